Context: an optimization exercise on an open-source flow, tuned for small area. The choices shown serve that exercise and are no tape-out recipe.
In this exercise RTL edits were held to simulation tests only and were not proved equivalent to the original.
Runs are listed by start time; runs that overlapped did not see each other's results, and the first one shown may already differ from the original design.
Not every run is shown, and edits may drop behaviour that the tests do not exercise.
Power is estimated from default activity; no workload was simulated. No driver is modelled on the clock port, so clocking that relies on it looks cheaper here than on a real chip.

**design/flow/run.sh**
```bash
#!/bin/bash
# synth_recipe.tcl (not shown) runs the flow's synth.tcl, then flattens the netlist and writes it again
# the make line also repeats each setting of config.mk as NAME=value (left out here)
make -C /OpenROAD-flow-scripts/flow DESIGN_CONFIG=/design/flow/config.mk WORK_HOME=/design/flow/orfs CLKGATE_MAP_FILE= SYNTH_SCRIPT=/design/flow/synth_recipe.tcl finish
```
**design/flow/design.v**
```verilog
module Core (
  input  logic        clock,
  input  logic        reset,
  output logic [31:0] imem_addr,
  input  logic [31:0] imem_rdata,
  output logic        dmem_req,
  output logic [31:0] dmem_addr,
  input  logic [31:0] dmem_rdata,
  output logic        wb_valid,
  output logic [4:0]  wb_addr,
  output logic [31:0] wb_data
);
  localparam logic [1:0] C_LOAD = 2'b00;
  localparam logic [1:0] C_OPIMM = 2'b01;
  localparam logic [1:0] C_JAL = 2'b10;
  localparam logic [1:0] C_OP = 2'b11;
  logic [29:0] pc;
  logic        d_v;
  logic [1:0]  d_cls;
  logic [31:7] d_f;
  logic        e_v;
  logic [1:0]  e_cls;
  logic [4:0]  e_rd;
  logic [31:12] e_f;
  logic [31:0] e_a;       
  logic        m_v;
  logic        m_ld;
  logic [4:0]  m_rd;
  logic [31:0] m_res;
  logic        w_v;
  logic [4:0]  w_rd;
  logic [31:0] w_data;
  logic [31:0] rf [1:31];
  logic [4:0] d_rs1, d_rs2, d_rd;
  logic d_op, d_opimm, d_load, d_jal;
  assign d_rs1 = d_f[19:15];
  assign d_rs2 = d_f[24:20];
  assign d_rd  = d_f[11:7];
  assign d_op    = d_v & (d_cls == C_OP);
  assign d_opimm = d_v & (d_cls == C_OPIMM);
  assign d_load  = d_v & (d_cls == C_LOAD);
  assign d_jal   = d_v & (d_cls == C_JAL);
  logic e_load;
  assign e_load = e_v & (e_cls == C_LOAD);
  logic wbh1, wbh2, lu1, lu2;
  assign wbh1 = (d_rs1 == w_rd) & (d_rs1 != e_rd) & (d_rs1 != m_rd) & w_v & (w_rd != 5'd0);
  assign wbh2 = (d_rs2 == w_rd) & (d_rs2 != e_rd) & (d_rs2 != m_rd) & w_v & (w_rd != 5'd0);
  assign lu1  = e_load & (d_rs1 == e_rd);
  assign lu2  = e_load & (d_rs2 == e_rd);
  logic stall, flush;
  assign stall = (d_op & (wbh1 | wbh2 | lu1 | lu2)) | ((d_opimm | d_load) & (wbh1 | lu1));
  assign flush = e_v & (e_cls == C_JAL);
  logic [31:0] rs1_val;
  assign rs1_val = (d_rs1 == 5'd0) ? 32'd0 : rf[d_rs1];
  logic [4:0] e_rs1, e_rs2;
  logic e_op, e_opimm, e_jal;
  assign e_rs1 = e_f[19:15];
  assign e_rs2 = e_f[24:20];
  assign e_op    = e_v & (e_cls == C_OP);
  assign e_opimm = e_v & (e_cls == C_OPIMM);
  assign e_jal   = e_v & (e_cls == C_JAL);
  logic fa_m, fa_w, fb_m, fb_w;
  assign fa_m = (e_op | e_opimm) & (e_rs1 == m_rd) & (m_rd != 5'd0) & m_v;
  assign fa_w = (e_op | e_opimm) & (e_rs1 == w_rd) & (w_rd != 5'd0) & w_v & ~fa_m;
  assign fb_m = (e_rs2 == m_rd) & (m_rd != 5'd0) & m_v;
  assign fb_w = (e_rs2 == w_rd) & (w_rd != 5'd0) & w_v & ~fb_m;
  logic [31:0] rs2_val;
  assign rs2_val = (e_rs2 == 5'd0) ? 32'd0 : rf[e_rs2];
  logic [29:0] jal_off;   
  assign jal_off = {{12{e_f[31]}}, e_f[19:12], e_f[20], e_f[30:22]} - 30'd1;
  logic [31:0] op_a, op_b;
  always_comb begin
    if (fa_m)      op_a = m_res;
    else if (fa_w) op_a = w_data;
    else           op_a = e_a;
    if (e_cls == C_OP) begin
      if (fb_m)      op_b = m_res;
      else if (fb_w) op_b = w_data;
      else           op_b = rs2_val;
    end else if (e_cls == C_JAL) begin
      op_b = {jal_off, 2'b00};
    end else begin
      op_b = {{20{e_f[31]}}, e_f[31:20]};
    end
  end
  logic sub, slt, lt;
  logic [31:0] sum, alu;
  assign sub = (e_cls == C_OP) & (e_f[30] | e_f[13]);
  assign slt = (e_cls == C_OP) & e_f[13];
  assign sum = op_a + (sub ? ~op_b : op_b) + {31'd0, sub};
  assign lt  = (op_a[31] ^ op_b[31]) ? op_a[31] : sum[31];
  assign alu = slt ? {31'd0, lt} : sum;
  always_ff @(posedge clock) begin
    if (reset)
      pc <= 30'd0;
    else if (flush)
      pc <= sum[31:2];
    else if (!stall)
      pc <= pc + 30'd1;
  end
  always_ff @(posedge clock) begin
    d_v <= ~(reset | flush);
    if (!stall) begin
      d_cls <= imem_rdata[5:4];
      d_f   <= imem_rdata[31:7];
    end
  end
  logic e_go;
  assign e_go = d_v & ~stall & ~flush & ~reset;
  always_ff @(posedge clock) begin
    e_v   <= e_go;
    e_rd  <= e_go ? d_rd : 5'd0;
    e_cls <= d_cls;
    e_f   <= d_f[31:12];
    e_a   <= d_jal ? {pc, 2'b00} : rs1_val;
  end
  always_ff @(posedge clock) begin
    m_v   <= e_v;
    m_ld  <= (e_cls == C_LOAD);
    m_rd  <= e_rd;
    m_res <= e_jal ? e_a : alu;
  end
  always_ff @(posedge clock) begin
    w_v    <= m_v;
    w_rd   <= m_rd;
    w_data <= m_ld ? dmem_rdata : m_res;
  end
  logic [31:0] rf_wdata;
  assign rf_wdata = reset ? 32'd0 : w_data;
  genvar i;
  generate
    for (i = 1; i < 32; i++) begin : g_rf
      always_ff @(posedge clock) begin
        if (reset | (w_v & (w_rd == i)))
          rf[i] <= rf_wdata;
      end
    end
  endgenerate
  assign imem_addr = {pc, 2'b00};
  assign dmem_req  = m_v & m_ld;
  assign dmem_addr = m_res;
  assign wb_valid  = w_v;
  assign wb_addr   = w_rd;
  assign wb_data   = w_data;
endmodule
```
**design/flow/constraint.sdc**
```tcl
create_clock -name core_clock -period 8.0 [get_ports {clock}]
set_input_delay 1.6000 -clock core_clock [delete_from_list [all_inputs] [get_ports {clock}]]
set_output_delay 1.6000 -clock core_clock [all_outputs]
set_load 0.01 [all_outputs]
```
**design/flow/config.mk**
```make
export PLATFORM = sky130hd
export DESIGN_NAME = Core
export DESIGN_NICKNAME = Core
export VERILOG_FILES = /design/flow/design.v
export SDC_FILE = /design/flow/constraint.sdc
export NUM_CORES = 4
export LEC_CHECK = 0
export CAP_MARGIN = 20
export CORE_MARGIN = 2
export CORE_UTILIZATION = 40
export SLEW_MARGIN = 20
```
==> impl_metrics.tcl, run 1 <==
set metrics [dict create \
    cts_buffers 118 \
    min_from "d_f[28]" \
    grt_max_degree 63 \
    finalSetupTns_ns 0 \
    rsz0062_at_grt "false" \
    ys_seq_elements 1187 \
    track_usage 0.3576 \
    finalWirelength_mm 249.8 \
    cts.repair.resized 0 \
    gr-total-overflow 0 \
    seq_area_frac_synth 0.6459 \
    pin_count 169 \
    skew_ns 0.07148 \
    min_period_ns 7.259 \
    yosysWarnings 34 \
    rows 133 \
    drc 0 \
    post_cts_buffers 0 \
    fmax_ghz 0.1378 \
    num_vias 44370 \
    cp-start-kind "register" \
    cts.sinks 1187 \
    r2r_start "e_f[21]" \
    status "timing/DRC/antenna clean" \
    syn_to_final_growth_pct 17.19 \
    cts_buffer_depth 3 \
    mostFrequentLayoutCells "edfxtp_1 (1019), a22oi_1 (538), buf_4 (206)" \
    syn_area_um2 52590 \
    h-tree-depth 3 \
    worstSetupEndpointType "register" \
    power_mw 17.82 \
    utilization 0.4706 \
    syn_inst 4010 \
    ys.flop_type "edfxtp_1" \
    drive_gt1_frac 0.1370 \
    drv_slew 0 \
    clk_latency_ns 0.80 \
    cp.arrival_ns 7.96 \
    grt_antenna_before_repair 13 \
    cts_root_buffer "clkbuf_16" \
    crit_required_ns 8.70 \
    syn_area_per_cell_um2 13.11 \
    hold_viol 0 \
    mostFrequentLayoutCell "edfxtp_1" \
    fp.dieArea_um2 134400 \
    grt_pass1_vias 41360 \
    fin_nets 4292 \
    powerDensity_nw_per_um2 289.2 \
    start_util 0.4015 \
    timing.final.setup_violations 0 \
    cellLeakagePower_nw 21.30 \
    cap_viol_max_count 0 \
    async_flop_share 0 \
    wire_per_inst_um 41.28 \
    maxSlewHeadroom 0.1272 \
    synthDistinctLibCells 83 \
    tritoncts "built" \
    startpoint "e_f[21]" \
    fin_crit_sh 0.9074 \
    crit_fanout 36 \
    drt_pass1_iterations 13 \
    vias_per_cell 7.334 \
    gp_congestion 0.9677 \
    hold_buffers 0 \
    drt_iter0_markers 11000 \
    max_slew.worst_pin.slew_ns 1.297 \
    die_h_um 366.6 \
    hp-class "reg -> reg" \
    synth-edff-count 1019 \
    core-area_um2 131000 \
    ir_worst_vdd_mv 0.2196 \
    clk_pin_slew_worst_paths_ns 0.06 \
    hpwl_mm 141.5 \
    die_width_um 366.6 \
    critPathKind "reg -> reg" \
    port_buffers 161 \
    grt_pass1_wl_mm 336.4 \
    ant_nets 0 \
]
worst paths after layout:
| kind | to | slack [ns] | depth (start not counted) |
|---|---|---|---|
| max | m_res[27] | 0.74 | 23 |
| min | e_f[28] | 0.34 | 0 |
| max reg2reg | m_res[27] | 0.74 | 23 |
| min reg2reg | e_f[28] | 0.34 | 0 |
cell type report:
cell class	instances	area, um^2
antenna	10	25.02
clock buffer	148	3118
clock inverter	70	970.9
fill	11530	69340
inverter	29	108.9
multi-input combinational	2479	18010
sequential	1187	33970
tap	1755	2196
timing repair buffer	372	3229
cell families (layout without fill, tap and decap cells):
group           after synthesis  in the layout  synth area share
other cells                   1             12        0.00007131
xor+xnor                    136            136           0.02265
simple gates                853            853           0.08549
mux                          91             91           0.01854
compound gates             1357           1357            0.1913
flops                      1187           1187            0.6459
buf+inv                     345            619           0.02641
fa+ha+maj                    40             40          0.009637
metrics by stage:
step           std cells  setup slack (ns)  hold slack (ns)  instance area, um^2
2_1_floorplan       4011             2.502           0.3233                52590
3_3_place_gp        5819             1.068           0.3264                57370
3_5_place_dp        5821             1.010           0.3269                57410
4_1_cts             6039             1.018           0.3408                61500
5_1_grt             6041            0.5599           0.3605                61600
6_report            6050            0.7406           0.3397                61630
routing by layer:
| metal | global-route usage | share of wire |
|---|---|---|
| met1 | 0.4321 | 0.33 |
| met2 | 0.5125 | 0.41 |
| met3 | 0.1667 | 0.17 |
| met4 | 0.2273 | 0.081 |
| met5 | 0.006766 | 0.0023 |
cells in the mapped netlist, drive strengths merged (29+ instances only):
master / number / area share
a211oi: 31 / 0.0045
a21oi: 152 / 0.015
a221oi: 156 / 0.026
a222oi: 62 / 0.012
a22o: 158 / 0.026
a22oi: 538 / 0.077
buf: 86 / 0.0079
clkbuf: 230 / 0.016
dfxtp: 168 / 0.064
edfxtp: 1019 / 0.58
ha: 38 / 0.0090
inv: 29 / 0.0021
mux2: 31 / 0.0066
mux2i: 58 / 0.011
nand2: 145 / 0.010
nand3: 91 / 0.0087
nand4: 169 / 0.020
nor2: 204 / 0.015
nor2b: 39 / 0.0046
nor3: 54 / 0.0052
nor4: 35 / 0.0042
o21ai: 151 / 0.015
xnor2: 80 / 0.013
xor2: 56 / 0.0093
state kept, by name, summed over array words and instances, names as in the netlist, 2 cells and up:
register,cells
e_f,20
e_rd,5
m_rd,5
e_cls,2
d_f,25
d_cls,2
e_a,32
w_data,32
pc,30
w_rd,5
m_res,32
rf,992
where the power goes:
part           internal, mW  switching, mW  leakage (nW)  total, mW
Sequential             8.09          0.879          11.8       8.97
Clock                  3.39           2.56          1.97       5.95
Combinational          1.03           1.87          7.52       2.90
critical path, stage by stage, from the launching register on:
cell      delay, ns
dfxtp_2        0.87
buf_4          0.32
inv_1          0.15
nor3_2         0.76
buf_4          0.37
a22oi_1        0.09
nand4_1        0.10
or3_1          0.33
o211ai_1       0.19
a31oi_1        0.31
o21a_1         0.15
nor3_1         0.04
a221oi_1       0.40
ha_1           0.37
a21o_1         0.20
or3_1          0.30
o22a_1         0.24
or4_1          0.53
a31o_2         0.29
nor2_1         0.16
o21ai_1        0.18
a41o_1         0.33
or2_1          0.28
o31ai_1        0.23
==> run 2: changes to the inputs <==
--- a/design/flow/design.v
+++ b/design/flow/design.v
@@ -1,3 +1,78 @@
+module rf_aoi222 (input logic a1, a2, b1, b2, c1, c2, output logic y);
+  assign y = ~((a1 & a2) | (b1 & b2) | (c1 & c2));
+endmodule
+module rf_nand2 (input logic a, b, output logic y);
+  assign y = ~(a & b);
+endmodule
+module rf_nand3 (input logic a, b, c, output logic y);
+  assign y = ~(a & b & c);
+endmodule
+module rf_nand4 (input logic a, b, c, d, output logic y);
+  assign y = ~(a & b & c & d);
+endmodule
+module rf_or2 (input logic a, b, output logic y);
+  assign y = a | b;
+endmodule
+module rf_or3 (input logic a, b, c, output logic y);
+  assign y = a | b | c;
+endmodule
+module rf_or4 (input logic a, b, c, d, output logic y);
+  assign y = a | b | c | d;
+endmodule
+module rf_mux_bit #(parameter int N = 34) (
+  input  logic [N-1:0] s,
+  input  logic [N-1:0] d,
+  output logic         y
+);
+  localparam int A3 = N / 3;                 
+  localparam int G1 = A3 + N % 3;            
+  localparam int G2 = (G1 + 3) / 4;          
+  logic [G1-1:0] l1;                         
+  logic [G2-1:0] l2;                         
+  genvar g;
+  generate
+    for (g = 0; g < G1; g++) begin : g_l1
+      if (g < A3) begin : g3
+        rf_aoi222 u (.a1(s[3*g]), .a2(d[3*g]), .b1(s[3*g+1]), .b2(d[3*g+1]),
+                     .c1(s[3*g+2]), .c2(d[3*g+2]), .y(l1[g]));
+      end else begin : g1
+        rf_nand2 u (.a(s[3*A3+g-A3]), .b(d[3*A3+g-A3]), .y(l1[g]));
+      end
+    end
+    for (g = 0; g < G2; g++) begin : g_l2
+      if (4 * g + 3 < G1) begin : g4
+        rf_nand4 u (.a(l1[4*g]), .b(l1[4*g+1]), .c(l1[4*g+2]), .d(l1[4*g+3]), .y(l2[g]));
+      end else if (4 * g + 2 < G1) begin : g3
+        rf_nand3 u (.a(l1[4*g]), .b(l1[4*g+1]), .c(l1[4*g+2]), .y(l2[g]));
+      end else begin : g2
+        rf_nand2 u (.a(l1[4*g]), .b(l1[4*g+1]), .y(l2[g]));
+      end
+    end
+    if (G2 == 4) begin : g_o4
+      rf_or4 u (.a(l2[0]), .b(l2[1]), .c(l2[2]), .d(l2[3]), .y(y));
+    end else if (G2 == 3) begin : g_o3
+      rf_or3 u (.a(l2[0]), .b(l2[1]), .c(l2[2]), .y(y));
+    end else begin : g_o2
+      rf_or2 u (.a(l2[0]), .b(l2[1]), .y(y));
+    end
+  endgenerate
+endmodule
+module rf_mux #(parameter int N = 34) (
+  input  logic [N-1:0]    s,
+  input  logic [N*32-1:0] d,                 
+  output logic [31:0]     y
+);
+  genvar b, i;
+  generate
+    for (b = 0; b < 32; b++) begin : g_bit
+      logic [N-1:0] col;
+      for (i = 0; i < N; i++) begin : g_col
+        assign col[i] = d[32*i + b];
+      end
+      rf_mux_bit #(.N(N)) u (.s(s), .d(col), .y(y[b]));
+    end
+  endgenerate
+endmodule
 module Core (
   input  logic        clock,
   input  logic        reset,
@@ -50,41 +125,55 @@
   logic stall, flush;
   assign stall = (d_op & (wbh1 | wbh2 | lu1 | lu2)) | ((d_opimm | d_load) & (wbh1 | lu1));
   assign flush = e_v & (e_cls == C_JAL);
-  logic [31:0] rs1_val;
-  assign rs1_val = (d_rs1 == 5'd0) ? 32'd0 : rf[d_rs1];
-  logic [4:0] e_rs1, e_rs2;
-  logic e_op, e_opimm, e_jal;
-  assign e_rs1 = e_f[19:15];
+  logic fa_m, fa_w, fb_m, fb_w;
+  assign fa_m = (d_op | d_opimm) & (d_rs1 == e_rd) & (e_rd != 5'd0) & e_v;
+  assign fa_w = (d_op | d_opimm) & (d_rs1 == m_rd) & (m_rd != 5'd0) & m_v & ~fa_m;
+  assign fb_m = d_op & (d_rs2 == e_rd) & (e_rd != 5'd0) & e_v;
+  assign fb_w = d_op & (d_rs2 == m_rd) & (m_rd != 5'd0) & m_v & ~fb_m;
+  logic [31:0]      alu, w_next;
+  logic [33:0]      ra_s;
+  logic [34*32-1:0] ra_d;
+  logic [31:0]      rs1_val;
+  always_comb begin
+    for (int k = 1; k < 32; k++) begin
+      ra_s[k-1] = (d_rs1 == k) & ~d_jal & ~fa_m & ~fa_w;
+      ra_d[32*(k-1) +: 32] = rf[k];
+    end
+    ra_s[31] = d_jal;
+    ra_d[32*31 +: 32] = {pc, 2'b00};
+    ra_s[32] = fa_m;
+    ra_d[32*32 +: 32] = alu;
+    ra_s[33] = fa_w;
+    ra_d[32*33 +: 32] = w_next;
+  end
+  rf_mux #(.N(34)) u_rd_a (.s(ra_s), .d(ra_d), .y(rs1_val));
+  logic [4:0] e_rs2;
+  logic e_jal;
   assign e_rs2 = e_f[24:20];
-  assign e_op    = e_v & (e_cls == C_OP);
-  assign e_opimm = e_v & (e_cls == C_OPIMM);
-  assign e_jal   = e_v & (e_cls == C_JAL);
-  logic fa_m, fa_w, fb_m, fb_w;
-  assign fa_m = (e_op | e_opimm) & (e_rs1 == m_rd) & (m_rd != 5'd0) & m_v;
-  assign fa_w = (e_op | e_opimm) & (e_rs1 == w_rd) & (w_rd != 5'd0) & w_v & ~fa_m;
-  assign fb_m = (e_rs2 == m_rd) & (m_rd != 5'd0) & m_v;
-  assign fb_w = (e_rs2 == w_rd) & (w_rd != 5'd0) & w_v & ~fb_m;
-  logic [31:0] rs2_val;
-  assign rs2_val = (e_rs2 == 5'd0) ? 32'd0 : rf[e_rs2];
+  assign e_jal = e_v & (e_cls == C_JAL);
+  logic e_fbm, e_fbw;     
   logic [29:0] jal_off;   
   assign jal_off = {{12{e_f[31]}}, e_f[19:12], e_f[20], e_f[30:22]} - 30'd1;
-  logic [31:0] op_a, op_b;
+  logic [31:0] op_a, op_b, imm;
+  assign op_a = e_a;
+  assign imm = (e_cls == C_JAL) ? {jal_off, 2'b00} : {{20{e_f[31]}}, e_f[31:20]};
+  logic [33:0]      rb_s;
+  logic [34*32-1:0] rb_d;
   always_comb begin
-    if (fa_m)      op_a = m_res;
-    else if (fa_w) op_a = w_data;
-    else           op_a = e_a;
-    if (e_cls == C_OP) begin
-      if (fb_m)      op_b = m_res;
-      else if (fb_w) op_b = w_data;
-      else           op_b = rs2_val;
-    end else if (e_cls == C_JAL) begin
-      op_b = {jal_off, 2'b00};
-    end else begin
-      op_b = {{20{e_f[31]}}, e_f[31:20]};
-    end
-  end
+    for (int k = 1; k < 32; k++) begin
+      rb_s[k-1] = (e_rs2 == k) & (e_cls == C_OP) & ~e_fbm & ~e_fbw;
+      rb_d[32*(k-1) +: 32] = rf[k];
+    end
+    rb_s[31] = e_fbm;
+    rb_d[32*31 +: 32] = m_res;
+    rb_s[32] = e_fbw;
+    rb_d[32*32 +: 32] = w_data;
+    rb_s[33] = (e_cls != C_OP);
+    rb_d[32*33 +: 32] = imm;
+  end
+  rf_mux #(.N(34)) u_rd_b (.s(rb_s), .d(rb_d), .y(op_b));
   logic sub, slt, lt;
-  logic [31:0] sum, alu;
+  logic [31:0] sum;
   assign sub = (e_cls == C_OP) & (e_f[30] | e_f[13]);
   assign slt = (e_cls == C_OP) & e_f[13];
   assign sum = op_a + (sub ? ~op_b : op_b) + {31'd0, sub};
@@ -112,7 +201,9 @@
     e_rd  <= e_go ? d_rd : 5'd0;
     e_cls <= d_cls;
     e_f   <= d_f[31:12];
-    e_a   <= d_jal ? {pc, 2'b00} : rs1_val;
+    e_a   <= rs1_val;
+    e_fbm <= fb_m;
+    e_fbw <= fb_w;
   end
   always_ff @(posedge clock) begin
     m_v   <= e_v;
@@ -120,10 +211,11 @@
     m_rd  <= e_rd;
     m_res <= e_jal ? e_a : alu;
   end
+  assign w_next = m_ld ? dmem_rdata : m_res;
   always_ff @(posedge clock) begin
     w_v    <= m_v;
     w_rd   <= m_rd;
-    w_data <= m_ld ? dmem_rdata : m_res;
+    w_data <= w_next;
   end
   logic [31:0] rf_wdata;
   assign rf_wdata = reset ? 32'd0 : w_data;
==> design/flow/flow/run.sh (new file) <==
#!/bin/bash
# Layout flow: the standard ORFS flow, with two changes of how the layout
# is built (the design, clock period and constraints are unchanged):
#  - ports are buffered with the smallest buffer cell instead of the default;
#  - clock tree synthesis clusters more sinks per leaf buffer and inserts no
#    dummy loads.
# Each tool's full output stays in orfs/logs/ (ORFS's own per-step logs) and
# the make output in flow_make.log, both in this work folder.
set -euo pipefail
export BUFFER_PORTS_ARGS="-buffer_cell sky130_fd_sc_hd__buf_1"
export CTS_ARGS="-sink_clustering_enable -repair_clock_nets -dont_use_dummy_load -sink_clustering_size 30 -sink_clustering_max_diameter 60 -buf_list sky130_fd_sc_hd__clkbuf_16"
bash standard.sh > flow_make.log 2>&1
==> design/flow/standard.sh (new file) <==
#!/bin/bash
# synth_recipe.tcl (not shown) runs the flow's synth.tcl, then flattens the netlist and writes it again
# the make line also repeats each setting of config.mk as NAME=value (left out here)
make -C /OpenROAD-flow-scripts/flow DESIGN_CONFIG=/design/flow/config.mk WORK_HOME=/design/flow/orfs CLKGATE_MAP_FILE= SYNTH_SCRIPT=/design/flow/synth_recipe.tcl "${@:-finish}"
--- a/design/flow/config.mk
+++ b/design/flow/config.mk
@@ -7,5 +7,7 @@
 export LEC_CHECK = 0
 export CAP_MARGIN = 20
 export CORE_MARGIN = 2
-export CORE_UTILIZATION = 40
+export CORE_UTILIZATION = 50
+export PLACE_DENSITY = 0.6
 export SLEW_MARGIN = 20
+export SYNTH_HIERARCHICAL = 1
removed: design/flow/run.sh
==> run 2 against run 1 <==
  * Still clean on timing, DRC and antenna
  * Final area decreased by 11%
  * Core utilization up 9.2 points
  * Combinational power down 18%
  * Flip-flop and latch count is 2 higher
  * Via count shrank 14%
  * Global-route usage up 0.60 points
  * Register-to-register slack better by 0.16 ns
  * Clock-buffer cell count shrank 55
  * Critical endpoint is now e_a[22]
  * Largest cell class unchanged
==> impl_metrics.tcl, run 2 <==
set metrics [dict create \
    yosysTopAreaCellShare 0.6213 \
    finalWirelength_mm 191.0 \
    grt_max_degree 57 \
    drv_slew 0 \
    status "timing/DRC/antenna clean" \
    crit_fanout 33 \
    hold_viol 0 \
    skew_ns 0.07642 \
    port_buffers 161 \
    num_vias 38190 \
    place_inst 4699 \
    track_usage 0.3636 \
    power_mw 15.23 \
    fin_crit_sh 0.8877 \
    syn_inst 3187 \
    synth-edff-count 1019 \
    die_h_um 317.9 \
    hpwl_mm 116.9 \
    utilization 0.5627 \
    ir_worst_vdd_mv 0.1524 \
    gr-total-overflow 0 \
    fmax_ghz 0.1408 \
    tritoncts "built" \
    top_register "rf" \
    hold_buffers 0 \
    core-area_um2 97990 \
    start_util 0.5026 \
    h-tree-depth 3 \
    cts.repair.resized 0 \
    crit_required_ns 8.57 \
    rsz0062_at_grt "false" \
    cts.sinks 1189 \
    grt_pass1_wl_mm 263.2 \
    syn_to_final_growth_pct 11.94 \
    max_slew.worst_pin.slew_ns 1.166 \
    drt_iter0_markers 9484 \
    cts_buffer_depth 3 \
    synth_common_cells "edfxtp_1 (1019), a222oi_1 (704), nand4_1 (208)" \
    drive_gt1_frac 0.1235 \
    syn_area_per_cell_um2 15.45 \
    netSwitchingPower_mw 4.363 \
    vias_per_cell 7.957 \
    seq_area_frac_synth 0.6904 \
    hp-class "reg -> reg" \
    syn_area_um2 49250 \
    fp.dieArea_um2 101000 \
    rows 115 \
    drc 0 \
    drt_pass1_iterations 14 \
    worstSetupEndpointType "register" \
    mostFrequentLayoutCell "edfxtp_1" \
    fin_nets 3611 \
    powerDensity_nw_per_um2 276.2 \
    wire_per_inst_um 39.80 \
    ant_nets 0 \
    comb_power_share 0.155 \
    maxSlewHeadroom 0.2225 \
    clk_pin_slew_worst_paths_ns 0.09 \
    ys.flop_type "edfxtp_1" \
    post-synth-top-count-cell "edfxtp_1" \
    timing.final.setup_violations 0 \
    synth_top_area_cell "edfxtp_1" \
    die_width_um 317.9 \
    post_cts_buffers 0 \
    pin_count 169 \
    grt_antenna_before_repair 24 \
    clk_latency_ns 0.72 \
    synthDistinctLibCells 74 \
    final_cell_count_no_fill 4799 \
    ys_seq_elements 1189 \
    clock_power_share 0.268 \
    critPathKind "reg -> reg" \
    synth_area_leaders "edfxtp_1 (62%), a222oi_1 (14%), dfxtp_1 (6.9%)" \
    cp.arrival_ns 7.67 \
    cp-start-kind "register" \
    min_period_ns 7.102 \
    finalSetupTns_ns 0 \
    switching_share 0.2865 \
    cts_buffers 93 \
    yosysWarnings 8 \
    pwr-share-seq 0.577 \
    largest_register_ffs 992 \
    internal_power_mw 10.86 \
    grt_pass1_vias 36310 \
    cts_root_buffer "clkbuf_16" \
    mostFrequentLayoutCells "edfxtp_1 (1019), a222oi_1 (704), nand4_1 (208)" \
    cap_viol_max_count 0 \
    gp_congestion 0.9654 \
    async_flop_share 0 \
    cellLeakagePower_nw 18.42 \
]
## run 2: worst paths after layout
kind | start | endpoint | slack, ns | cells after the start
worst max-delay path | e_fbm | e_a[22] | 0.90 | 22
worst min-delay path | d_f[30] | e_f[30] | 0.34 | 0
worst max register to register | e_fbm | e_a[22] | 0.90 | 22
worst min register to register | d_f[30] | e_f[30] | 0.34 | 0
## run 2: per-module statistics from Yosys (local to each module, per instance), a selection
module     copies in the design  cell area [um^2]  flip-flops and latches
Core                          1             40360                    1189
rf_aoi222                   704             10.01                       0
rf_or3                       64             6.256                       0
rf_nand2                     64             3.754                       0
rf_nand4                    192             6.256                       0
## run 2: cells by family (layout without fill, tap and decap cells)
logic type,after synthesis,in the layout,synth area share
flip-flops,1189,1189,0.6904
AO/OA/AOI/OAI,926,926,0.1754
AND/OR/NAND/NOR,755,755,0.08078
XOR/XNOR,127,127,0.02258
buffers and inverters,108,424,0.01120
multiplexers,43,43,0.009806
adder cells (fa/ha/maj),38,38,0.009755
other,1,10,0.00007614
## run 2: critical path, stage by stage, from the launching register on
cell	delay, ns
dfxtp_1	0.35
buf_4	0.54
nor4b_1	0.13
buf_4	0.20
nand2_1	0.19
nor2_2	0.04
buf_4	0.34
a222oi_1	0.46
nand4_1	0.28
or3_1	0.60
nand2_1	0.21
o21ai_0	0.13
fa_1	0.47
a211oi_1	0.41
o21ai_0	0.25
a22oi_1	0.53
and2_1	0.25
a21o_1	0.17
xor2_1	0.34
nor2_1	0.09
a222oi_1	0.32
nand4_1	0.29
or3_1	0.37
## run 2: layout make-up
class / instances / area [um^2]
inverters: 13 / 48.80
flip-flops and latches: 1189 / 34000
diodes: 6 / 15.01
multi-input cells: 1893 / 15240
repair buffers: 318 / 1889
fillers: 7764 / 42850
well taps: 1287 / 1610
clock buffers: 93 / 2327
## run 2: power groups by stage
| stage | Combinational [mW] | Sequential [mW] | Clock [mW] |
|---|---|---|---|
| floorplan | 1.27 | 8.68 | 0 |
| global placement | 2.21 | 8.78 | 0 |
| detailed placement | 2.26 | 8.86 | 0 |
| CTS | 2.27 | 8.73 | 4.09 |
| global route | 2.48 | 8.86 | 4.31 |
| finish | 2.37 | 8.78 | 4.08 |
## run 2: routing by layer
layer	global-route usage	vias up	part of all wire
li1	-	15050	-
met1	0.4922	19010	0.36
met2	0.5432	3545	0.43
met3	0.1199	558	0.16
met4	0.1449	16	0.040
met5	0	-	0.00054
## run 2: per-stage QoR
stage / worst slack, ns / hold WS [ns] / cell area, um^2
after floorplan: 1.867 / 0.3233 / 49260
after global placement: 1.189 / 0.3369 / 52650
after detailed placement: 1.228 / 0.3269 / 52690
after CTS: 1.190 / 0.3505 / 55020
after global routing: 0.7211 / 0.3641 / 55120
final: 0.8981 / 0.3445 / 55140
==> run 3: changes to the inputs <==
==> design/flow/run.sh (new file) <==
#!/bin/bash
# synth_recipe.tcl (not shown) runs the flow's synth.tcl, then flattens the netlist and writes it again
# the make line also repeats each setting of config.mk as NAME=value (left out here)
make -C /OpenROAD-flow-scripts/flow DESIGN_CONFIG=/design/flow/config.mk WORK_HOME=/design/flow/orfs CLKGATE_MAP_FILE= SYNTH_SCRIPT=/design/flow/synth_recipe.tcl finish
--- a/design/flow/config.mk
+++ b/design/flow/config.mk
@@ -8,6 +8,8 @@
 export CAP_MARGIN = 20
 export CORE_MARGIN = 2
 export CORE_UTILIZATION = 50
+export CTS_CLUSTER_DIAMETER = 60
+export CTS_CLUSTER_SIZE = 30
 export PLACE_DENSITY = 0.6
 export SLEW_MARGIN = 20
 export SYNTH_HIERARCHICAL = 1
removed: design/flow/flow/run.sh
removed: design/flow/standard.sh
==> run 3 against run 2 <==
  * Synthesized cell count unchanged
  * Sequential power about the same
  * Flip-flop and latch count unchanged
  * Final area up 3.2%
  * Combinational power up 11%
  * Critical path type unchanged
  * Critical endpoint is now e_a[31]
  * Largest power group unchanged
==> impl_metrics.tcl, run 3 <==
set metrics [dict create \
    mostFrequentLayoutCells "edfxtp_1 (1019), a222oi_1 (704), nand4_1 (208)" \
    synth-edff-count 1019 \
    track_usage 0.3561 \
    start_util 0.5026 \
    pin_count 169 \
    die_h_um 317.9 \
    cts_buffer_depth 3 \
    clk_latency_ns 0.72 \
    ant_nets 0 \
    cts.sinks 1189 \
    fillers 7438 \
    top_register "rf" \
    finalSetupTns_ns 0 \
    syn_area_um2 49250 \
    mostFrequentLayoutCell "edfxtp_1" \
    cts.repair.resized 0 \
    port_buffers 161 \
    fp.dieArea_um2 101000 \
    crit_fanout 20 \
    hpwl_mm 113.3 \
    synthDistinctLibCells 74 \
    cellLeakagePower_nw 19.19 \
    r2r_cells 21 \
    grt_busiest_layer "met2" \
    synth_common_cells "edfxtp_1 (1019), a222oi_1 (704), nand4_1 (208)" \
    wire_per_inst_um 38.42 \
    finalWirelength_mm 186.5 \
    rows 115 \
    fmax_ghz 0.1350 \
    r2r-end "e_a[31]" \
    critPathKind "reg -> reg" \
    largest_register_ffs 992 \
    grt_pass1_wl_mm 260.3 \
    crit_required_ns 8.60 \
    skew_ns 0.03313 \
    hold_viol 0 \
    num_vias 38140 \
    hold_depth 0 \
    drt_pass1_iterations 14 \
    grt_util_met3 0.1169 \
    h-tree-depth 3 \
    ys.flop_type "edfxtp_1" \
    drive_gt1_frac 0.1364 \
    worstSetupEndpointType "register" \
    syn_to_final_growth_pct 15.47 \
    drv_slew 0 \
    gr-total-overflow 0 \
    grt_max_degree 65 \
    cts_root_buffer "clkbuf_16" \
    timing.final.setup_violations 0 \
    die_width_um 317.9 \
    async_flop_share 0 \
    tritoncts "built" \
    syn_area_per_cell_um2 15.45 \
    cap_viol_max_count 0 \
    yosysWarnings 8 \
    hp-class "reg -> reg" \
    post-synth-top-count-cell "edfxtp_1" \
    rsz0062_at_grt "false" \
    hold_buffers 0 \
    fin_crit_sh 0.9260 \
    gp_congestion 1.050 \
    min_period_ns 7.408 \
    r2r_slack_ns 0.59 \
    final-seq-area_um2 34000 \
    ys_seq_elements 1189 \
    drc 0 \
    ir_worst_vdd_mv 0.1696 \
    maxSlewHeadroom 0.2060 \
    multiInputGateArea_um2 15250 \
    yosysTopAreaCellShare 0.6213 \
    grt_antenna_before_repair 16 \
    drt_iter0_markers 10280 \
    use_met1 0.4828 \
    hold_end "e_f[13]" \
    grt_use_met2 0.5324 \
    status "timing/DRC/antenna clean" \
    clk_pin_slew_worst_paths_ns 0.08 \
    powerDensity_nw_per_um2 287.4 \
    fin_nets 3593 \
    cp-start-kind "register" \
    max_slew.worst_pin.slew_ns 1.190 \
    holdWs_ns 0.3437 \
    core-area_um2 97990 \
    cp.arrival_ns 8.00 \
    startpoint "e_fbm" \
    vias_per_cell 7.855 \
    seq_area_frac_synth 0.6904 \
    synth_top_area_cell "edfxtp_1" \
    r2r_start "e_fbm" \
    min_from "d_f[13]" \
    post_cts_buffers 0 \
    cts_buffers 85 \
    grt_pass1_vias 36750 \
    syn_inst 3187 \
    utilization 0.5804 \
    synth_area_leaders "edfxtp_1 (62%), a222oi_1 (14%), dfxtp_1 (6.9%)" \
]
==> run 3: cell counts after synthesis <==
Identical to the previous run, type by type.
==> run 3: logic make-up (layout without fill, tap and decap cells) <==
kind of cell / count (synthesis) / after routing / synth area share
mux: 43 / 43 / 0.009806
simple gates: 755 / 755 / 0.08078
compound gates: 926 / 926 / 0.1754
other cells: 1 / 9 / 0.00007614
flops: 1189 / 1189 / 0.6904
fa+ha+maj: 38 / 38 / 0.009755
buf+inv: 108 / 481 / 0.01120
xor+xnor: 127 / 127 / 0.02258
==> run 3: modules after synthesis (local to each module, per instance), a selection <==
| module | flip-flops and latches | cell area (um^2) | cells |
|---|---|---|---|
| rf_nand4 | 0 | 6.256 | 1 |
| Core | 1189 | 40360 | 2163 |
| rf_aoi222 | 0 | 10.01 | 1 |
| rf_or3 | 0 | 6.256 | 1 |
| rf_nand2 | 0 | 3.754 | 1 |
==> run 3: layer usage <==
metal | vias to the layer above | routed length [um]
li1 | 15110 | -
met1 | 18820 | 66360
met2 | 3634 | 81090
met3 | 565 | 31350
met4 | 10 | 7673
met5 | - | 58
==> run 3: area by class of cell <==
class / instances / share of cell area
sequential: 1189 / 0.5979
multi-input combinational: 1893 / 0.2681
timing repair buffer: 308 / 0.04791
clock buffer: 85 / 0.03740
tap: 1287 / 0.02831
clock inverter: 75 / 0.01929
inverter: 13 / 0.0008580
antenna: 5 / 0.0002200
==> run 3: through the flow <==
stage	area [um^2]	std cells	worst slack, ns	total power, mW
2_1_floorplan	49260	3190	1.867	9.956
3_3_place_gp	53530	4690	1.037	11.22
3_5_place_dp	53560	4690	0.9890	11.37
4_1_cts	56780	4850	0.9812	16.22
5_1_grt	56860	4850	0.3224	16.81
6_report	56870	4855	0.5922	16.35
==> run 3: worst max-delay path by stage <==
stage,to,slack (ns),cells after the start
2_1_floorplan,e_a[20],1.87,19
3_3_place_gp,e_a[29],1.04,21
3_5_place_dp,e_a[22],0.99,21
4_1_cts,e_a[22],0.98,21
5_1_grt,e_a[22],0.32,21
6_report,e_a[31],0.59,21
==> run 3: critical path, cell delays in order (launching register included) <==
cell and delay, ns:
dfxtp_1 0.94, nor4_1 0.10, buf_4 0.20, nand2_1 0.31, nor2_2 0.27, buf_4 0.35
a222oi_1 0.40, nand4_1 0.41, or3_1 0.50, xnor2_1 0.14, ha_1 0.43, a21oi_1 0.28
nor2_1 0.06, a2111oi_0 0.67, o21ai_0 0.27, a21oi_2 0.34, o31ai_4 0.13, xnor2_1 0.43
nor2_1 0.08, a222oi_1 0.34, nand4_1 0.26, or3_1 0.37
==> run 3: report_power, final <==
part,internal (mW),switching [mW]
clock network,2.36,2.58
registers,8.08,0.705
logic,0.936,1.68
total,11.4,4.97
==> run 4: changes to the inputs <==
==> design/flow/flow/run.sh (new file) <==
#!/bin/bash
# Layout flow: the standard ORFS flow, with two changes of how the layout
# is built (the design, clock period and constraints are unchanged):
#  - ports are buffered with the smallest buffer cell instead of the default;
#  - clock tree synthesis clusters more sinks per leaf buffer and inserts no
#    dummy loads.
# Each tool's full output stays in orfs/logs/ (ORFS's own per-step logs) and
# the make output in flow_make.log, both in this work folder.
set -euo pipefail
export BUFFER_PORTS_ARGS="-buffer_cell sky130_fd_sc_hd__buf_1"
export CTS_ARGS="-sink_clustering_enable -repair_clock_nets -dont_use_dummy_load -sink_clustering_size 25 -sink_clustering_max_diameter 100 -buf_list sky130_fd_sc_hd__clkbuf_16"
bash standard.sh > flow_make.log 2>&1
==> design/flow/standard.sh (new file) <==
#!/bin/bash
# synth_recipe.tcl (not shown) runs the flow's synth.tcl, then flattens the netlist and writes it again
# the make line also repeats each setting of config.mk as NAME=value (left out here)
make -C /OpenROAD-flow-scripts/flow DESIGN_CONFIG=/design/flow/config.mk WORK_HOME=/design/flow/orfs CLKGATE_MAP_FILE= SYNTH_SCRIPT=/design/flow/synth_recipe.tcl "${@:-finish}"
--- a/design/flow/config.mk
+++ b/design/flow/config.mk
@@ -8,8 +8,6 @@
 export CAP_MARGIN = 20
 export CORE_MARGIN = 2
 export CORE_UTILIZATION = 50
-export CTS_CLUSTER_DIAMETER = 60
-export CTS_CLUSTER_SIZE = 30
 export PLACE_DENSITY = 0.6
 export SLEW_MARGIN = 20
 export SYNTH_HIERARCHICAL = 1
removed: design/flow/run.sh
==> run 4 against run 3 <==
  * First-iteration DRC count shrank 11%
  * Cell count shrank 2.1%
  * Flip-flop and latch count is the same
  * Area after synthesis is the same
  * Power shrank 13%
  * Die area is the same
  * Still clean on timing, DRC and antenna
  * Global-route usage grew 0.63 points
  * Maximum frequency grew 4.4%
  * Final area shrank 4.9%
  * Hold slack gained 0.010 ns
  * Non-clock buffer count grew 9
  * Clock power shrank 38%
==> impl_metrics.tcl, run 4 <==
set metrics [dict create \
    status "timing/DRC/antenna clean" \
    start_util 0.5026 \
    fin_nets 3570 \
    top_register "rf" \
    cts.sinks 1189 \
    synth_simple_gate_area_share 0.08078 \
    synth-edff-count 1019 \
    ys.flop_type "edfxtp_1" \
    grt_max_degree 57 \
    gr-total-overflow 0 \
    synth_top_family_by_area "compound AO/OA/AOI/OAI gates" \
    crit_top_cell "buf_4" \
    final-seq-area_um2 34000 \
    crit_fanout 33 \
    die_h_um 317.9 \
    syn_area_per_cell_um2 15.45 \
    fmax_ghz 0.1409 \
    hold_end "e_f[31]" \
    cts_buffers 53 \
    mostFrequentLayoutCell "edfxtp_1" \
    synth_common_cells "edfxtp_1 (1019), a222oi_1 (704), nand4_1 (208)" \
    max_stage_delay_ns 0.59 \
    ant_nets 0 \
    multiInputGateArea_um2 15250 \
    rows 115 \
    min_period_ns 7.095 \
    holdWs_ns 0.3540 \
    cts_buffer_depth 3 \
    worstSetupEndpointType "register" \
    critPathKind "reg -> reg" \
    synthXorXnorAreaFrac 0.02258 \
    track_usage 0.3624 \
    yosysTopAreaCellShare 0.6213 \
    largest_register_ffs 992 \
    post_cts_buffers 0 \
    synth_compound_area_frac 0.1754 \
    grt_antenna_before_repair 25 \
    cp-start-kind "register" \
    vias_per_cell 7.937 \
    cellLeakagePower_nw 17.91 \
    drive_gt1_frac 0.1131 \
    hold_viol 0 \
    r2r_cells 22 \
    clk_latency_ns 0.73 \
    hp-class "reg -> reg" \
    tritoncts "built" \
    synth_top_area_cell "edfxtp_1" \
    drt_pass1_iterations 14 \
    cts_root_buffer "clkbuf_16" \
    synthAdderAreaFrac 0.009755 \
    wire_per_inst_um 39.94 \
    grt_pass1_wl_mm 262.5 \
    ir_worst_vdd_mv 0.1741 \
    hpwl_mm 116.9 \
    cts.repair.resized 0 \
    cp.arrival_ns 7.67 \
    core-area_um2 97990 \
    mostFrequentLayoutCells "edfxtp_1 (1019), a222oi_1 (704), nand4_1 (208)" \
    crit_chain "buf_4 -> nor4b_1 -> buf_4 -> nand2_1 -> nor2_2 -> buf_4 -> a222oi_1 -> nand4_1 -> or3_1 -> nand2_1 -> o21ai_0 -> fa_1 -> a211oi_1 -> o21ai_0 -> a22oi_1 -> and2_1 -> a21o_1 -> xor2_1 -> nor2_1 -> a222oi_1 -> nand4_1 -> or3_1" \
    drv_slew 0 \
    hold_buffers 0 \
    finalWirelength_mm 189.9 \
    post-synth-top-count-cell "edfxtp_1" \
    r2r-end "e_a[22]" \
    syn_to_final_growth_pct 9.867 \
    timing.final.setup_violations 0 \
    utilization 0.5522 \
    fin_crit_sh 0.8869 \
    crit_required_ns 8.57 \
    yosysWarnings 8 \
    ys_seq_elements 1189 \
    drt_iter0_markers 9136 \
    rsz0062_at_grt "false" \
    r2r_slack_ns 0.90 \
    cap_viol_max_count 0 \
    seq_area_frac_synth 0.6904 \
    syn_inst 3187 \
    pin_count 169 \
    finalSetupTns_ns 0 \
    fillers 7870 \
    die_width_um 317.9 \
    clk_pin_slew_worst_paths_ns 0.10 \
    h-tree-depth 2 \
    async_flop_share 0 \
    synth_mux_area_frac 0.009806 \
    synthDistinctLibCells 74 \
    drc 0 \
    min_from "d_f[31]" \
    fp.dieArea_um2 101000 \
    synth_area_leaders "edfxtp_1 (62%), a222oi_1 (14%), dfxtp_1 (6.9%)" \
    maxSlewHeadroom 0.2354 \
    cp_slowest_cell "or3_1" \
    gp_congestion 0.9654 \
    num_vias 37740 \
    max_slew.worst_pin.slew_ns 1.147 \
    grt_pass1_vias 35900 \
    port_buffers 161 \
    powerDensity_nw_per_um2 262.2 \
    r2r_start "e_fbm" \
    skew_ns 0.06581 \
    hold_depth 0 \
    syn_area_um2 49250 \
]
-- run 4: cell families after synthesis --
logic type,count (synthesis)
mux,43
flops,1189
xor+xnor,127
other cells,1
buf+inv,108
fa+ha+maj,38
compound gates,926
simple gates,755
-- run 4: how the worst max path moves through the flow --
stage              from  endpoint  slack, ns  cells after the start
2_1_floorplan  e_cls[0]   e_a[20]       1.87                     19
3_3_place_gp      e_fbm   e_a[22]       1.19                     22
3_5_place_dp      e_fbm   e_a[22]       1.23                     22
4_1_cts           e_fbm   e_a[22]       1.16                     22
5_1_grt         e_f[29]   e_a[24]       0.67                     22
6_report          e_fbm   e_a[22]       0.90                     22
-- run 4: metrics by stage --
step	setup WS [ns]	cells	power, mW	area [um^2]
after CTS	1.156	4752	14.06	54020
after global routing	0.6687	4752	14.59	54110
after floorplan	1.867	3190	9.956	49260
final	0.9048	4755	14.19	54110
after detailed placement	1.228	4699	11.12	52690
after global placement	1.189	4697	10.99	52650
-- run 4: power by group --
group | switching (mW) | internal [mW]
logic | 1.63 | 0.735
clock network | 1.87 | 1.18
registers | 0.687 | 8.08
total | 4.19 | 10.0
-- run 4: routing by layer --
| layer | track usage | up-vias | part of all wire |
|---|---|---|---|
| li1 | - | 14950 | - |
| met1 | 0.4953 | 18830 | 0.37 |
| met2 | 0.5422 | 3417 | 0.44 |
| met3 | 0.1132 | 521 | 0.16 |
| met4 | 0.1416 | 20 | 0.041 |
| met5 | 0 | - | 0.00070 |
-- run 4: per-module statistics from Yosys (local to each module, per instance), a selection --
module | cells | copies in the design | cell area (um^2)
rf_nand2 | 1 | 64 | 3.754
rf_aoi222 | 1 | 704 | 10.01
rf_or3 | 1 | 64 | 6.256
rf_nand4 | 1 | 192 | 6.256
Core | 2163 | 1 | 40360
-- run 4: area by class of cell --
| cell class | count | area share |
|---|---|---|
| diodes | 3 | 0.0001387 |
| flip-flops and latches | 1189 | 0.6284 |
| multi-input cells | 1893 | 0.2818 |
| repair buffers | 317 | 0.03454 |
| inverters | 13 | 0.0009018 |
| clock buffers | 53 | 0.02451 |
| well taps | 1287 | 0.02976 |
-- run 4: worst max-delay path: cells and delay by family (launching register included) --
kind                       cells  cell delay [ns]
AOI/OAI and AO/OA              7             2.22
adders and majority gates      1             0.46
xor gates and xnor gates       1             0.36
and+or+nand+nor               10             2.44
buffers and inverters          3             1.09
DFF                            1             0.36
==> run 5: changes to the inputs <==
==> design/flow/config.mk (replaced) <==
export PLATFORM = sky130hd
export DESIGN_NAME = Core
export DESIGN_NICKNAME = Core
export VERILOG_FILES = /design/flow/design.v
export SDC_FILE = /design/flow/constraint.sdc
export NUM_CORES = 4
export LEC_CHECK = 0
export CAP_MARGIN = 10
export CORE_MARGIN = 2
export CORE_UTILIZATION = 50
export PLACE_DENSITY = 0.6
export SLEW_MARGIN = 10
export SYNTH_HIERARCHICAL = 1
==> run 5 against run 4 <==
  * Critical endpoint unchanged
  * Still clean on timing, DRC and antenna
  * Largest cell class unchanged
  * Cell count barely moved
  * Largest power group unchanged
  * Critical path type unchanged
  * Combinational power barely moved
  * Non-clock buffer count rose by 1
==> impl_metrics.tcl, run 5 <==
set metrics [dict create \
    ys_seq_elements 1189 \
    min_period_ns 7.136 \
    max_stage_delay_ns 0.60 \
    skew_ns 0.05899 \
    timing.final.setup_violations 0 \
    rows 115 \
    synth_simple_gate_area_share 0.08078 \
    synth_top_area_cell "edfxtp_1" \
    hp-class "reg -> reg" \
    yosysWarnings 8 \
    syn_area_per_cell_um2 15.45 \
    die_h_um 317.9 \
    tritoncts "built" \
    h-tree-depth 2 \
    num_vias 37810 \
    fp.dieArea_um2 101000 \
    post-synth-top-count-cell "edfxtp_1" \
    cp.arrival_ns 7.71 \
    finalSetupTns_ns 0 \
    synthDistinctLibCells 74 \
    largest_register_ffs 992 \
    status "timing/DRC/antenna clean" \
    grt_max_degree 57 \
    synth_common_cells "edfxtp_1 (1019), a222oi_1 (704), nand4_1 (208)" \
    r2r-end "e_a[22]" \
    cellLeakagePower_nw 17.91 \
    syn_inst 3187 \
    min_from "d_f[29]" \
    die_width_um 317.9 \
    cts.repair.resized 0 \
    max_slew.worst_pin.slew_ns 1.289 \
    ir_worst_vdd_mv 0.1639 \
    rsz0062_at_grt "false" \
    synth_top_family_by_area "compound AO/OA/AOI/OAI gates" \
    drive_gt1_frac 0.1134 \
    wire_per_inst_um 40.05 \
    cts_buffers 53 \
    start_util 0.5026 \
    gp_congestion 0.9654 \
    synth_compound_area_frac 0.1754 \
    wl_met2_mm 83.59 \
    fin_crit_sh 0.8920 \
    cts_buffer_depth 3 \
    syn_area_um2 49250 \
    r2r_slack_ns 0.86 \
    powerDensity_nw_per_um2 262.3 \
    cp-start-kind "register" \
    hold_depth 0 \
    seq_area_frac_synth 0.6904 \
    synth_mux_area_frac 0.009806 \
    critPathKind "reg -> reg" \
    r2r_start "e_fbm" \
    crit_required_ns 8.58 \
    ant_nets 0 \
    drc 0 \
    worstSetupEndpointType "register" \
    preCtsSetupSlack_ns 1.221 \
    hold_viol 0 \
    port_buffers 161 \
    cap_viol_max_count 0 \
    synthAdderAreaFrac 0.009755 \
    track_usage 0.3618 \
    hold_buffers 0 \
    fin_nets 3571 \
    finalWirelength_mm 190.5 \
    synthXorXnorAreaFrac 0.02258 \
    routed.top_layer "met5" \
    fmax_ghz 0.1401 \
    core-area_um2 97990 \
    grt_antenna_before_repair 21 \
    yosysTopAreaCellShare 0.6213 \
    drt_iter0_markers 9435 \
    mostFrequentLayoutCells "edfxtp_1 (1019), a222oi_1 (704), nand4_1 (208)" \
    mostFrequentLayoutCell "edfxtp_1" \
    hold_end "e_f[29]" \
    grt_pass1_wl_mm 262.0 \
    synth_area_leaders "edfxtp_1 (62%), a222oi_1 (14%), dfxtp_1 (6.9%)" \
    holdWs_ns 0.3529 \
    crit_top_cell "buf_4" \
    cp_slowest_cell "or3_1" \
    hpwl_mm 117.0 \
    drt_pass1_iterations 14 \
    gr-total-overflow 0 \
    cts_root_buffer "clkbuf_16" \
    syn_to_final_growth_pct 9.831 \
    maxSlewHeadroom 0.1365 \
    async_flop_share 0 \
    clk_pin_slew_worst_paths_ns 0.10 \
    synth-edff-count 1019 \
    drv_slew 0 \
    r2r_cells 22 \
    crit_fanout 33 \
    vias_per_cell 7.951 \
    fin_ws_ns 0.8637 \
    ys.flop_type "edfxtp_1" \
    pin_count 169 \
    startpoint "e_fbm" \
    met1_length_mm 69.49 \
    post_cts_buffers 0 \
    clk_latency_ns 0.72 \
    top_register "rf" \
    grt_pass1_vias 35860 \
    wl_met3_mm 30.24 \
    cts.sinks 1189 \
    crit_chain "buf_4 -> nor4b_1 -> buf_4 -> nand2_1 -> nor2_2 -> buf_4 -> a222oi_1 -> nand4_1 -> or3_1 -> nand2_1 -> o21ai_0 -> fa_1 -> a211oi_1 -> o21ai_0 -> a22oi_1 -> and2_1 -> a21o_1 -> xor2_1 -> nor2_1 -> a222oi_1 -> nand4_1 -> or3_1" \
]
==> run 5: kinds of logic after synthesis <==
kind of cell | Yosys count
flops | 1189
compound gates | 926
simple gates | 755
xor+xnor | 127
buf+inv | 108
mux | 43
fa+ha+maj | 38
other cells | 1
==> run 5: how the worst max path moves through the flow <==
| stage | depth (start not counted) | endpoint | slack, ns |
|---|---|---|---|
| floorplan | 19 | e_a[20] | 1.87 |
| global placement | 22 | e_a[22] | 1.19 |
| detailed placement | 22 | e_a[22] | 1.22 |
| CTS | 22 | e_a[22] | 1.15 |
| global route | 22 | e_a[22] | 0.70 |
| finish | 22 | e_a[22] | 0.86 |
==> run 5: final cells by class <==
class                           instances  area (um^2)
Clock buffer                           53         1326
Inverter                               13        48.80
Sequential cell                      1189        34000
Tap cell                             1287         1610
Multi-Input combinational cell       1893        15210
Antenna cell                            3        7.507
Timing Repair Buffer                  318         1884
Fill cell                            7799        43890
==> run 5: layer usage <==
layer,vias up,global-route usage
li1,14940,-
met1,18940,0.4935
met2,3445,0.5444
met3,477,0.1120
met4,10,0.1386
met5,-,0
==> run 5: power breakdown <==
group          total, mW  switching [mW]  leakage, nW  internal (mW)
registers           8.77           0.688         11.8           8.08
logic               2.37            1.63         5.42          0.732
clock network       3.06            1.87        0.653           1.18
==> run 5: through the flow <==
step	total power, mW	utilization	cells	area, um^2
after detailed placement	11.12	0.5373	4697	52650
final	14.19	0.5521	4756	54100
after floorplan	9.956	-	3190	49260
after CTS	14.05	0.5508	4750	53970
after global placement	10.99	0.5373	4697	52650
after global routing	14.58	0.5520	4753	54090
==> run 5: per-module statistics from Yosys, one instance, submodules excluded, a selection <==
module,copies in the design,flops+latches,area [um^2],cells
Core,1,1189,40360,2163
rf_aoi222,704,0,10.01,1
rf_nand4,192,0,6.256,1
rf_or3,64,0,6.256,1
rf_nand2,64,0,3.754,1
==> run 5: worst max-delay path: cells and delay by family, from the launching register on <==
kind / cells / cell delay (ns)
simple gates: 10 / 2.45
compound gates: 7 / 2.27
flops: 1 / 0.35
xor+xnor: 1 / 0.34
buf+inv: 3 / 1.11
fa+ha+maj: 1 / 0.46
==> run 6: changes to the inputs <==
--- a/design/flow/design.v
+++ b/design/flow/design.v
@@ -136,7 +136,7 @@
   logic [31:0]      rs1_val;
   always_comb begin
     for (int k = 1; k < 32; k++) begin
-      ra_s[k-1] = (d_rs1 == k) & ~d_jal & ~fa_m & ~fa_w;
+      ra_s[k-1] = (d_rs1 == 5'(k)) & ~d_jal & ~fa_m & ~fa_w;
       ra_d[32*(k-1) +: 32] = rf[k];
     end
     ra_s[31] = d_jal;
@@ -161,7 +161,7 @@
   logic [34*32-1:0] rb_d;
   always_comb begin
     for (int k = 1; k < 32; k++) begin
-      rb_s[k-1] = (e_rs2 == k) & (e_cls == C_OP) & ~e_fbm & ~e_fbw;
+      rb_s[k-1] = (e_rs2 == 5'(k)) & (e_cls == C_OP) & ~e_fbm & ~e_fbw;
       rb_d[32*(k-1) +: 32] = rf[k];
     end
     rb_s[31] = e_fbm;
@@ -176,7 +176,30 @@
   logic [31:0] sum;
   assign sub = (e_cls == C_OP) & (e_f[30] | e_f[13]);
   assign slt = (e_cls == C_OP) & e_f[13];
-  assign sum = op_a + (sub ? ~op_b : op_b) + {31'd0, sub};
+  logic [31:0] bx, g0, p0;
+  assign bx = sub ? ~op_b : op_b;
+  assign g0 = op_a & bx;
+  assign p0 = op_a ^ bx;
+  logic [31:0] G;       
+  always_comb begin
+    logic [31:0] g, p;
+    g = g0; p = p0;
+    g[0] = g0[0] | (p0[0] & sub);
+    for (int l = 0; l < 5; l++)
+      for (int i = 0; i < 32; i++)
+        if ((i + 1) % (2 << l) == 0) begin
+          g[i] = g[i] | (p[i] & g[i-(1<<l)]);
+          p[i] = p[i] & p[i-(1<<l)];
+        end
+    for (int l = 3; l >= 0; l--)
+      for (int i = 0; i < 32; i++)
+        if (i >= (3 << l) - 1 && (i + 1 - (3 << l)) % (2 << l) == 0) begin
+          g[i] = g[i] | (p[i] & g[i-(1<<l)]);
+          p[i] = p[i] & p[i-(1<<l)];
+        end
+    G = g;
+  end
+  assign sum = p0 ^ {G[30:0], sub};
   assign lt  = (op_a[31] ^ op_b[31]) ? op_a[31] : sum[31];
   assign alu = slt ? {31'd0, lt} : sum;
   always_ff @(posedge clock) begin
==> design/flow/config.mk (replaced) <==
export PLATFORM = sky130hd
export DESIGN_NAME = Core
export DESIGN_NICKNAME = Core
export VERILOG_FILES = /design/flow/design.v
export SDC_FILE = /design/flow/constraint.sdc
export NUM_CORES = 4
export LEC_CHECK = 0
export CAP_MARGIN = 20
export CORE_MARGIN = 2
export CORE_UTILIZATION = 50
export PLACE_DENSITY = 0.6
export SLEW_MARGIN = 20
export SYNTH_HIERARCHICAL = 1
==> run 6 against run 5 <==
  * Core utilization up 0.12 points
  * Flip-flop and latch count unchanged
  * Clock power about the same
  * Area after synthesis down 1.2%
  * Register-to-register slack worse by 0.55 ns
  * Power down 1.5%
  * Die area down 1.2%
  * Critical endpoint is now e_a[31]
==> impl_metrics.tcl, run 6 <==
set metrics [dict create \
    cts.sinks 1189 \
    clk_pin_slew_worst_paths_ns 0.11 \
    rows 114 \
    place_inst 4524 \
    syn_area_per_cell_um2 16.08 \
    cts_buffer_depth 3 \
    cellLeakagePower_nw 17.89 \
    min_period_ns 7.687 \
    comb_power_share 0.152 \
    mostFrequentLayoutCell "edfxtp_1" \
    crit_fanout 21 \
    cap_viol_max_count 0 \
    seq_area_frac_synth 0.6989 \
    gp_congestion 0.9669 \
    hp-class "reg -> reg" \
    cts_buffers 53 \
    grt_max_degree 61 \
    synth_top_area_cell "edfxtp_1" \
    syn_area_um2 48650 \
    finalWirelength_mm 180.0 \
    ir_worst_vdd_mv 0.1805 \
    cp-start-kind "register" \
    pin_count 169 \
    num_vias 36300 \
    switching_share 0.2863 \
    syn_inst 3025 \
    die_width_um 315.9 \
    status "timing/DRC/antenna clean" \
    synth_common_cells "edfxtp_1 (1019), a222oi_1 (704), nand4_1 (205)" \
    synth-edff-count 1019 \
    final_cell_count_no_fill 4581 \
    mostFrequentLayoutCells "edfxtp_1 (1019), a222oi_1 (704), nand4_1 (205)" \
    grt_antenna_before_repair 16 \
    grt_pass1_wl_mm 248.4 \
    tritoncts "built" \
    maxSlewHeadroom 0.1941 \
    skew_ns 0.03478 \
    yosysWarnings 8 \
    powerDensity_nw_per_um2 261.7 \
    hpwl_mm 112.6 \
    drv_slew 0 \
    fin_nets 3420 \
    hold_buffers 0 \
    ys_seq_elements 1189 \
    hold_viol 0 \
    die_h_um 315.9 \
    clock_power_share 0.219 \
    clk_latency_ns 0.69 \
    fmax_ghz 0.1301 \
    core-area_um2 96570 \
    post-synth-top-count-cell "edfxtp_1" \
    max_slew.worst_pin.slew_ns 1.208 \
    internal_power_mw 9.978 \
    power_mw 13.98 \
    async_flop_share 0 \
    drt_pass1_iterations 14 \
    timing.final.setup_violations 0 \
    ant_nets 0 \
    ys.flop_type "edfxtp_1" \
    port_buffers 161 \
    largest_register_ffs 992 \
    top_register "rf" \
    fin_crit_sh 0.9609 \
    design_area_um2 53430 \
    hold_depth 0 \
    vias_per_cell 7.923 \
    worstSetupEndpointType "register" \
    drc 0 \
    netSwitchingPower_mw 4.002 \
    grt_pass1_vias 35010 \
    h-tree-depth 2 \
    pwr-share-seq 0.629 \
    rsz0062_at_grt "false" \
    cts_root_buffer "clkbuf_16" \
    yosysTopAreaCellShare 0.6290 \
    drive_gt1_frac 0.1245 \
    track_usage 0.3491 \
    cp.arrival_ns 8.25 \
    placed_area_um2 51890 \
    drt_iter0_markers 9781 \
    r2r_cells 25 \
    crit_required_ns 8.56 \
    syn_to_final_growth_pct 9.825 \
    gr-total-overflow 0 \
    utilization 0.5533 \
    wire_per_inst_um 39.30 \
    start_util 0.5038 \
    fp.dieArea_um2 99810 \
    synthDistinctLibCells 54 \
    synth_area_leaders "edfxtp_1 (63%), a222oi_1 (14%), dfxtp_1 (7.0%)" \
    critPathKind "reg -> reg" \
]
==> run 6: cell count changes after synthesis, sizes merged, moves of 8 or more <==
cell,previous run,this run
nand2,146,122
xor2,38,54
clkbuf,46,37
fa,1,16
a21oi,39,18
mux2,42,63
nor2,146,110
xnor2,89,68
nor3,32,16
o31ai,13,1
o21bai,20,12
o21ai,36,23
a211oi,29,21
==> run 6: final timing paths <==
path / from / to / slack [ns]
worst max-delay path: e_cls[0] / e_a[31] / 0.31
worst min-delay path: d_f[14] / e_f[14] / 0.35
worst max register to register: e_cls[0] / e_a[31] / 0.31
worst min register to register: d_f[14] / e_f[14] / 0.35
==> run 6: cell families (layout without fill, tap and decap cells) <==
family	count (synthesis)	after routing	share of synthesized area
buffers and inverters	92	366	0.01036
AND/OR/NAND/NOR	681	681	0.07651
flip-flops	1189	1189	0.6989
other	1	7	0.00007708
adder cells (fa/ha/maj)	50	50	0.01533
multiplexers	65	65	0.01499
XOR/XNOR	122	122	0.02196
AO/OA/AOI/OAI	825	825	0.1618
==> run 6: per-module statistics from Yosys (local to each module, per instance), a selection <==
module     area, um^2  times used
rf_or3          6.256          64
rf_nand4        6.256         192
rf_nand2        3.754          64
Core            39760           1
rf_aoi222       10.01         704
==> run 6: per-layer routing <==
metal | wire [um] | track usage | vias to the layer above
met3 | 28000 | 0.1021 | 527
li1 | - | - | 14300
met1 | 64870 | 0.4741 | 18110
met2 | 79240 | 0.5257 | 3357
met5 | 9 | 0 | -
met4 | 7901 | 0.1494 | 2
==> run 6: power groups by stage <==
stage / Combinational (mW) / Clock, mW / Sequential, mW
floorplan: 1.11 / 0 / 8.70
global route: 2.24 / 3.26 / 8.87
detailed placement: 2.03 / 0 / 8.89
global placement: 1.98 / 0 / 8.81
finish: 2.13 / 3.06 / 8.79
CTS: 2.03 / 3.06 / 8.75
==> run 6: layout make-up <==
class | instances | area [um^2]
multi-input combinational | 1747 | 14770
fill | 7646 | 43140
antenna | 3 | 7.507
inverter | 9 | 33.78
timing repair buffer | 304 | 1694
clock buffer | 53 | 1326
tap | 1276 | 1597
sequential | 1189 | 34010
==> run 6: critical path: stages (launching register included) <==
cell,delay (ns)
dfxtp_1,0.47
nand2_1,0.17
nor4b_1,0.48
nand2_1,0.28
nor2_4,0.44
buf_4,0.48
a222oi_1,0.20
nand4_1,0.17
or3_1,0.19
o21ai_0,0.18
fa_1,0.49
a211oi_1,0.27
nor2_1,0.09
o31a_1,0.35
a211o_1,0.41
a31o_2,0.37
a31oi_1,0.15
nand3_1,0.17
o31ai_1,0.54
fa_1,0.30
xor2_1,0.26
xnor2_1,0.14
and2_1,0.18
a222oi_1,0.28
nand4_1,0.15
or3_1,0.32
==> run 6: metrics by stage <==
| stage | TNS [ns] | hold slack, ns | worst slack (ns) |
|---|---|---|---|
| after floorplan | 0 | 0.3233 | 0.6077 |
| after global placement | 0 | 0.3351 | 0.01366 |
| after detailed placement | -0.1401 | 0.3269 | -0.07879 |
| after CTS | 0 | 0.3534 | 0.2214 |
| after global routing | 0 | 0.3625 | 0.006148 |
| final | 0 | 0.3539 | 0.3129 |
==> run 6: what timing repair did <==
action                                  CTS  global route
endpoints found under the setup margin    2             2
setup buffers                             0             0
gates resized for setup                   1            13
==> run 7: changes to the inputs <==
--- a/design/flow/config.mk
+++ b/design/flow/config.mk
@@ -7,7 +7,7 @@
 export LEC_CHECK = 0
 export CAP_MARGIN = 20
 export CORE_MARGIN = 2
-export CORE_UTILIZATION = 50
-export PLACE_DENSITY = 0.6
+export CORE_UTILIZATION = 58
+export PLACE_DENSITY = 0.68
 export SLEW_MARGIN = 20
 export SYNTH_HIERARCHICAL = 1
==> run 7 against run 6 <==
  * Still clean on timing, DRC and antenna
  * Register-to-register slack better by 0.25 ns
  * Clock-buffer cell count is the same
  * Area after synthesis is the same
  * Core utilization increased by 8.4 points
  * Flip-flop and latch count is the same
  * Power about the same
  * Non-clock buffer count down 4
  * Clock power is essentially flat
  * Die area decreased by 14%
==> impl_metrics.tcl, run 7 <==
set metrics [dict create \
    cts_buffer_depth 3 \
    synth_simple_gate_area_share 0.07651 \
    post-synth-top-count-cell "edfxtp_1" \
    powerDensity_nw_per_um2 263.2 \
    post_cts_buffers 0 \
    drt_pass1_iterations 14 \
    mostFrequentLayoutCells "edfxtp_1 (1019), a222oi_1 (704), nand4_1 (205)" \
    placed_area_um2 51650 \
    crit_fanout 11 \
    r2r-end "e_a[31]" \
    path_depth 28 \
    ys.flop_type "edfxtp_1" \
    mostFrequentLayoutCell "edfxtp_1" \
    hpwl_mm 106.4 \
    cts_buffers 53 \
    gp_congestion 0.9575 \
    endpoint "e_a[31]" \
    clk_pin_slew_worst_paths_ns 0.10 \
    hold_viol 0 \
    drv_slew 0 \
    largest_register_ffs 992 \
    ys_seq_elements 1189 \
    skew_ns 0.04681 \
    die_h_um 293.6 \
    maxSlewHeadroom 0.1961 \
    r2r_slack_ns 0.56 \
    max_slew.worst_pin.slew_ns 1.206 \
    gr-total-overflow 0 \
    synth_compound_area_frac 0.1618 \
    cp-start-kind "register" \
    h-tree-depth 2 \
    synth-edff-count 1019 \
    synth_mux_area_frac 0.01499 \
    port_buffers 161 \
    yosysWarnings 8 \
    critPathTopFamily "compound AO/OA/AOI/OAI gates" \
    startpoint "e_cls[0]" \
    synth_area_leaders "edfxtp_1 (63%), a222oi_1 (14%), dfxtp_1 (7.0%)" \
    min_period_ns 7.442 \
    finalSetupTns_ns 0 \
    hp-class "reg -> reg" \
    status "timing/DRC/antenna clean" \
    synthDistinctLibCells 54 \
    ant_nets 0 \
    syn_area_um2 48650 \
    seq_area_frac_synth 0.6989 \
    core-area_um2 83290 \
    top_register "rf" \
    finalWirelength_mm 173.6 \
    track_usage 0.3898 \
    fillers 5975 \
    utilization 0.6373 \
    r2r_cells 28 \
    drt_iter0_markers 9431 \
    critPathKind "reg -> reg" \
    grt_pass1_wl_mm 241.6 \
    r2r_start "e_cls[0]" \
    cts_root_buffer "clkbuf_16" \
    crit_required_ns 8.55 \
    synth_top_area_cell "edfxtp_1" \
    vias_per_cell 8.325 \
    num_vias 36520 \
    fmax_ghz 0.1344 \
    place_inst 4325 \
    crit_buf_inv 3 \
    fp.dieArea_um2 86210 \
    rsz0062_at_grt "false" \
    fin_nets 3416 \
    max_stage_delay_ns 0.48 \
    design_area_um2 53080 \
    synth_common_cells "edfxtp_1 (1019), a222oi_1 (704), nand4_1 (205)" \
    cp_slowest_cell "or3_1" \
    cts.sinks 1189 \
    pin_count 169 \
    start_util 0.5841 \
    cts.repair.resized 0 \
    clk_latency_ns 0.68 \
    tritoncts "built" \
    yosysTopAreaCellShare 0.6290 \
    cellLeakagePower_nw 17.89 \
    synthXorXnorAreaFrac 0.02196 \
    worstSetupEndpointType "register" \
    synth_top_family_by_area "compound AO/OA/AOI/OAI gates" \
    die_width_um 293.6 \
    wire_per_inst_um 39.58 \
    async_flop_share 0 \
    grt_max_degree 76 \
    hold_buffers 0 \
    syn_to_final_growth_pct 9.115 \
    cap_viol_max_count 0 \
    rows 106 \
    synthAdderAreaFrac 0.01533 \
    ir_worst_vdd_mv 0.1689 \
    drive_gt1_frac 0.1222 \
    fin_crit_sh 0.9302 \
    grt_antenna_before_repair 19 \
    holdWs_ns 0.3533 \
    cp.arrival_ns 7.99 \
    syn_inst 3025 \
    timing.final.setup_violations 0 \
    grt_pass1_vias 35120 \
    drc 0 \
    final_cell_count_no_fill 4387 \
    syn_area_per_cell_um2 16.08 \
]
-- run 7: cell counts after synthesis --
No cell type changed its count.
-- run 7: per-module statistics from Yosys (local to each module, per instance), excerpt --
module,flip-flops and latches,times used
Core,1189,1
rf_aoi222,0,704
rf_nand4,0,192
rf_or3,0,64
rf_nand2,0,64
-- run 7: worst reg2reg max path: cells and delay by family, from the launching register on --
family	cells	cell delay (ns)
AOI/OAI and AO/OA	9	2.69
DFF	1	0.37
adders and majority gates	2	0.76
and+or+nand+nor	12	2.54
xor gates and xnor gates	2	0.43
buffers and inverters	3	0.54
-- run 7: metrics by stage --
stage	worst slack, ns	power, mW
after CTS	0.6633	13.82
after floorplan	0.6077	9.811
final	0.5582	13.97
after global placement	0.6864	10.75
after global routing	0.3345	14.33
after detailed placement	0.6929	10.92
-- run 7: cell families (layout without fill, tap and decap cells) --
group           after synthesis  after routing
compound gates              825            825
xor+xnor                    122            122
fa+ha+maj                    50             50
buf+inv                      92            362
flops                      1189           1189
mux                          65             65
other cells                   1             13
simple gates                681            681
-- run 7: area by class of cell --
type,instances,area [um^2],area share
sequential,1189,34000,0.6406
multi-input combinational,1747,14690,0.2768
timing repair buffer,300,1652,0.03111
tap,1080,1351,0.02546
clock buffer,53,1326,0.02498
inverter,9,33.78,0.0006364
antenna,9,22.52,0.0004243
-- run 7: report_power, final --
| part | internal [mW] | switching [mW] | total (mW) |
|---|---|---|---|
| Clock | 1.19 | 1.85 | 3.03 |
| Combinational | 0.706 | 1.43 | 2.13 |
| Sequential | 8.09 | 0.713 | 8.80 |
| Total | 9.98 | 3.99 | 14.0 |
-- run 7: worst min path at each step --
| stage | from | endpoint | slack (ns) | cells past startpoint |
|---|---|---|---|---|
| 2_1_floorplan | d_f[12] | e_f[12] | 0.32 | 0 |
| 5_1_grt | d_f[13] | e_f[13] | 0.37 | 0 |
| 3_5_place_dp | d_f[26] | e_f[26] | 0.33 | 0 |
| 4_1_cts | d_f[30] | e_f[30] | 0.36 | 0 |
| 6_report | d_f[30] | e_f[30] | 0.35 | 0 |
| 3_3_place_gp | d_f[26] | e_f[26] | 0.33 | 0 |
-- run 7: layer usage --
layer	GRT usage	part of all wire	vias to the layer above
met5	0	0.00020	-
met4	0.1624	0.047	6
met3	0.1263	0.18	619
met2	0.5824	0.43	3653
met1	0.5299	0.35	17940
li1	-	-	14310
==> run 8: changes to the inputs <==
--- a/design/flow/flow/run.sh
+++ b/design/flow/flow/run.sh
@@ -8,5 +8,5 @@
 # the make output in flow_make.log, both in this work folder.
 set -euo pipefail
 export BUFFER_PORTS_ARGS="-buffer_cell sky130_fd_sc_hd__buf_1"
-export CTS_ARGS="-sink_clustering_enable -repair_clock_nets -dont_use_dummy_load -sink_clustering_size 25 -sink_clustering_max_diameter 100 -buf_list sky130_fd_sc_hd__clkbuf_16"
+export CTS_ARGS="-sink_clustering_enable -repair_clock_nets -dont_use_dummy_load -sink_clustering_size 28 -sink_clustering_max_diameter 100 -buf_list sky130_fd_sc_hd__clkbuf_16"
 bash standard.sh > flow_make.log 2>&1
--- a/design/flow/config.mk
+++ b/design/flow/config.mk
@@ -7,7 +7,7 @@
 export LEC_CHECK = 0
 export CAP_MARGIN = 20
 export CORE_MARGIN = 2
-export CORE_UTILIZATION = 58
-export PLACE_DENSITY = 0.68
+export CORE_UTILIZATION = 62
+export PLACE_DENSITY = 0.72
 export SLEW_MARGIN = 20
 export SYNTH_HIERARCHICAL = 1
==> run 8 against run 7 <==
  * Final area shrank 0.44%
  * Clock skew grew 0.025 ns
  * Critical path depth is 1 lower
  * Register-to-register slack lost 0.14 ns
  * Global-route usage grew 1.3 points
  * Still clean on timing, DRC and antenna
  * Clock power shrank 5%
  * Routed wire length fell by 2.7%
==> impl_metrics.tcl, run 8 <==
set metrics [dict create \
    tritoncts "built" \
    ys_seq_elements 1189 \
    grt_pass1_vias 34840 \
    clk_pin_slew_worst_paths_ns 0.11 \
    seq_area_frac_synth 0.6989 \
    cp-start-kind "register" \
    drc 0 \
    cts_buffers 48 \
    die_h_um 284.1 \
    top_register "rf" \
    fin_crit_sh 0.9477 \
    grt_pass1_wl_mm 237.1 \
    pin_count 169 \
    hp-class "reg -> reg" \
    timing.final.setup_violations 0 \
    maxSlewHeadroom 0.2490 \
    yosysTopAreaCellShare 0.6290 \
    syn_area_per_cell_um2 16.08 \
    cellLeakagePower_nw 17.78 \
    cts_buffer_depth 3 \
    worstSetupEndpointType "register" \
    cp.arrival_ns 8.13 \
    status "timing/DRC/antenna clean" \
    num_vias 36570 \
    post-synth-top-count-cell "edfxtp_1" \
    syn_to_final_growth_pct 8.636 \
    h-tree-depth 2 \
    fin_nets 3399 \
    place_inst 4273 \
    fmax_ghz 0.1319 \
    hold_viol 0 \
    grt_max_degree 76 \
    clk_latency_ns 0.68 \
    final_cell_count_no_fill 4326 \
    cts_root_buffer "clkbuf_16" \
    start_util 0.6270 \
    syn_area_um2 48650 \
    drt_iter0_markers 10300 \
    powerDensity_nw_per_um2 261.1 \
    finalWirelength_mm 168.9 \
    synth_area_leaders "edfxtp_1 (63%), a222oi_1 (14%), dfxtp_1 (7.0%)" \
    fp.dieArea_um2 80720 \
    min_period_ns 7.582 \
    gr-total-overflow 0 \
    cp_slowest_cell "or3_1" \
    ir_worst_vdd_mv 0.1970 \
    holdWs_ns 0.3509 \
    max_slew.worst_pin.slew_ns 1.126 \
    gp_congestion 1.017 \
    cap_viol_max_count 0 \
    fin_ws_ns 0.4183 \
    critPathKind "reg -> reg" \
    wire_per_inst_um 39.03 \
    synth_top_area_cell "edfxtp_1" \
    mostFrequentLayoutCell "edfxtp_1" \
    skew_ns 0.07225 \
    ys.flop_type "edfxtp_1" \
    utilization 0.6811 \
    async_flop_share 0 \
    vias_per_cell 8.454 \
    drive_gt1_frac 0.1149 \
    mostFrequentLayoutCells "edfxtp_1 (1019), a222oi_1 (704), nand4_1 (205)" \
    crit_required_ns 8.55 \
    crit_top_cell "nand2_1" \
    synthDistinctLibCells 54 \
    yosysWarnings 8 \
    syn_inst 3025 \
    drv_slew 0 \
    rsz0062_at_grt "false" \
    grt_antenna_before_repair 21 \
    power_mw 13.80 \
    synth-edff-count 1019 \
    ant_nets 0 \
    synth_common_cells "edfxtp_1 (1019), a222oi_1 (704), nand4_1 (205)" \
    die_width_um 284.1 \
    cts.sinks 1189 \
    largest_register_ffs 992 \
    finalSetupTns_ns 0 \
    core-area_um2 77590 \
    crit_fanout 12 \
    design_area_um2 52850 \
    port_buffers 161 \
    rows 102 \
    hpwl_mm 103.6 \
    drt_pass1_iterations 15 \
    track_usage 0.4025 \
    preCtsSetupSlack_ns 0.4300 \
    max_stage_delay_ns 0.52 \
    placed_area_um2 51500 \
]
run 8: kinds of logic after synthesis:
group                    after synthesis  synth area share
XOR/XNOR                             122           0.02196
flip-flops                          1189            0.6989
adder cells (fa/ha/maj)               50           0.01533
AND/OR/NAND/NOR                      681           0.07651
other                                  1        0.00007708
AO/OA/AOI/OAI                        825            0.1618
multiplexers                          65           0.01499
buffers and inverters                 92           0.01036
run 8: worst max-delay path: cells and delay by family (launching register included):
family / cells / cell delay (ns)
AND/OR/NAND/NOR: 12 / 2.89
AO/OA/AOI/OAI: 9 / 2.65
adder cells (fa/ha/maj): 2 / 0.77
buffers and inverters: 2 / 0.40
XOR/XNOR: 2 / 0.39
flip-flops: 1 / 0.38
run 8: worst paths after layout:
path	cells after the start	endpoint	slack, ns	startpoint
worst max-delay path	27	e_a[31]	0.42	e_cls[1]
worst min-delay path	0	e_f[29]	0.35	d_f[29]
worst max register to register	27	e_a[31]	0.42	e_cls[1]
worst min register to register	0	e_f[29]	0.35	d_f[29]
run 8: repair_timing:
item | CTS | global route
gates resized for setup | 0 | 1
endpoints found under the hold margin | 0 | 0
buffers inserted | 0 | 0
hold buffers | 0 | 0
endpoints found under the setup margin | 0 | 2
run 8: area by class of cell:
cell class | count | area (um^2)
flip-flops and latches | 1189 | 34000
diodes | 5 | 12.51
well taps | 1040 | 1301
fillers | 5322 | 24740
multi-input cells | 1747 | 14730
repair buffers | 288 | 1573
inverters | 9 | 33.78
clock buffers | 48 | 1201
run 8: routing by layer:
layer | share of wire | track usage | routed length [um] | vias up
li1 | - | - | - | 14260
met1 | 0.34 | 0.5521 | 56650 | 17830
met2 | 0.43 | 0.5866 | 72410 | 3827
met3 | 0.19 | 0.1465 | 31450 | 646
met4 | 0.049 | 0.1649 | 8257 | 14
met5 | 0.00050 | 0 | 85 | -
run 8: modules after synthesis (local to each module, per instance), excerpt:
module	area [um^2]	flops+latches	times used	cells inside
Core	39760	1189	1	2001
rf_aoi222	10.01	0	704	1
rf_nand4	6.256	0	192	1
rf_or3	6.256	0	64	1
rf_nand2	3.754	0	64	1
run 8: where the power goes:
part | total, mW | switching, mW | internal [mW]
combinational | 2.10 | 1.39 | 0.705
sequential | 8.81 | 0.720 | 8.09
clock | 2.89 | 1.81 | 1.08
total | 13.8 | 3.93 | 9.88
==> run 9: changes to the inputs <==
--- a/design/flow/config.mk
+++ b/design/flow/config.mk
@@ -7,7 +7,7 @@
 export LEC_CHECK = 0
 export CAP_MARGIN = 20
 export CORE_MARGIN = 2
-export CORE_UTILIZATION = 62
-export PLACE_DENSITY = 0.72
+export CORE_UTILIZATION = 66
+export PLACE_DENSITY = 0.76
 export SLEW_MARGIN = 20
 export SYNTH_HIERARCHICAL = 1
==> run 9 against run 8 <==
  * Combinational power about the same
  * Clock skew decreased by 0.0044 ns
  * Area after synthesis unchanged
  * Global-route usage increased by 2.6 points
  * Clock-buffer cell count unchanged
  * Largest power group unchanged
==> impl_metrics.tcl, run 9 <==
set metrics [dict create \
    status "timing/DRC/antenna clean" \
    clk_pin_slew_worst_paths_ns 0.10 \
    synth_mux_area_frac 0.01499 \
    clk_latency_ns 0.68 \
    mostFrequentLayoutCells "edfxtp_1 (1019), a222oi_1 (704), nand4_1 (205)" \
    seq_area_frac_synth 0.6989 \
    cp.arrival_ns 7.82 \
    grt_pass1_vias 35440 \
    die_width_um 275.5 \
    num_vias 36930 \
    max_stage_delay_ns 0.70 \
    cts_root_buffer "clkbuf_16" \
    switching_share 0.2832 \
    netSwitchingPower_mw 3.902 \
    cap_viol_max_count 0 \
    rsz0062_at_grt "false" \
    critPathKind "reg -> reg" \
    hold_viol 0 \
    maxSlewHeadroom 0.1998 \
    post_cts_buffers 0 \
    tritoncts "built" \
    crit_required_ns 8.52 \
    hpwl_mm 104.4 \
    fin_nets 3429 \
    crit_buf_inv 1 \
    synth_top_family_by_area "compound AO/OA/AOI/OAI gates" \
    pin_count 169 \
    synth_top_area_cell "edfxtp_1" \
    ir_worst_vdd_mv 0.2246 \
    yosysTopAreaCellShare 0.6290 \
    synth_common_cells "edfxtp_1 (1019), a222oi_1 (704), nand4_1 (205)" \
    cp_slowest_cell "dfxtp_1" \
    holdWs_ns 0.3493 \
    gr-total-overflow 0 \
    drc 0 \
    synth_area_leaders "edfxtp_1 (63%), a222oi_1 (14%), dfxtp_1 (7.0%)" \
    async_flop_share 0 \
    cp-start-kind "register" \
    finalSetupTns_ns 0 \
    grt_pass1_wl_mm 234.1 \
    skew_ns 0.06790 \
    vias_per_cell 8.642 \
    min_period_ns 7.298 \
    internal_power_mw 9.878 \
    drv_slew 0 \
    fillers 4596 \
    crit_fanout 11 \
    synthDistinctLibCells 54 \
    syn_area_um2 48650 \
    max_slew.worst_pin.slew_ns 1.200 \
    worstSetupEndpointType "register" \
    clock_power_share 0.207 \
    yosysWarnings 8 \
    wire_per_inst_um 39.01 \
    cts.repair.resized 0 \
    hold_buffers 0 \
    cts_buffer_depth 3 \
    cellLeakagePower_nw 17.94 \
    ant_nets 0 \
    ys.flop_type "edfxtp_1" \
    ys_seq_elements 1189 \
    finalWirelength_mm 166.7 \
    synth_simple_gate_area_share 0.07651 \
    grt_antenna_before_repair 15 \
    grt_max_degree 76 \
    rows 99 \
    powerDensity_nw_per_um2 260.2 \
    synthXorXnorAreaFrac 0.02196 \
    drt_iter0_markers 10880 \
    drive_gt1_frac 0.1226 \
    drt_pass1_iterations 19 \
    synth_compound_area_frac 0.1618 \
    syn_inst 3025 \
    hp-class "reg -> reg" \
    syn_to_final_growth_pct 8.860 \
    synthAdderAreaFrac 0.01533 \
    cts_buffers 48 \
    fin_crit_sh 0.9122 \
    power_mw 13.78 \
    post-synth-top-count-cell "edfxtp_1" \
    die_h_um 275.5 \
    port_buffers 161 \
    mostFrequentLayoutCell "edfxtp_1" \
    largest_register_ffs 992 \
    pwr-share-seq 0.640 \
    critPathTopFamily "compound AO/OA/AOI/OAI gates" \
    start_util 0.6668 \
    top_register "rf" \
    h-tree-depth 2 \
    fp.dieArea_um2 75900 \
    fmax_ghz 0.1370 \
    gp_congestion 0.9950 \
    synth-edff-count 1019 \
    cts.sinks 1189 \
    syn_area_per_cell_um2 16.08 \
    comb_power_share 0.153 \
    core-area_um2 72960 \
    track_usage 0.4286 \
    timing.final.setup_violations 0 \
]
## run 9: final cells by class
type / instances / area [um^2] / area share
diodes: 3 / 7.507 / 0.0001418
inverters: 9 / 33.78 / 0.0006379
flip-flops and latches: 1189 / 34000 / 0.6421
multi-input cells: 1747 / 14730 / 0.2781
repair buffers: 318 / 1787 / 0.03374
well taps: 959 / 1200 / 0.02266
clock buffers: 48 / 1201 / 0.02268
## run 9: worst paths after layout
kind | slack [ns] | start | depth (start not counted) | to
hold / removal | 0.35 | d_f[26] | 0 | e_f[26]
setup reg to reg | 0.70 | e_fbw | 25 | e_a[31]
setup / recovery | 0.70 | e_fbw | 25 | e_a[31]
hold reg to reg | 0.35 | d_f[26] | 0 | e_f[26]
## run 9: modules after synthesis, one instance, submodules excluded, a selection
module | flops+latches | cell area, um^2 | cells
Core | 1189 | 39760 | 2001
rf_aoi222 | 0 | 10.01 | 1
rf_nand4 | 0 | 6.256 | 1
rf_or3 | 0 | 6.256 | 1
rf_nand2 | 0 | 3.754 | 1
## run 9: layer usage
layer	share of wire	GRT usage	routed length (um)	vias to the layer above
li1	-	-	-	14330
met4	0.049	0.1825	8220	12
met2	0.43	0.6229	71600	4114
met5	0.00075	0	125	-
met1	0.32	0.5773	53970	17740
met3	0.20	0.1718	32780	736
## run 9: cells by family (layout without fill, tap and decap cells)
family	Yosys count	after routing
other cells	1	7
mux	65	65
compound gates	825	825
xor+xnor	122	122
fa+ha+maj	50	50
flops	1189	1189
simple gates	681	681
buf+inv	92	375
## run 9: power groups by stage
stage | registers (mW) | logic [mW] | clock network (mW)
finish | 8.82 | 2.10 | 2.85
global route | 8.89 | 2.20 | 3.04
CTS | 8.76 | 1.98 | 2.84
detailed placement | 8.90 | 1.97 | 0
global placement | 8.80 | 1.90 | 0
floorplan | 8.70 | 1.11 | 0
## run 9: per-stage QoR
| stage | worst slack [ns] | std cells | util | cell area (um^2) |
|---|---|---|---|---|
| after floorplan | 0.6077 | 3028 | - | 48660 |
| final | 0.7022 | 4273 | 0.7259 | 52960 |
| after global placement | 0.9786 | 4222 | 0.7069 | 51580 |
| after CTS | 0.8723 | 4270 | 0.7238 | 52810 |
| after detailed placement | 0.8816 | 4222 | 0.7074 | 51610 |
| after global routing | 0.4122 | 4270 | 0.7258 | 52950 |
==> run 10: changes to the inputs <==
--- a/design/flow/flow/run.sh
+++ b/design/flow/flow/run.sh
@@ -8,5 +8,5 @@
 # the make output in flow_make.log, both in this work folder.
 set -euo pipefail
 export BUFFER_PORTS_ARGS="-buffer_cell sky130_fd_sc_hd__buf_1"
-export CTS_ARGS="-sink_clustering_enable -repair_clock_nets -dont_use_dummy_load -sink_clustering_size 28 -sink_clustering_max_diameter 100 -buf_list sky130_fd_sc_hd__clkbuf_16"
+export CTS_ARGS="-sink_clustering_enable -repair_clock_nets -dont_use_dummy_load -sink_clustering_size 30 -sink_clustering_max_diameter 100 -buf_list sky130_fd_sc_hd__clkbuf_16"
 bash standard.sh > flow_make.log 2>&1
--- a/design/flow/config.mk
+++ b/design/flow/config.mk
@@ -7,7 +7,7 @@
 export LEC_CHECK = 0
 export CAP_MARGIN = 20
 export CORE_MARGIN = 2
-export CORE_UTILIZATION = 66
-export PLACE_DENSITY = 0.76
+export CORE_UTILIZATION = 62
+export PLACE_DENSITY = 0.72
 export SLEW_MARGIN = 20
 export SYNTH_HIERARCHICAL = 1
==> run 10 against run 9 <==
  * Sequential power hardly changed
  * Final area is 0.34% lower
  * Clock skew is 0.0091 ns lower
  * Flip-flop and latch count stayed put
  * Die area is 6.4% higher
  * Worst setup slack worse by 0.36 ns
  * Routed wire length is 1.4% higher
  * Maximum frequency is 4.6% lower
  * Critical path depth stayed put
  * Combinational power hardly changed
  * Hold slack better by 0.0063 ns
  * Largest cell class unchanged
==> impl_metrics.tcl, run 10 <==
set metrics [dict create \
    status "timing/DRC/antenna clean" \
    skew_ns 0.05877 \
    finalWirelength_mm 168.9 \
    timing.final.setup_violations 0 \
    cts_root_buffer "clkbuf_16" \
    gp_congestion 1.017 \
    grt_max_degree 76 \
    max_slew.worst_pin.slew_ns 1.122 \
    post-synth-top-count-cell "edfxtp_1" \
    die_width_um 284.1 \
    mostFrequentLayoutCell "edfxtp_1" \
    die_h_um 284.1 \
    port_buffers 161 \
    clk_pin_slew_worst_paths_ns 0.12 \
    gr-total-overflow 0 \
    synth-edff-count 1019 \
    largest_register_ffs 992 \
    ir_worst_vdd_mv 0.1981 \
    drv_slew 0 \
    crit_fanout 13 \
    hold_viol 0 \
    tritoncts "built" \
    grt_antenna_before_repair 24 \
    r2r_cells 25 \
    clk_latency_ns 0.68 \
    cp-start-kind "register" \
    hpwl_mm 103.6 \
    design_area_um2 52780 \
    start_util 0.6270 \
    async_flop_share 0 \
    cts.sinks 1189 \
    cp.arrival_ns 8.20 \
    fp.dieArea_um2 80720 \
    syn_to_final_growth_pct 8.492 \
    drt_pass1_iterations 14 \
    pin_count 169 \
    clock_power_share 0.205 \
    fin_crit_sh 0.9567 \
    min_period_ns 7.653 \
    synth_top_area_cell "edfxtp_1" \
    critPathKind "reg -> reg" \
    core-area_um2 77590 \
    comb_power_share 0.153 \
    cellLeakagePower_nw 17.74 \
    powerDensity_nw_per_um2 259.9 \
    vias_per_cell 8.486 \
    switching_share 0.2848 \
    drive_gt1_frac 0.1141 \
    track_usage 0.4032 \
    finalSetupTns_ns 0 \
    cts_buffers 45 \
    drt_iter0_markers 10280 \
    num_vias 36700 \
    synth_common_cells "edfxtp_1 (1019), a222oi_1 (704), nand4_1 (205)" \
    ys_seq_elements 1189 \
    mostFrequentLayoutCells "edfxtp_1 (1019), a222oi_1 (704), nand4_1 (205)" \
    ys.flop_type "edfxtp_1" \
    rsz0062_at_grt "false" \
    crit_required_ns 8.54 \
    pwr-share-seq 0.642 \
    yosysTopAreaCellShare 0.6290 \
    cap_viol_max_count 0 \
    hp-class "reg -> reg" \
    synth_area_leaders "edfxtp_1 (63%), a222oi_1 (14%), dfxtp_1 (7.0%)" \
    placed_area_um2 51500 \
    drc 0 \
    netSwitchingPower_mw 3.907 \
    wire_per_inst_um 39.06 \
    seq_area_frac_synth 0.6989 \
    fin_nets 3396 \
    internal_power_mw 9.812 \
    top_register "rf" \
    yosysWarnings 8 \
    hold_depth 0 \
    syn_inst 3025 \
    cts_buffer_depth 3 \
    maxSlewHeadroom 0.2522 \
    syn_area_um2 48650 \
    grt_pass1_wl_mm 237.0 \
    rows 102 \
    syn_area_per_cell_um2 16.08 \
    h-tree-depth 2 \
    fillers 5335 \
    synthDistinctLibCells 54 \
    grt_pass1_vias 34700 \
    fmax_ghz 0.1307 \
    worstSetupEndpointType "register" \
    ant_nets 0 \
]
run 10: cell families after synthesis:
family,Yosys count,share of synthesized area
buffers and inverters,92,0.01036
adder cells (fa/ha/maj),50,0.01533
XOR/XNOR,122,0.02196
flip-flops,1189,0.6989
multiplexers,65,0.01499
AO/OA/AOI/OAI,825,0.1618
other,1,0.00007708
AND/OR/NAND/NOR,681,0.07651
run 10: path summary, 6_finish.rpt:
check,endpoint,slack (ns),startpoint
setup reg to reg,e_a[31],0.35,e_cls[1]
hold / removal,e_f[29],0.36,d_f[29]
hold reg to reg,e_f[29],0.36,d_f[29]
setup / recovery,e_a[31],0.35,e_cls[1]
run 10: per-module statistics from Yosys, one instance, submodules excluded, excerpt:
module / area (um^2) / flops+latches
Core: 39760 / 1189
rf_aoi222: 10.01 / 0
rf_nand2: 3.754 / 0
rf_nand4: 6.256 / 0
rf_or3: 6.256 / 0
run 10: critical path: stages, from the launching register on:
cell and delay [ns]:
dfxtp_1 0.45, nand2_1 0.38, nor4b_1 0.43, buf_4 0.21, nand2_1 0.19, nor2_2 0.73, a222oi_1 0.28, nand4_1 0.21
or3_1 0.19, o21ai_0 0.13, fa_1 0.51, a211oi_1 0.25, nor2_1 0.09, o31a_1 0.35, a211o_1 0.42, a31o_2 0.35
a31oi_1 0.15, nand3_1 0.17, o31ai_1 0.36, fa_1 0.26, xor2_1 0.25, xnor2_1 0.14, and2_1 0.19, a222oi_1 0.31
nand4_1 0.20, or3_1 0.36
run 10: area by class of cell:
| cell class | count | area (um^2) | share of cell area |
|---|---|---|---|
| diodes | 7 | 17.52 | 0.0003319 |
| clock buffers | 45 | 1126 | 0.02134 |
| inverters | 9 | 33.78 | 0.0006401 |
| multi-input cells | 1747 | 14730 | 0.2790 |
| flip-flops and latches | 1189 | 34000 | 0.6442 |
| well taps | 1040 | 1301 | 0.02465 |
| repair buffers | 288 | 1573 | 0.02980 |
run 10: per-stage QoR:
| stage | std cells | worst slack [ns] | hold slack (ns) | power (mW) | utilization |
|---|---|---|---|---|---|
| after floorplan | 3028 | 0.6077 | 0.3233 | 9.811 | - |
| after global placement | 4271 | 0.5346 | 0.3370 | 10.70 | 0.6630 |
| after detailed placement | 4273 | 0.4300 | 0.3287 | 10.88 | 0.6637 |
| after CTS | 4318 | 0.3944 | 0.3532 | 13.54 | 0.6782 |
| after global routing | 4318 | 0.05816 | 0.3614 | 14.09 | 0.6800 |
| final | 4325 | 0.3466 | 0.3556 | 13.72 | 0.6802 |
run 10: repair_timing:
item / 4_1_cts / 5_1_grt
setup endpoints to repair: 0 / 2
buffers inserted: 0 / 0
gates resized for setup: 0 / 1
hold buffers: 0 / 0
run 10: layer usage:
| metal | track usage | wire, um | up-vias |
|---|---|---|---|
| met2 | 0.5869 | 72820 | 3859 |
| met3 | 0.1416 | 31130 | 615 |
| met4 | 0.1578 | 7729 | 16 |
| met5 | 0 | 101 | - |
| li1 | - | - | 14250 |
| met1 | 0.5605 | 57160 | 17960 |
run 10: power groups by stage:
stage               clock (mW)  combinational, mW  sequential (mW)
floorplan                    0               1.11             8.70
global placement             0               1.90             8.80
global route              3.01               2.20             8.88
finish                    2.82               2.10             8.81
CTS                       2.80               1.99             8.75
detailed placement           0               1.98             8.90

## separate check: timing with driven ports
The results above use ideal ports. As a check the final layouts listed here were re-extracted and re-timed, cells and wires unchanged.
Step 1 (the two cells are an assumption about what drives the block):
set clk [get_ports {clock}]
set_driving_cell -lib_cell sky130_fd_sc_hd__clkbuf_16 $clk
set_driving_cell -lib_cell sky130_fd_sc_hd__buf_2 [delete_from_list [all_inputs] $clk]
Step 2 adds t to the input delays and takes it off the output delays; t is the mean of the earliest and latest rising clock arrival at the registers after step 1. Input paths then give back, and output paths get back, about the clock's delay inside the block.
a / b / c = ideal ports / drivers / drivers and shift; a / b = the first two.
run | t, ns | slack for setup (ns) | hold slack, ns | worst setup path after step 2 | pins driven straight from the clock port
run 1 | 0.845 | 0.741 / 0.741 / 0.741 | 0.340 / 0.340 / 0.340 | register to register | 1
run 2 | 0.744 | 0.898 / 0.898 / 0.898 | 0.344 / 0.344 / 0.344 | register to register | 1
run 3 | 0.774 | 0.592 / 0.592 / 0.592 | 0.344 / 0.344 / 0.344 | register to register | 1
run 4 | 0.760 | 0.905 / 0.905 / 0.905 | 0.354 / 0.354 / 0.354 | register to register | 1
run 5 | 0.760 | 0.864 / 0.864 / 0.864 | 0.353 / 0.353 / 0.353 | register to register | 1
run 6 | 0.742 | 0.313 / 0.313 / 0.313 | 0.354 / 0.354 / 0.354 | register to register | 1
run 7 | 0.720 | 0.558 / 0.558 / 0.558 | 0.353 / 0.353 / 0.353 | register to register | 1
run 8 | 0.713 | 0.418 / 0.418 / 0.418 | 0.351 / 0.351 / 0.351 | register to register | 1
run 9 | 0.715 | 0.702 / 0.702 / 0.702 | 0.349 / 0.349 / 0.349 | register to register | 1
run 10 | 0.722 | 0.347 / 0.347 / 0.347 | 0.356 / 0.356 / 0.356 | register to register | 1
After both steps setup and hold are still met in every run listed.
